Context: an optimization exercise on an open-source flow, tuned for a short achievable clock period and few clock cycles. The choices shown serve that exercise and are no tape-out recipe.
Only simulation tests tie the RTL to the original design; equivalence was not proved.
Runs are listed by start time; runs that overlapped did not see each other's results, and the first one shown may already differ from the original design.
The series may have gaps, and a smaller design here may also do less where the tests do not look.
Power is estimated from default activity; no workload was simulated.

$ cat config.mk
export PLATFORM = sky130hd
export DESIGN_NAME = SingleCycleMIPS
export DESIGN_NICKNAME = SingleCycleMIPS
export VERILOG_FILES = /design/flow/design.v
export SDC_FILE = /design/flow/constraint.sdc
export NUM_CORES = 8
export LEC_CHECK = 0
export CAP_MARGIN = 20
export CORE_MARGIN = 2
export CORE_UTILIZATION = 35
export SLEW_MARGIN = 20
$ cat constraint.sdc
create_clock -name core_clock -period 13.0 [get_ports {clk}]
set_input_delay 2.6000 -clock core_clock [delete_from_list [all_inputs] [get_ports {clk}]]
set_output_delay 2.6000 -clock core_clock [all_outputs]
set_load 0.01 [all_outputs]
$ cat design.v
module SingleCycleMIPS(clk,
                       rst_n,
                       IR_addr,
                       IR,
                       ReadDataMem,
                       CEN,
                       WEN,
                       A,
                       Data2Mem,
                       OEN);
input         clk, rst_n;
input  [31:0] IR;
output [31:0] IR_addr;
input  [31:0] ReadDataMem;
output        CEN;
output        WEN;
output  [6:0] A;
output [31:0] Data2Mem;
output        OEN;
wire [5:0] OP;
wire [4:0] RS;
wire [4:0] RT;
wire [4:0] RD;
wire [4:0] SHAMT;
wire [31:0] SHAMT_EXT;
wire [5:0] FUNCT;
wire signed [15:0] IMME;
wire signed [31:0] IMME_EXT;
wire [25:0] ADDR;
wire Jump;
wire JumpReg;
wire StoreRA;
wire Branch;
wire RegDst;
wire RegWrite;
wire MemRead;
wire Mem2Reg;
wire MemWrite;
wire [1:0] ALUSrc;
wire [1:0] ALUOp;
wire [3:0] ALUCtrl;
wire signed [31:0] ALUResult;
wire Zero;
reg signed [31:0] REG [0:31];
reg signed [31:0] n_REG [0:31];
reg  [31:0] IR_addr;
wire [31:0] n_IR_addr;
wire [31:0] IR_addr_plus_4;
wire signed [31:0] ReadData1, ReadData2;
wire [31:0] Data2Mem;
wire [6:0] A;
wire CEN;
wire WEN;
wire OEN;
wire [4:0] WriteRegister;
wire [31:0] WriteData;
integer num;
integer i;
assign OP    = IR[31:26];
assign RS    = IR[25:21];
assign RT    = IR[20:16];
assign RD    = IR[15:11];
assign SHAMT = IR[10:6];
assign FUNCT = IR[5:0];
assign IMME  = IR[15:0];
assign ADDR  = IR[25:0];
assign WriteRegister = (RegDst)? RD : (StoreRA)? 5'b11111 : RT;
assign WriteData     = (Mem2Reg)? ReadDataMem : (StoreRA)? IR_addr_plus_4 : ALUResult;
assign A             = ALUResult[8:2];
Ctrl control(
         .OP(OP),
         .FUNCT(FUNCT),
         .Jump(Jump),
         .JumpReg(JumpReg),
         .StoreRA(StoreRA),
         .Branch(Branch),
         .RegDst(RegDst),
         .RegWrite(RegWrite),
         .MemRead(MemRead),
         .Mem2Reg(Mem2Reg),
         .MemWrite(MemWrite),
         .ALUSrc(ALUSrc),
         .ALUOp(ALUOp),
         .CEN(CEN),
         .OEN(OEN),
         .WEN(WEN)
     );
ALU alu(
        .ReadData1(ReadData1),
        .ReadData2(ReadData2),
        .SHAMT_EXT(SHAMT_EXT),
        .IMME_EXT(IMME_EXT),
        .ALUSrc(ALUSrc),
        .ALUCtrl(ALUCtrl),
        .ALUResult(ALUResult),
        .Zero(Zero)
    );
ALUCtrl alucontrol(
            .ALUOp(ALUOp),
            .FUNCT(FUNCT),
            .ALUCtrl(ALUCtrl)
        );
IRCal PC(
          .IR_addr(IR_addr),
          .ADDR(ADDR),
          .Jump(Jump),
          .JumpReg(JumpReg),
          .ReadData1(ReadData1),
          .IMME_EXT(IMME_EXT),
          .Branch(Branch),
          .Zero(Zero),
          .IR_addr_plus_4(IR_addr_plus_4),
          .n_IR_addr(n_IR_addr)
      );
SignExt sign_extension(
            .IMME(IMME),
            .IMME_EXT(IMME_EXT)
        );
UnsignExt unsign_extension(
              .SHAMT(SHAMT),
              .SHAMT_EXT(SHAMT_EXT)
          );
assign ReadData1 = (OP == 0 && (FUNCT == 0 || FUNCT == 2))? REG[RT] : REG[RS];
assign ReadData2 = REG[RT];
assign Data2Mem  = REG[RT];
always@(posedge clk)begin
    if (rst_n)begin
        if (RegWrite == 1'b1)begin
            REG[WriteRegister] <= WriteData;
        end
        IR_addr <= n_IR_addr;
    end else begin
        for(i = 0; i <= 31; i = i + 1)begin
            REG[i] <= 32'd0;
        end
        IR_addr <= 32'd0;
    end
end
endmodule
    module Ctrl(OP, FUNCT, Jump, JumpReg, StoreRA, Branch, RegDst, RegWrite, MemRead, Mem2Reg, MemWrite, ALUSrc, ALUOp,CEN ,OEN, WEN);
input  wire [5:0] OP;
input  wire [5:0] FUNCT;
output reg  Jump;
output reg  JumpReg;
output reg  StoreRA;
output reg  Branch;
output reg  RegDst;
output reg  RegWrite;
output reg  MemRead;
output reg  Mem2Reg;
output reg  MemWrite;
output reg  [1:0] ALUSrc;
output reg  [1:0] ALUOp;
output reg CEN;
output reg OEN;
output reg WEN;
parameter R_FORMAT = 6'h00;
parameter ADDI     = 6'h08;
parameter BEQ      = 6'h04;
parameter BNE      = 6'h05;
parameter JMP      = 6'h02;
parameter JAL      = 6'h03;
parameter LW       = 6'h23;
parameter SW       = 6'h2B;
always@(*)begin
    case(OP)
        R_FORMAT: begin
            RegDst  = 1'b1;
            Jump    = 1'b0;
            Branch  = 1'b0;
            MemRead = 1'b0;
            Mem2Reg = 1'b0;
            if (FUNCT == 6'h08) begin
                JumpReg  = 1'b1;
                RegWrite = 1'b0;
            end else begin
                JumpReg  = 1'b0;
                RegWrite = 1'b1;
            end
            StoreRA  = 1'b0;
            MemWrite = 1'b0;
            if (FUNCT == 6'h0 || FUNCT == 6'h2)
                ALUSrc = 2'b11;
            else
                ALUSrc = 2'b00;
            ALUOp  = 2'b10;
            CEN    = 1'b1;
            OEN = 1'b0;
            WEN = 1'b1;
        end
        ADDI: begin
            RegDst   = 1'b0;
            Jump     = 1'b0;
            Branch   = 1'b0;
            RegWrite = 1'b1;
            MemRead  = 1'b0;
            Mem2Reg  = 1'b0;
            JumpReg  = 1'b0;
            StoreRA  = 1'b0;
            MemWrite = 1'b0;
            ALUSrc   = 2'b01;
            ALUOp    = 2'b00;
            CEN      = 1'b1;
            OEN = 1'b0;
            WEN = 1'b1;
        end
        BEQ: begin
            RegDst   = 1'b0;
            Jump     = 1'b0;
            Branch   = 1'b1;
            RegWrite = 1'b0;
            MemRead  = 1'b0;
            Mem2Reg  = 1'b0;
            JumpReg  = 1'b0;
            StoreRA  = 1'b0;
            MemWrite = 1'b0;
            ALUSrc   = 2'b00;
            ALUOp    = 2'b01;
            CEN      = 1'b1;
            OEN = 1'b0;
            WEN = 1'b1;
        end
        BNE: begin
            RegDst   = 1'b0;
            Jump     = 1'b0;
            Branch   = 1'b1;
            RegWrite = 1'b0;
            MemRead  = 1'b0;
            Mem2Reg  = 1'b0;
            JumpReg  = 1'b0;
            StoreRA  = 1'b0;
            MemWrite = 1'b0;
            ALUSrc   = 2'b00;
            ALUOp = 2'b11;
            CEN   = 1'b1;
            OEN = 1'b0;
            WEN = 1'b1;
        end
        JMP: begin
            RegDst   = 1'b0;
            Jump     = 1'b1;
            Branch   = 1'b0;
            RegWrite = 1'b0;
            MemRead  = 1'b0;
            Mem2Reg  = 1'b0;
            JumpReg  = 1'b0;
            StoreRA  = 1'b0;
            MemWrite = 1'b0;
            ALUSrc = 2'b00;
            ALUOp  = 2'b00;
            CEN    = 1'b1;
            OEN = 1'b0;
            WEN = 1'b1;
        end
        JAL: begin
            RegDst = 1'b0;
            Jump   = 1'b1;
            Branch = 1'b0;
            RegWrite = 1'b1;
            StoreRA  = 1'b1;
            MemRead  = 1'b0;
            Mem2Reg  = 1'b0;
            JumpReg  = 1'b0;
            MemWrite = 1'b0;
            ALUSrc = 2'b00;
            ALUOp  = 2'b00;
            CEN    = 1'b1;
            OEN = 1'b0;
            WEN = 1'b1;
        end
        LW: begin
            RegDst   = 1'b0;
            Jump     = 1'b0;
            Branch   = 1'b0;
            RegWrite = 1'b1;
            MemRead  = 1'b0;
            Mem2Reg  = 1'b1;
            JumpReg  = 1'b0;
            StoreRA  = 1'b0;
            MemWrite = 1'b0;
            ALUSrc   = 2'b01;
            ALUOp    = 2'b00;
            CEN      = 1'b0;
            OEN      = 1'b0;
            WEN      = 1'b1;
        end
        SW: begin
            RegDst   = 1'b0;
            Jump     = 1'b0;
            Branch   = 1'b0;
            RegWrite = 1'b0;
            MemRead  = 1'b0;
            Mem2Reg  = 1'b0;
            JumpReg  = 1'b0;
            StoreRA  = 1'b0;
            MemWrite = 1'b1;
            ALUSrc   = 2'b01;
            ALUOp    = 2'b00;
            CEN      = 1'b0;
            OEN      = 1'b1;
            WEN      = 1'b0;
        end
        default: begin
            RegDst   = 1'bx;
            Jump     = 1'bx;
            Branch   = 1'bx;
            RegWrite = 1'bx;
            MemRead  = 1'bx;
            Mem2Reg  = 1'bx;
            JumpReg  = 1'bx;
            StoreRA  = 1'bx;
            MemWrite = 1'bx;
            ALUSrc   = 2'bxx;
            ALUOp    = 2'bxx;
            CEN      = 1'bx;
            OEN      = 1'bx;
            WEN      = 1'bx;
        end
    endcase
end
endmodule
    module ALU(ReadData1, ReadData2, SHAMT_EXT, IMME_EXT, ALUSrc, ALUCtrl, ALUResult, Zero);
input wire signed [31:0] ReadData1;
input wire signed [31:0] ReadData2;
input        wire [31:0] SHAMT_EXT;
input wire signed [31:0] IMME_EXT;
input        wire [1:0] ALUSrc;
input wire signed [3:0]  ALUCtrl;
output reg signed [31:0] ALUResult;
output       wire Zero;
reg        signed [31:0] SecondData;
assign Zero = (ReadData1 == SecondData)? ((ALUCtrl[0]) ? 1'b0 : 1'b1) : ((ALUCtrl[0]) ? 1'b1 :1'b0);
always@(*) begin
    case(ALUSrc)
        2'b00:
            SecondData = ReadData2;
        2'b01:
            SecondData = IMME_EXT;
        2'b11:
            SecondData = SHAMT_EXT;
        default:
            SecondData = 32'bX;
    endcase
    case(ALUCtrl)
        4'b0000:
            ALUResult = ReadData1 & SecondData;
        4'b0001:
            ALUResult = ReadData1 | SecondData;
        4'b0010:
            ALUResult = ReadData1 + SecondData;
        4'b0110:
            ALUResult = ReadData1 - SecondData;
        4'b0111:
            if (ReadData1 - SecondData < 0)begin
                ALUResult = 32'd1;
            end else begin
                ALUResult = 32'd0;
            end
        4'b1100:
            ALUResult = ~(ReadData1 | SecondData);
        4'b1111:
            ALUResult = ReadData1 << SecondData;
        4'b1110:
            ALUResult = ReadData1 >> SecondData;
        default:
            ALUResult = 32'bX;
    endcase
end
endmodule
    module ALUCtrl(ALUOp, FUNCT, ALUCtrl);
input wire [1:0] ALUOp;
input wire [5:0] FUNCT;
output reg [3:0] ALUCtrl;
reg        [7:0] Concat;
always@(*) begin
    Concat = {ALUOp,FUNCT};
    casex(Concat)
        8'b00xxxxxx:
            ALUCtrl = 4'b0010;
        8'b01xxxxxx:
            ALUCtrl = 4'b0110;
        8'b10100000:
            ALUCtrl = 4'b0010;
        8'b10100010:
            ALUCtrl = 4'b0110;
        8'b10100100:
            ALUCtrl = 4'b0000;
        8'b10100101:
            ALUCtrl = 4'b0001;
        8'b10101010:
            ALUCtrl = 4'b0111;
        8'b10000000:
            ALUCtrl = 4'b1111;
        8'b10000010:
            ALUCtrl = 4'b1110;
        8'b11xxxxxx: begin
            ALUCtrl = 4'b0111;
        end
        default: begin
            ALUCtrl = 4'bXXXX;
        end
    endcase
end
endmodule
    module IRCal(IR_addr, ADDR, Jump, JumpReg, ReadData1, IMME_EXT, Branch, Zero, IR_addr_plus_4, n_IR_addr);
input wire [31:0] IR_addr;
input wire [25:0] ADDR;
input wire [31:0] ReadData1;
input wire Jump, JumpReg;
input wire [31:0] IMME_EXT;
input wire Branch, Zero;
output wire [31:0] IR_addr_plus_4;  
output wire [31:0] n_IR_addr;
wire [31:0] IMME_EXT_Shift_2;  
wire [31:0] Jump_addr;         
wire [31:0] Branch_addr;       
assign IR_addr_plus_4   = IR_addr + 4;
assign IMME_EXT_Shift_2 = {IMME_EXT[29:0], 2'b00};
assign Jump_addr        = {IR_addr[31:28], ADDR, 2'b00};
assign Branch_addr      = IMME_EXT_Shift_2 + IR_addr_plus_4;
assign n_IR_addr        = (Jump | JumpReg)? ((Jump)? Jump_addr : ReadData1) : ((Branch & Zero)? Branch_addr : IR_addr_plus_4);
endmodule
    module SignExt(IMME, IMME_EXT);
input wire signed [15:0] IMME;
output reg signed [31:0] IMME_EXT;
integer i;
always@(*)begin
    for(i = 0; i <= 31; i = i + 1)begin
        if (i >= 16)begin
            IMME_EXT[i] = IMME[15];
        end else begin
            IMME_EXT[i] = IMME[i];
        end
    end
end
endmodule
    module UnsignExt(SHAMT, SHAMT_EXT);
input wire [4:0] SHAMT;
output reg [31:0] SHAMT_EXT;
integer i;
always@(*)begin
    for(i = 5; i <= 31; i = i + 1) begin
        SHAMT_EXT[i] = 1'b0;
    end
    SHAMT_EXT[4:0] = SHAMT;
end
endmodule
$ cat run.sh
#!/bin/bash
# synth_recipe.tcl (not shown) runs the flow's synth.tcl, then flattens the netlist and writes it again
# the make line also repeats each setting of config.mk as NAME=value (left out here)
make -C /OpenROAD-flow-scripts/flow DESIGN_CONFIG=/design/flow/config.mk WORK_HOME=/design/flow/orfs CLKGATE_MAP_FILE= SYNTH_SCRIPT=/design/flow/synth_recipe.tcl finish
==> results of run 1 <==
power by group through the flow:
stage	Sequential, mW	Combinational [mW]	Clock [mW]
global placement	3.39	1.66	0
CTS	3.32	1.66	3.38
finish	3.32	1.74	3.36
floorplan	3.38	0.988	0
global route	3.32	1.78	3.51
detailed placement	3.39	1.66	0
layout make-up:
class                      instances  area [µm²]
fill                           18540      111000
tap                             2464        3080
clock inverter                    44         572
clock buffer                     157        3250
multi-input combinational       5506       40000
sequential                      1056       21100
antenna                           11        27.5
inverter                         123         465
timing repair buffer             416        3580
layer usage:
layer | wire length, µm | track usage (%) | up-vias
met5 | 117 | 0 | -
met4 | 23400 | 20.4 | 18
met3 | 40400 | 9.31 | 1013
li1 | - | - | 27502
met2 | 135000 | 48.1 | 4586
met1 | 130000 | 44.7 | 31527
state kept, by name, summed over array words and instances (netlist names):
name and count:
REG 1024, IR_addr 32
cell usage in the layout, fill, tap and decap left out, types with 28 or more instances in the layout:
master	instances
sky130_fd_sc_hd__a21oi_2	33
sky130_fd_sc_hd__mux2i_1	562
sky130_fd_sc_hd__and3_1	67
sky130_fd_sc_hd__a211oi_1	61
sky130_fd_sc_hd__o211ai_1	59
sky130_fd_sc_hd__xnor2_1	51
sky130_fd_sc_hd__nand2_2	32
sky130_fd_sc_hd__clkbuf_16	114
sky130_fd_sc_hd__buf_4	269
sky130_fd_sc_hd__a21oi_1	455
sky130_fd_sc_hd__o31ai_1	52
sky130_fd_sc_hd__a21o_1	69
sky130_fd_sc_hd__a31oi_1	38
sky130_fd_sc_hd__nand4_1	51
sky130_fd_sc_hd__nand3_1	899
sky130_fd_sc_hd__inv_1	114
sky130_fd_sc_hd__nor2b_1	28
sky130_fd_sc_hd__mux2_2	44
sky130_fd_sc_hd__o21ai_0	921
sky130_fd_sc_hd__ha_1	126
sky130_fd_sc_hd__dfxtp_1	1056
sky130_fd_sc_hd__or3_1	29
sky130_fd_sc_hd__mux4_2	297
sky130_fd_sc_hd__a22oi_1	289
sky130_fd_sc_hd__nor3_1	59
sky130_fd_sc_hd__o21ai_1	82
sky130_fd_sc_hd__nor2_1	292
sky130_fd_sc_hd__o21a_1	28
sky130_fd_sc_hd__nand2_1	390
sky130_fd_sc_hd__clkdlybuf4s50_1	129
worst register-to-register path, cell delays in order (launching register included):
cell                        delay (ns)
sky130_fd_sc_hd__dfxtp_1          0.32
sky130_fd_sc_hd__mux4_2           0.45
sky130_fd_sc_hd__and3_1           0.19
sky130_fd_sc_hd__a31oi_1          0.23
sky130_fd_sc_hd__nand4_1          0.39
sky130_fd_sc_hd__mux2i_1          0.70
sky130_fd_sc_hd__inv_1            0.20
sky130_fd_sc_hd__ha_1             0.34
sky130_fd_sc_hd__fa_1             0.51
sky130_fd_sc_hd__a211oi_1         0.29
sky130_fd_sc_hd__o21bai_1         0.20
sky130_fd_sc_hd__a2111oi_0        0.85
sky130_fd_sc_hd__nor4_1           0.21
sky130_fd_sc_hd__a31oi_1          0.41
sky130_fd_sc_hd__o31ai_1          0.23
sky130_fd_sc_hd__a2111o_1         0.53
sky130_fd_sc_hd__a31oi_1          0.22
sky130_fd_sc_hd__o21bai_1         0.10
sky130_fd_sc_hd__xnor2_1          0.16
sky130_fd_sc_hd__a221oi_2         0.30
sky130_fd_sc_hd__buf_4            0.25
sky130_fd_sc_hd__or2_2            0.46
sky130_fd_sc_hd__o21ai_0          0.20
kinds of logic after synthesis:
family	Yosys count
AOI/OAI and AO/OA	2393
xor gates and xnor gates	73
adders and majority gates	129
buffers and inverters	901
DFF	1056
muxes	903
and+or+nand+nor	2008
how the worst max path moves through the flow:
stage / slack, ns / to
after floorplan: 3.24 / A[4]
after global placement: 1.00 / A[6]
after detailed placement: 0.91 / A[6]
after CTS: 0.88 / A[6]
after global routing: 1.09 / A[6]
final: 1.18 / A[6]
==> results_dict.tcl, run 1 <==
set metrics [dict create \
    outcome "finished clean" \
    stdcell_area_um2 72100 \
    leakagePower_nw 26.8 \
    fin_worst_hold_slack_ns 0.474 \
    combPwrFrac_pct 20.7 \
    most_numerous_cell_types_in_the_synthesized_netlist "sky130_fd_sc_hd__dfxtp_1, sky130_fd_sc_hd__o21ai_0, sky130_fd_sc_hd__nand3_1" \
    synth_compound_area_share_pct 22.8 \
    synthAdderAreaFrac_pct 2.53 \
    antenna_found_initial 21 \
    cts_inserted_buffers 113 \
    initial_utilization_pct 35.3 \
    synth_simple_gate_area_share_pct 15.0 \
    die_width_um 434 \
    synth-warning-count 6 \
    yosys.area_share.xor_xnor_pct 0.988 \
    worstHoldPathCells 2 \
    power_switching_mw 2.72 \
    cp_data_required_time_ns 10.40 \
    crit_start "IR[3]" \
    finalHoldViolCount 0 \
    postCtsResizedCells 0 \
    async_reset_ff_share_pct 0 \
    clock_tree.buffer_depth 3 \
    min_period_over_period_pct 90.9 \
    synth-seq-area-share_pct 32.7 \
    grt_start_max_net_pins 120 \
    layout-area-overhead-vs-synth_pct 11.5 \
    post-route-util_pct 39.3 \
    detailed_place.area_um2 68200 \
    final-max-slew-violation-count 0 \
    pre_cts_ws_ns 0.909 \
    timing_worst_setup_path_type "input pin to primary output" \
    ctsHoldBuffers 0 \
    worst_setup_path_end_kind "primary output" \
    ant_nets 0 \
    detail_route.first_pass.iterations 6 \
    hold_path_class "flop to flop" \
    clock_tree.htree_level_count 3 \
    clk_pin_slew_ns 0.06 \
    finalWirelength_mm 328 \
    worstPathBufferInverterCount 3 \
    max_slew.worst_pin.slew_ns 1.23 \
    core_area_um2 183000 \
    ctsRootBufferMaster "sky130_fd_sc_hd__clkbuf_16" \
    tritoncts_clock_tree "built" \
    worst_setup_path_start_kind "input pin" \
    grt.overflow.total 0 \
    synthesis.instances 7463 \
    grt_use_total_pct 33.6 \
    postSynthRegisterBits 1056 \
    synth_mux_area_share_pct 19.8 \
    timing.clock.skew_ns 0.101 \
    netlist_area_um2 64700 \
    max_freq_ghz 0.0846 \
    share_seq_of_total_power_pct 39.5 \
    post-cts-setup-buffers 0 \
    final_period_minus_worst_setup_slack_ns 11.82 \
    rsz0062_at_grt "no" \
    setup_viol 0 \
    cp_slowest_stage_delay_ns 0.71 \
    routabilityCongestion 1.07 \
    die_height_um 434 \
    sinks_on_clock_net 1056 \
    portBuffers 139 \
    regToRegSetupSlack_ns 5.12 \
    layout-drive-gt1-share_pct 13.5 \
    grt_first_pass_wirelength_mm 456 \
    remaining_drc_errors 0 \
    io_pins 140 \
    post_route_setup_slack_ns 1.18 \
    synth_top_area_cells "sky130_fd_sc_hd__dfxtp_1, sky130_fd_sc_hd__mux4_2, sky130_fd_sc_hd__mux2i_1" \
    logic_depth_of_the_worst_setup_path_including_buffers 19 \
    reg2reg_depth 22 \
    row_count 157 \
    worst_ir_drop_vdd_mv 0.126 \
    intPower_mw 5.69 \
    yosys.cell_count.top_type "sky130_fd_sc_hd__dfxtp_1" \
    switching_share_pct 32.4 \
    combinational_family_with_the_most_area_after_synthesis "compound AO/OA/AOI/OAI gates" \
    path_max_fanout 15 \
    min_from "REG[1][19]" \
    reg2reg_to "REG[18][28]" \
    first_global_vias 59258 \
    post_drt_wl_per_cell_um 33.6 \
    slowest_stage "sky130_fd_sc_hd__clkdlybuf4s50_1" \
    detail_route.vias_per_cell 6.61 \
    num_vias 64646 \
    setup_tns_ns 0 \
    min_delay_worst_endpoint "REG[1][19]" \
    top_area_cell_type_share_of_the_netlist_area_pct 32.7 \
    power_density_nw_per_um2 117 \
    clock_insertion_delay_worst_skew_ns 0.80 \
    synth_largest_area_cell "sky130_fd_sc_hd__dfxtp_1" \
    max-cap-violations 0 \
    post_layout_nonfiller_instances 9777 \
    placed_cells_incl_taps 9563 \
    ys.flop_type "sky130_fd_sc_hd__dfxtp_1" \
    synth_cell_type_count 106 \
    nets 7411 \
    post_dp_hpwl_mm 223 \
    critical-path-top-delay-family "compound AO/OA/AOI/OAI gates" \
    clock_share_of_power_pct 39.9 \
    rr_startpoint "REG[7][0]" \
    synth_area_per_cell_um2 8.67 \
    synthesis.nets 7658 \
    design_power_total_mw 8.42 \
    die_outline_area_um2 188000 \
    detail_route.iter0.violations 9738 \
    synth_enable_flop_cells 0 \
    cp_data_arrival_time_ns 9.22 \
    max_slew_margin_pct 17.3 \
    cp_cell_sequence "clkdlybuf4s50_1 > nor2_1 > nand4_1 > buf_4 > and2_1 > a21boi_0 > a221oi_2 > ha_1 > or2_2 > a221oi_1 > o21a_1 > nand2_1 > nand2_1 > a221o_1 > a21oi_1 > o211ai_1 > o21ai_0 > a31oi_1 > clkdlybuf4s50_1" \
]
Testbench counts, summed over its fixed seeds: cycles 142,138.
==> inputs of run 2 (changes only) <==
==> design.v (replaced) <==
module SingleCycleMIPS(clk,
                       rst_n,
                       IR_addr,
                       IR,
                       ReadDataMem,
                       CEN,
                       WEN,
                       A,
                       Data2Mem,
                       OEN);
input         clk, rst_n;
input  [31:0] IR;
output [31:0] IR_addr;
input  [31:0] ReadDataMem;
output        CEN;
output        WEN;
output  [6:0] A;
output [31:0] Data2Mem;
output        OEN;
localparam NB = 16;              
localparam NBL = 4;              
integer i;
reg rst_q;
always @(posedge clk) rst_q <= rst_n;
reg  [31:0] pc;
reg  [31:0] ir_d, pc_d, pc4_d, ptgt_d;
reg         v_d, ptk_d;
reg  [NB-1:0] bhit_d;
reg         v_e, wr_e, ld_e, br_e, bne_e, jr_e, ctl_e, ptk_e;
reg  [4:0]  dst_e;
reg  [31:0] a_e, b_e, pc_e, pc4_e, tgt_e, ptgt_e;
reg  [6:0]  op_e;                        
reg  [NB-1:0] bhit_e;
reg         wr_w, ld_w;
reg  [4:0]  dst_w;
reg  [31:0] res_w, ld_data_w;
reg  [31:0] REG [0:31];
reg  [31:0] ra_p;                        
reg         cen_r, wen_r, oen_r;
reg  [6:0]  a_r;
reg  [31:0] d2m_r;
reg          bv   [0:NB-1];
reg  [31:0]  btag [0:NB-1];
reg  [31:0]  btgt [0:NB-1];
reg  [1:0]   bctr [0:NB-1];
reg  [NBL-1:0] brep;
reg           u_v, u_tk, u_jr;
reg  [NB-1:0] u_hit;
reg  [31:0]   u_pc, u_tgt;
assign IR_addr  = pc;
assign CEN      = cen_r;
assign WEN      = wen_r;
assign OEN      = oen_r;
assign A        = a_r;
assign Data2Mem = d2m_r;
wire [31:0] pc4 = pc + 32'd4;
reg  [NB-1:0] f_hit;
reg  [NB-1:0] f_tk;
reg  [31:0]   f_tgt;
always @(*) begin
    f_tgt = 32'd0;
    for (i = 0; i < NB; i = i + 1) begin
        f_hit[i] = bv[i] && (btag[i] == pc);
        f_tk[i]  = f_hit[i] && bctr[i][1];
        f_tgt    = f_tgt | ({32{f_tk[i]}} & btgt[i]);
    end
end
wire f_ptk = |f_tk;
wire          alloc = u_v && u_tk && !(|u_hit);
wire [NB-1:0] amask = {NB{alloc}} & ({{(NB-1){1'b0}}, 1'b1} << brep);
wire [31:0] x = a_e;
wire [31:0] y = b_e;
wire        sub = op_e[1] | op_e[4];
wire [31:0] sum = x + (sub ? ~y : y) + {31'd0, sub};
wire [31:0] alu = ({32{op_e[0] | op_e[1]}} & sum)
                | ({32{op_e[2]}} & (x & y))
                | ({32{op_e[3]}} & (x | y))
                | ({32{op_e[4]}} & {31'd0, sum[31]})
                | ({32{op_e[5]}} & (x << y[4:0]))
                | ({32{op_e[6]}} & (x >> y[4:0]));
wire        e_brtk = (x == y) ^ bne_e;
wire        e_tk   = br_e ? e_brtk : ctl_e;
wire [31:0] e_tgt  = jr_e ? x : tgt_e;
wire        mis    = v_e && (br_e ? (e_brtk != ptk_e) : jr_e ? (x != ptgt_e) : 1'b0);
wire [31:0] e_npc  = jr_e ? x : e_brtk ? tgt_e : pc4_e;
wire [5:0]  op = ir_d[31:26];
wire [4:0]  rs = ir_d[25:21];
wire [4:0]  rt = ir_d[20:16];
wire [4:0]  rd = ir_d[15:11];
wire [4:0]  sh = ir_d[10:6];
wire [5:0]  fn = ir_d[5:0];
wire [31:0] simm = {{16{ir_d[15]}}, ir_d[15:0]};
wire is_r   = (op == 6'h00);
wire is_jr  = is_r && (fn == 6'h08);
wire is_sh  = is_r && (fn == 6'h00 || fn == 6'h02);
wire is_alu = is_r && !is_jr;
wire is_addi= (op == 6'h08);
wire is_lw  = (op == 6'h23);
wire is_sw  = (op == 6'h2b);
wire is_beq = (op == 6'h04);
wire is_bne = (op == 6'h05);
wire is_br  = is_beq || is_bne;
wire is_j   = (op == 6'h02);
wire is_jal = (op == 6'h03);
wire is_jmp = is_j || is_jal;
wire is_ctl = is_br || is_jmp || is_jr;
wire        d_wr  = is_alu || is_addi || is_lw || is_jal;
wire [4:0]  d_dst = is_alu ? rd : is_jal ? 5'd31 : rt;
wire [31:0] val_w = ld_w ? ld_data_w : res_w;
wire [31:0] rs_v = (wr_w && dst_w == rs) ? val_w : REG[rs];
wire [31:0] rt_v = (wr_w && dst_w == rt) ? val_w : REG[rt];
wire e_s = v_e && wr_e && (dst_e == rs);
wire e_t = v_e && wr_e && (dst_e == rt);
wire [4:0]  sa   = is_sh ? rt : rs;
wire        e_a  = v_e && wr_e && (dst_e == sa);
wire [31:0] av   = e_a ? (ld_e ? ReadDataMem : alu) : (is_sh ? rt_v : rs_v);
wire [31:0] bv_  = e_t ? (ld_e ? ReadDataMem : alu) : rt_v;
wire        stall = v_d && (is_lw || is_sw) && e_s && !ld_e;
wire [31:0] base = e_s ? ReadDataMem : rs_v;
wire [8:0]  addr = base[8:0] + simm[8:0];
wire        go   = v_d && !mis && !stall;
wire        st_tk = (rs == rt) ? is_beq : (ir_d[15] || is_bne);
wire [31:0] btg  = pc4_d + {simm[29:0], 2'b00};
wire [31:0] jtg  = {pc_d[31:28], ir_d[25:0], 2'b00};
wire        d_rd = go && (ptk_d ? !is_ctl : (is_jmp || is_jr || (is_br && st_tk)));
wire [31:0] d_npc = is_jmp ? jtg : is_br ? btg : is_jr ? ra_p : pc4_d;
wire [31:0] npc = mis ? e_npc : stall ? pc : d_rd ? d_npc : f_ptk ? f_tgt : pc4;
always @(posedge clk) begin
    if (!stall) begin
        ir_d   <= IR;
        pc_d   <= pc;
        pc4_d  <= pc4;
        ptk_d  <= f_ptk;
        ptgt_d <= f_tgt;
    end
    bhit_d <= (stall ? bhit_d : f_hit) & ~amask;
    wr_e   <= d_wr;
    ld_e   <= is_lw;
    br_e   <= is_br;
    bne_e  <= is_bne;
    jr_e   <= is_jr;
    ctl_e  <= is_ctl;
    ptk_e  <= ptk_d || (is_br ? st_tk : (is_jmp || is_jr));
    ptgt_e <= ptk_d ? ptgt_d : ra_p;
    tgt_e  <= is_jmp ? jtg : btg;
    pc_e   <= pc_d;
    pc4_e  <= pc4_d;
    bhit_e <= bhit_d & ~amask;
    dst_e  <= d_dst;
    a_e    <= is_jal ? pc4_d : av;
    b_e    <= is_addi ? simm : is_sh ? {27'd0, sh} : is_jal ? 32'd0 : bv_;
    op_e   <= {is_alu && fn == 6'h02,
               is_alu && fn == 6'h00,
               is_alu && fn == 6'h2a,
               is_alu && fn == 6'h25,
               is_alu && fn == 6'h24,
               is_alu && fn == 6'h22,
               (is_alu && fn == 6'h20) || is_addi || is_jal};
    a_r    <= addr[8:2];
    d2m_r  <= bv_;
    ld_w      <= ld_e;
    dst_w     <= dst_e;
    res_w     <= alu;
    ld_data_w <= ReadDataMem;
    u_tk  <= e_tk;
    u_jr  <= jr_e;
    u_hit <= bhit_e & ~amask;
    u_pc  <= pc_e;
    u_tgt <= e_tgt;
    if (!rst_n) begin
        pc    <= 32'd0;
        v_d   <= 1'b0;
        v_e   <= 1'b0;
        wr_w  <= 1'b0;
        u_v   <= 1'b0;
        cen_r <= 1'b1;
        wen_r <= 1'b1;
        oen_r <= 1'b0;
    end else begin
        pc    <= npc;
        v_d   <= mis ? 1'b0 : stall ? 1'b1 : !d_rd;
        v_e   <= go;
        wr_w  <= v_e && wr_e;
        u_v   <= v_e && ctl_e;
        cen_r <= !(go && (is_lw || is_sw));
        wen_r <= !(go && is_sw);
        oen_r <= go && is_sw;
    end
end
always @(posedge clk) begin
    if (!rst_q) begin
        for (i = 0; i < 32; i = i + 1) REG[i] <= 32'd0;
        for (i = 0; i < NB; i = i + 1) bv[i] <= 1'b0;
        brep <= {NBL{1'b0}};
        ra_p <= 32'd0;
    end else begin
        if (wr_w) REG[dst_w] <= val_w;
        if (v_d && is_jal) ra_p <= pc4_d;
        if (u_v) begin
            for (i = 0; i < NB; i = i + 1) begin
                if (u_hit[i]) begin
                    bctr[i] <= u_tk ? (bctr[i] == 2'd3 ? 2'd3 : bctr[i] + 2'd1)
                                    : (bctr[i] == 2'd0 ? 2'd0 : bctr[i] - 2'd1);
                    if (u_jr) btgt[i] <= u_tgt;
                end
            end
            if (alloc) begin
                bv[brep]   <= 1'b1;
                btag[brep] <= u_pc;
                btgt[brep] <= u_tgt;
                bctr[brep] <= 2'd2;
                brep       <= brep + 1'b1;
            end
        end
    end
end
endmodule
==> flow/run.sh (new file) <==
#!/bin/bash
set -euo pipefail
export SETUP_SLACK_MARGIN=9.5
bash standard.sh finish > flow.log 2>&1
==> standard.sh (new file) <==
#!/bin/bash
# synth_recipe.tcl (not shown) runs the flow's synth.tcl, then flattens the netlist and writes it again
# the make line also repeats each setting of config.mk as NAME=value (left out here)
make -C /OpenROAD-flow-scripts/flow DESIGN_CONFIG=/design/flow/config.mk WORK_HOME=/design/flow/orfs CLKGATE_MAP_FILE= SYNTH_SCRIPT=/design/flow/synth_recipe.tcl "${@:-finish}"
--- a/config.mk
+++ b/config.mk
@@ -5,6 +5,7 @@
 export SDC_FILE = /design/flow/constraint.sdc
 export NUM_CORES = 8
 export LEC_CHECK = 0
+export ABC_CLOCK_PERIOD_IN_PS = 3000
 export CAP_MARGIN = 20
 export CORE_MARGIN = 2
 export CORE_UTILIZATION = 35
removed: run.sh
==> results_dict.tcl, run 2 <==
set metrics [dict create \
    synth_area_per_cell_um2 13.6 \
    synth_cell_type_count 98 \
    timing_worst_setup_path_type "flop to primary output" \
    detail_route.iter0.violations 15227 \
    largest_registers "REG x1024, btag x512, btgt x512" \
    rsz0062_at_grt "yes" \
    setup_tns_ns 0 \
    postSynthRegisterBits 2741 \
    min_from "pc_e[30]" \
    synth-warning-count 1 \
    ctsHoldBuffers 0 \
    final_period_minus_worst_setup_slack_ns 4.21 \
    rr_startpoint "op_e[1]" \
    number_of_flip_flops_under_the_largest_register_name 1024 \
    detail_route.first_pass.iterations 9 \
    leakagePower_nw 55.0 \
    portBuffers 139 \
    netlist_area_um2 126000 \
    outcome "finished clean" \
    pre_cts_ws_ns 7.69 \
    synth-seq-area-share_pct 60.6 \
    max_slew.worst_pin.slew_ns 1.29 \
    post_layout_nonfiller_instances 14984 \
    clock_tree.htree_level_count 5 \
    path_max_fanout 3 \
    final-max-slew-violation-count 0 \
    cts_inserted_buffers 293 \
    num_vias 93306 \
    most_numerous_cell_types_in_the_synthesized_netlist "sky130_fd_sc_hd__edfxtp_1, sky130_fd_sc_hd__nor2_1, sky130_fd_sc_hd__mux4_2" \
    grt.overflow.total 0 \
    min_delay_worst_endpoint "u_pc[30]" \
    layout-drive-gt1-share_pct 28.5 \
    clock_tree.buffer_depth 4 \
    nets 10154 \
    post_dp_hpwl_mm 291 \
    synthesis.instances 9281 \
    worst_setup_path_start_kind "flop" \
    die_height_um 605 \
    reg2reg_depth 19 \
    routabilityCongestion 0.926 \
    synth_largest_area_cell "sky130_fd_sc_hd__edfxtp_1" \
    die_width_um 605 \
    setup_viol 0 \
    async_reset_ff_share_pct 0 \
    max_slew_margin_pct 14.2 \
    clk_pin_slew_ns 0.07 \
    initial_utilization_pct 35.2 \
    synth_top_area_cells "sky130_fd_sc_hd__edfxtp_1, sky130_fd_sc_hd__mux4_2, sky130_fd_sc_hd__dfxtp_1" \
    worst_ir_drop_vdd_mv 0.102 \
    io_pins 140 \
    min_period_over_period_pct 32.4 \
    ys.flop_type "sky130_fd_sc_hd__edfxtp_1" \
    reg2reg_to "b_e[29]" \
    final_common_cell "sky130_fd_sc_hd__edfxtp_1" \
    placed_cells_incl_taps 13775 \
    die_outline_area_um2 366000 \
    layout_common_cells "sky130_fd_sc_hd__edfxtp_1, sky130_fd_sc_hd__nor2_1, sky130_fd_sc_hd__mux4_2" \
    remaining_drc_errors 0 \
    worstHoldPathCells 0 \
    synthesis.nets 9487 \
    finalHoldViolCount 0 \
    regToRegSetupSlack_ns 9.00 \
    ant_nets 0 \
    synth_enable_flop_cells 2175 \
    first_global_vias 89071 \
    largest-register "REG" \
    antenna_found_initial 34 \
    tritoncts_clock_tree "built" \
    top_area_cell_type_share_of_the_netlist_area_pct 51.7 \
    sinks_on_clock_net 2741 \
    power_density_nw_per_um2 134 \
    finalWirelength_mm 536 \
    max_freq_ghz 0.237 \
    timing.clock.skew_ns 0.0819 \
    max-cap-violations 0 \
    post_route_setup_slack_ns 8.79 \
    ctsRootBufferMaster "sky130_fd_sc_hd__clkbuf_16" \
    clock_insertion_delay_worst_skew_ns 0.91 \
    cp_data_arrival_time_ns 1.61 \
    layout-area-overhead-vs-synth_pct 23.1 \
    row_count 220 \
    hold_path_class "flop to flop" \
    post_drt_wl_per_cell_um 35.8 \
    detail_route.vias_per_cell 6.23 \
    grt_use_total_pct 28.4 \
    cp_data_required_time_ns 10.40 \
    grt_first_pass_wirelength_mm 722 \
    worst_setup_path_end_kind "primary output" \
    yosys.cell_count.top_type "sky130_fd_sc_hd__edfxtp_1" \
    grt_start_max_net_pins 92 \
    core_area_um2 359000 \
]
## run 2: area by class of cell
type	instances	area, µm²
Antenna cell	32	80.1
Clock buffer	406	8340
Clock inverter	120	1100
Fill cell	31847	204000
Inverter	201	826
Multi-Input combinational cell	5626	49300
Sequential cell	2741	77000
Tap cell	4773	5970
Timing Repair Buffer	1084	13000
Timing Repair inverter	1	8.76
## run 2: kinds of logic after synthesis
family | Yosys count | share of synthesized area (%)
AOI/OAI and AO/OA | 1240 | 6.67
xor gates and xnor gates | 650 | 4.51
adders and majority gates | 140 | 1.40
buffers and inverters | 921 | 3.08
DFF | 2741 | 60.6
muxes | 931 | 14.4
and+or+nand+nor | 2658 | 9.38
## run 2: how the worst max path moves through the flow
stage	start	to	slack (ns)	depth (start not counted)
4_1_cts	pc[0]	IR_addr[0]	8.78	3
5_1_grt	pc[0]	IR_addr[0]	8.78	3
2_1_floorplan	ReadDataMem[1]	a_r[6]	8.86	10
3_3_place_gp	flop	a_e[13]	7.56	12
3_5_place_dp	flop	a_e[13]	7.69	12
6_report	pc[0]	IR_addr[0]	8.79	3
## run 2: critical path, stage by stage, from the launching register on
cell                      delay (ns)
sky130_fd_sc_hd__dfxtp_2        0.33
sky130_fd_sc_hd__buf_12         0.14
sky130_fd_sc_hd__buf_16         0.14
sky130_fd_sc_hd__buf_6          0.12
## run 2: stage by stage
| stage | utilization, % | total power [mW] | instance area, µm² | hold slack (ns) |
|---|---|---|---|---|
| 4_1_cts | 42.6 | 20.6 | 153000 | 0.292 |
| 3_5_place_dp | 37.3 | 12.0 | 134000 | 0.312 |
| 2_1_floorplan | - | 11.2 | 127000 | 0.310 |
| 3_3_place_gp | 37.3 | 12.0 | 134000 | 0.310 |
| 5_1_grt | 43.3 | 21.2 | 156000 | 0.287 |
| 6_report | 43.3 | 20.8 | 156000 | 0.284 |
## run 2: per-layer routing
layer,routed length [µm],up-vias,GRT usage (%)
met5,178,-,0.118
met4,42100,20,17.6
met3,75100,1688,7.96
met2,230000,7640,42.4
met1,189000,47559,36.5
li1,-,36399,-
## run 2: where the power goes
group | leakage [nW] | switching (mW) | internal, mW
sequential | 25.9 | 0.273 | 9.67
combinational | 24.4 | 1.41 | 1.02
clock | 4.64 | 3.59 | 4.84
## run 2: repair_timing
action                                 4_1_cts  5_1_grt
endpoints found under the hold margin        0        0
setup endpoints to repair                  829      806
gates resized for setup                   1244      356
pin swaps                                  180      208
setup buffers                              452      115
gates cloned                                71        7
Testbench counts for the RTL of run 2, summed over its fixed seeds: cycles 157,043.
==> inputs of run 3 (changes only) <==
==> design.v (replaced) <==
module SingleCycleMIPS(clk,
                       rst_n,
                       IR_addr,
                       IR,
                       ReadDataMem,
                       CEN,
                       WEN,
                       A,
                       Data2Mem,
                       OEN);
input         clk, rst_n;
input  [31:0] IR;
output [31:0] IR_addr;
input  [31:0] ReadDataMem;
output        CEN;
output        WEN;
output  [6:0] A;
output [31:0] Data2Mem;
output        OEN;
integer i;
reg rst_q;
always @(posedge clk) rst_q <= rst_n;
reg  [31:0] pc;
reg  [31:0] pco;                         
reg  [31:0] ir_d, pc_d, pc4_d, ptgt_d;
reg         v_d, ptk_d;
reg  [15:0] bhit_d;
reg         v_e, wr_e, ld_e, br_e, bne_e, jr_e, ptk_e, bst_e, bsm_e;
reg  [5:0]  bix_e;
reg  [4:0]  dst_e;
reg  [31:0] a_e, b_e, bs_e, pc_e, pc4_e, tgt_e, ptgt_e;
reg  [15:0] bhit_e;
reg  [6:0]  op_e;                        
reg         wr_w, ld_w;
reg  [4:0]  dst_w;
reg  [31:0] res_w, ld_data_w;
reg  [31:0] REG [0:31];
reg  [31:0] zf;                          
reg  [31:0] ra_p;                        
reg  [1:0]  bht [0:63];                  
reg          bv   [0:15];
reg  [31:0]  btag [0:15];
reg  [31:0]  btgt [0:15];
reg  [1:0]   bctr [0:15];
reg  [3:0]   brep;
reg          u_v, u_tk, u_jr;
reg  [15:0]  u_hit;
reg  [31:0]  u_pc, u_tgt;
reg         cen_r, wen_r, oen_r;
reg  [6:0]  a_r;
reg  [31:0] d2m_r;
assign IR_addr  = pco;
assign CEN      = cen_r;
assign WEN      = wen_r;
assign OEN      = oen_r;
assign A        = a_r;
assign Data2Mem = d2m_r;
wire [31:0] pc4  = pc + 32'd4;
reg  [15:0] f_hit, f_bt;
reg  [31:0] b_tgt;
always @(*) begin
    b_tgt = 32'd0;
    for (i = 0; i < 16; i = i + 1) begin
        f_hit[i] = bv[i] && (btag[i] == pc);
        f_bt[i]  = f_hit[i] && bctr[i][1];
        b_tgt    = b_tgt | ({32{f_bt[i]}} & btgt[i]);
    end
end
wire        b_tk = |f_bt;
wire        alloc = u_v && u_tk && !(|u_hit);
wire [15:0] amask = {16{alloc}} & (16'd1 << brep);
wire        dec_jmp  = (IR[31:27] == 5'b00001);
wire        dec_jr31 = (IR[31:26] == 6'h00) && (IR[5:0] == 6'h08) && (IR[25:21] == 5'd31);
wire        dec_tk   = dec_jmp || dec_jr31;
wire [31:0] dec_tgt  = dec_jmp ? {pc[31:28], IR[25:0], 2'b00} : ra_p;
wire        f_tk     = b_tk || dec_tk;
wire [31:0] x = a_e;
wire [31:0] y = b_e;
wire        sub = op_e[1] | op_e[4];
wire [31:0] sum = x + bs_e + {31'd0, sub};    
wire [31:0] shl = x << y[4:0];
wire [31:0] shr = x >> y[4:0];
wire [31:0] alu = ({32{op_e[0] | op_e[1]}} & sum)
                | ({32{op_e[2]}} & (x & y))
                | ({32{op_e[3]}} & (x | y))
                | ({32{op_e[4]}} & {31'd0, sum[31]})
                | ({32{op_e[5]}} & shl)
                | ({32{op_e[6]}} & shr);
wire        ez_as = ~|((x ^ bs_e) ^ {x[30:0] | bs_e[30:0], sub});
wire        e_z   = op_e[4] ? !sum[31] : ez_as;
wire        e_rz  = ld_e ? (ReadDataMem == 32'd0) :
                    ((op_e[0] | op_e[1]) & ez_as) | (op_e[4] & !sum[31]) |
                    (op_e[2] & ((x & y) == 32'd0)) | (op_e[3] & ((x | y) == 32'd0)) |
                    (op_e[5] & (shl == 32'd0)) | (op_e[6] & (shr == 32'd0));
wire        e_brtk = (x == y) ^ bne_e;
wire        mis    = v_e && (br_e ? (e_brtk != ptk_e) : jr_e ? (!ptk_e || x != ptgt_e) : 1'b0);
wire [31:0] e_npc  = jr_e ? x : e_brtk ? tgt_e : pc4_e;
wire [5:0]  op = ir_d[31:26];
wire [4:0]  rs = ir_d[25:21];
wire [4:0]  rt = ir_d[20:16];
wire [4:0]  rd = ir_d[15:11];
wire [4:0]  sh = ir_d[10:6];
wire [5:0]  fn = ir_d[5:0];
wire [31:0] simm = {{16{ir_d[15]}}, ir_d[15:0]};
wire is_r   = (op == 6'h00);
wire is_jr  = is_r && (fn == 6'h08);
wire is_sh  = is_r && (fn == 6'h00 || fn == 6'h02);
wire is_alu = is_r && !is_jr;
wire is_addi= (op == 6'h08);
wire is_lw  = (op == 6'h23);
wire is_sw  = (op == 6'h2b);
wire is_beq = (op == 6'h04);
wire is_bne = (op == 6'h05);
wire is_br  = is_beq || is_bne;
wire is_j   = (op == 6'h02);
wire is_jal = (op == 6'h03);
wire is_jmp = is_j || is_jal;
wire        d_wr  = is_alu || is_addi || is_lw || is_jal;
wire [4:0]  d_dst = is_alu ? rd : is_jal ? 5'd31 : rt;
wire [31:0] val_w = ld_w ? ld_data_w : res_w;
wire [31:0] rs_v = (wr_w && dst_w == rs) ? val_w : REG[rs];
wire [31:0] rt_v = (wr_w && dst_w == rt) ? val_w : REG[rt];
wire e_s = v_e && wr_e && (dst_e == rs);
wire e_t = v_e && wr_e && (dst_e == rt);
wire [4:0]  sa   = is_sh ? rt : rs;
wire        e_a  = v_e && wr_e && (dst_e == sa);
wire [31:0] ra_v = is_sh ? rt_v : rs_v;
wire [31:0] av   = ({32{e_a && (op_e[0] | op_e[1])}} & sum)
                 | ({32{e_a && op_e[2]}} & (x & y))
                 | ({32{e_a && op_e[3]}} & (x | y))
                 | ({32{e_a && op_e[4]}} & {31'd0, sum[31]})
                 | ({32{e_a && op_e[5]}} & shl)
                 | ({32{e_a && op_e[6]}} & shr)
                 | ({32{e_a && ld_e}} & ReadDataMem)
                 | ({32{!e_a}} & ra_v);
wire [31:0] bv_  = ({32{e_t && (op_e[0] | op_e[1])}} & sum)
                 | ({32{e_t && op_e[2]}} & (x & y))
                 | ({32{e_t && op_e[3]}} & (x | y))
                 | ({32{e_t && op_e[4]}} & {31'd0, sum[31]})
                 | ({32{e_t && op_e[5]}} & shl)
                 | ({32{e_t && op_e[6]}} & shr)
                 | ({32{e_t && ld_e}} & ReadDataMem)
                 | ({32{!e_t}} & rt_v);
wire        stall = v_d && (is_lw || is_sw) && e_s && !ld_e;
wire [31:0] base = e_s ? ReadDataMem : rs_v;
wire [8:0]  addr = base[8:0] + simm[8:0];
wire        oth_z = e_s ? zf[rt] : zf[rs];
wire        d_res = is_br && (e_s != e_t) && !ld_e && (op_e[0] | op_e[1] | op_e[4]) && oth_z;
wire        known = |bhit_d;
wire        st_tk = (rs == rt) ? is_beq : ((ir_d[15] || is_bne) ^ bht[pc_d[7:2]][1]);
wire        p_tk  = known ? ptk_d : st_tk;
wire        go   = v_d && !mis && !stall;
wire [31:0] btg  = pc4_d + {simm[29:0], 2'b00};
wire [31:0] jtg  = {pc_d[31:28], ir_d[25:0], 2'b00};
wire        tk1  = d_res ? !is_bne : p_tk;
wire        tk0  = d_res ?  is_bne : p_tk;
wire        rd1  = go && (is_br ? (tk1 != ptk_d) : is_jmp ? !ptk_d : is_jr ? 1'b0 : ptk_d);
wire        rd0  = go && (is_br ? (tk0 != ptk_d) : is_jmp ? !ptk_d : is_jr ? 1'b0 : ptk_d);
wire [31:0] dn1  = is_jmp ? jtg : (is_br && tk1) ? btg : pc4_d;
wire [31:0] dn0  = is_jmp ? jtg : (is_br && tk0) ? btg : pc4_d;
wire        fu1  = !(mis || stall || rd1);
wire        fu0  = !(mis || stall || rd0);
wire [31:0] o1   = mis ? e_npc : stall ? pc : dn1;
wire [31:0] o0   = mis ? e_npc : stall ? pc : dn0;
wire [31:0] oo1  = mis ? e_npc : stall ? pco : dn1;
wire [31:0] oo0  = mis ? e_npc : stall ? pco : dn0;
wire        d_tk = e_z ? tk1 : tk0;
wire        d_rd = e_z ? rd1 : rd0;
wire [31:0] npc, npo;
nsel n_pc (.z(e_z), .dk(dec_tk), .dt(dec_tgt), .bk(b_tk), .bt(b_tgt), .p4(pc4),
           .u1(fu1), .o1(o1), .u0(fu0), .o0(o0), .y(npc));
nsel n_po (.z(e_z), .dk(dec_tk), .dt(dec_tgt), .bk(b_tk), .bt(b_tgt), .p4(pc4),
           .u1(fu1), .o1(oo1), .u0(fu0), .o0(oo0), .y(npo));
always @(posedge clk) begin
    if (!stall) begin
        ir_d   <= IR;
        pc_d   <= pc;
        pc4_d  <= pc4;
        ptk_d  <= f_tk;
        ptgt_d <= b_tk ? b_tgt : ra_p;
    end
    bhit_d <= (stall ? bhit_d : f_hit) & ~amask;
    wr_e   <= d_wr;
    ld_e   <= is_lw;
    br_e   <= is_br;
    bne_e  <= is_bne;
    jr_e   <= is_jr;
    ptk_e  <= is_br ? d_tk : (ptk_d || is_jmp);
    pc_e   <= pc_d;
    bhit_e <= bhit_d & ~amask;
    bst_e  <= (rs == rt) ? 1'b1 : (ir_d[15] || is_bne);    
    bix_e  <= pc_d[7:2];
    bsm_e  <= (rs == rt);
    ptgt_e <= ptgt_d;
    tgt_e  <= btg;
    pc4_e  <= pc4_d;
    dst_e  <= d_dst;
    a_e    <= is_jal ? pc4_d : av;
    b_e    <= is_addi ? simm : is_sh ? {27'd0, sh} : is_jal ? 32'd0 : bv_;
    bs_e   <= is_addi ? simm : is_jal ? 32'd0 : (is_alu && (fn == 6'h22 || fn == 6'h2a)) ? ~bv_ : bv_;
    op_e   <= {is_alu && fn == 6'h02,
               is_alu && fn == 6'h00,
               is_alu && fn == 6'h2a,
               is_alu && fn == 6'h25,
               is_alu && fn == 6'h24,
               is_alu && fn == 6'h22,
               (is_alu && fn == 6'h20) || is_addi || is_jal};
    a_r    <= addr[8:2];
    d2m_r  <= bv_;
    ld_w      <= ld_e;
    dst_w     <= dst_e;
    res_w     <= alu;
    ld_data_w <= ReadDataMem;
    u_tk  <= br_e ? e_brtk : 1'b1;
    u_jr  <= jr_e;
    u_hit <= bhit_e & ~amask;
    u_pc  <= pc_e;
    u_tgt <= jr_e ? x : tgt_e;
    if (!rst_n) begin
        pc    <= 32'd0;
        pco   <= 32'd0;
        v_d   <= 1'b0;
        v_e   <= 1'b0;
        wr_w  <= 1'b0;
        u_v   <= 1'b0;
        cen_r <= 1'b1;
        wen_r <= 1'b1;
        oen_r <= 1'b0;
    end else begin
        pc    <= npc;
        pco   <= npo;
        v_d   <= mis ? 1'b0 : stall ? 1'b1 : !d_rd;
        v_e   <= go;
        wr_w  <= v_e && wr_e;
        u_v   <= v_e && (br_e || jr_e);
        cen_r <= !(go && (is_lw || is_sw));
        wen_r <= !(go && is_sw);
        oen_r <= go && is_sw;
    end
end
always @(posedge clk) begin
    if (!rst_q) begin
        for (i = 0; i < 32; i = i + 1) REG[i] <= 32'd0;
        for (i = 0; i < 64; i = i + 1) bht[i] <= 2'd1;
        for (i = 0; i < 16; i = i + 1) bv[i] <= 1'b0;
        brep <= 4'd0;
        zf   <= 32'hffffffff;
        ra_p <= 32'd0;
    end else begin
        if (wr_w) REG[dst_w] <= val_w;
        if (v_e && wr_e) zf[dst_e] <= e_rz;
        if (v_d && is_jal) ra_p <= pc4_d;
        if (u_v) begin
            for (i = 0; i < 16; i = i + 1) begin
                if (u_hit[i]) begin
                    bctr[i] <= u_tk ? (bctr[i] == 2'd3 ? 2'd3 : bctr[i] + 2'd1)
                                    : (bctr[i] == 2'd0 ? 2'd0 : bctr[i] - 2'd1);
                    if (u_jr) btgt[i] <= u_tgt;
                end
            end
            if (alloc) begin
                bv[brep]   <= 1'b1;
                btag[brep] <= u_pc;
                btgt[brep] <= u_tgt;
                bctr[brep] <= 2'd2;
                brep       <= brep + 4'd1;
            end
        end
        if (v_e && br_e && !bsm_e) begin
            if (e_brtk == bst_e) bht[bix_e] <= (bht[bix_e] == 2'd0) ? 2'd0 : bht[bix_e] - 2'd1;
            else                 bht[bix_e] <= (bht[bix_e] == 2'd3) ? 2'd3 : bht[bix_e] + 2'd1;
        end
    end
end
endmodule
module nsel (z, dk, dt, bk, bt, p4, u1, o1, u0, o0, y);
input         z, dk, bk, u1, u0;
input  [31:0] dt, bt, p4, o1, o0;
output [31:0] y;
wire [31:0] e1 = u1 ? (bk ? bt : p4) : o1;
wire [31:0] e0 = u0 ? (bk ? bt : p4) : o0;
wire [31:0] y1 = (u1 && !bk && dk) ? dt : e1;
wire [31:0] y0 = (u0 && !bk && dk) ? dt : e0;
assign y = z ? y1 : y0;
endmodule
==> flow/run.sh (replaced) <==
#!/bin/bash
set -euo pipefail
export SETUP_SLACK_MARGIN=9.2
export BUFFER_PORTS_ARGS="-buffer_cell sky130_fd_sc_hd__buf_8"
bash standard.sh finish > flow.log 2>&1
--- a/config.mk
+++ b/config.mk
@@ -5,8 +5,10 @@
 export SDC_FILE = /design/flow/constraint.sdc
 export NUM_CORES = 8
 export LEC_CHECK = 0
-export ABC_CLOCK_PERIOD_IN_PS = 3000
+export ABC_CLOCK_PERIOD_IN_PS = 1000
 export CAP_MARGIN = 20
 export CORE_MARGIN = 2
 export CORE_UTILIZATION = 35
 export SLEW_MARGIN = 20
+export SYNTH_HIERARCHICAL = 1
+export SYNTH_MINIMUM_KEEP_SIZE = 0
==> results_dict.tcl, run 3 <==
set metrics [dict create \
    core_area_um2 407000 \
    path_max_fanout 7 \
    cp_data_required_time_ns 13.85 \
    min_period_over_period_pct 34.9 \
    final_common_cell "sky130_fd_sc_hd__edfxtp_1" \
    max_slew_margin_pct 15.9 \
    number_of_flip_flops_under_the_largest_register_name 1024 \
    die_width_um 644 \
    detail_route.vias_per_cell 6.10 \
    crit_start "ir_d[21]" \
    finalHoldViolCount 0 \
    sinks_on_clock_net 2970 \
    grt_first_pass_wirelength_mm 795 \
    layout-drive-gt1-share_pct 26.1 \
    synth_cell_type_count 91 \
    netlist_area_um2 143000 \
    max_slew.worst_pin.slew_ns 1.25 \
    synth-seq-area-share_pct 57.6 \
    die_outline_area_um2 414000 \
    largest-register "REG" \
    post_layout_nonfiller_instances 17269 \
    rsz0062_at_grt "yes" \
    max-cap-violations 0 \
    nets 11782 \
    outcome "finished clean" \
    portBuffers 139 \
    detail_route.iter0.violations 15941 \
    ctsRootBufferMaster "sky130_fd_sc_hd__clkbuf_16" \
    clock_insertion_delay_worst_skew_ns 1.00 \
    num_vias 105304 \
    synth_enable_flop_cells 2303 \
    routabilityCongestion 0.972 \
    placed_cells_incl_taps 16143 \
    rr_startpoint "ir_d[21]" \
    remaining_drc_errors 0 \
    initial_utilization_pct 35.2 \
    hold_path_class "flop to flop" \
    final-max-slew-violation-count 0 \
    min_from "pc_e[12]" \
    final_period_minus_worst_setup_slack_ns 4.54 \
    synth_top_area_cells "sky130_fd_sc_hd__edfxtp_1, sky130_fd_sc_hd__mux4_2, sky130_fd_sc_hd__dfxtp_1" \
    max_freq_ghz 0.220 \
    fin_worst_hold_slack_ns 0.317 \
    synth_area_per_cell_um2 12.8 \
    post-route-util_pct 42.6 \
    power_density_nw_per_um2 133 \
    ctsHoldBuffers 0 \
    clock_tree.buffer_depth 4 \
    tritoncts_clock_tree "built" \
    async_reset_ff_share_pct 0 \
    regToRegSetupSlack_ns 8.46 \
    post_dp_hpwl_mm 340 \
    postSynthRegisterBits 2970 \
    grt_use_total_pct 27.1 \
    die_height_um 644 \
    synthesis.nets 11401 \
    first_global_vias 99724 \
    cts_inserted_buffers 326 \
    row_count 234 \
    grt_start_max_net_pins 102 \
    layout-area-overhead-vs-synth_pct 21.0 \
    synthesis.instances 11160 \
    yosys.cell_count.top_type "sky130_fd_sc_hd__edfxtp_1" \
    grt.overflow.total 0 \
    ant_nets 0 \
    synth-warning-count 7 \
    worst_ir_drop_vdd_mv 0.125 \
    design_power_total_mw 23.1 \
    fillerInstances 36736 \
    timing.clock.skew_ns 0.0893 \
    reg2reg_depth 20 \
    ys.flop_type "sky130_fd_sc_hd__edfxtp_1" \
    reg2reg_to "pco[13]" \
    worst_setup_path_end_kind "flop" \
    largest_registers "REG x1024, btag x512, btgt x512" \
    detail_route.first_pass.iterations 6 \
    setup_tns_ns 0 \
    post_drt_wl_per_cell_um 33.8 \
    timing.critical_path.to "pco[13]" \
    clock_tree.htree_level_count 5 \
    layout_common_cells "sky130_fd_sc_hd__edfxtp_1, sky130_fd_sc_hd__nor2_1, sky130_fd_sc_hd__nand2_1" \
    worst_setup_path_start_kind "flop" \
    synth_largest_area_cell "sky130_fd_sc_hd__edfxtp_1" \
    top_area_cell_type_share_of_the_netlist_area_pct 48.3 \
    clk_pin_slew_ns 0.06 \
    leakagePower_nw 60.2 \
    timing_worst_setup_path_type "flop to flop" \
    cp_data_arrival_time_ns 5.38 \
    io_pins 140 \
    finalWirelength_mm 583 \
    most_numerous_cell_types_in_the_synthesized_netlist "sky130_fd_sc_hd__edfxtp_1, sky130_fd_sc_hd__nor2_1, sky130_fd_sc_hd__nand2_1" \
    antenna_found_initial 37 \
    setup_viol 0 \
]
==> run 3: cell types whose count changed after synthesis, sizes merged, moves of 67 or more <==
cell	before	now
xor2	429	222
dfxtp	566	667
xnor2	220	471
nor2	1315	1409
nand3	87	161
clkbuf	480	700
edfxtp	2175	2303
a211oi	69	293
nand2	630	844
a222oi	69	2
nand4	100	169
o21ai	296	376
and2	48	118
==> run 3: how the worst min path moves through the flow <==
stage	depth (start not counted)	end
floorplan	0	u_pc[10]
global placement	0	u_pc[8]
detailed placement	0	u_pc[15]
CTS	0	u_pc[18]
global route	0	u_pc[25]
finish	0	u_pc[12]
==> run 3: what timing repair did <==
item,CTS,global route
setup endpoints to repair,1194,533
cloned,62,14
buffers inserted,269,149
pin swaps,122,153
gates resized for setup,821,312
==> run 3: layer usage <==
layer,vias to the layer above,GRT usage [%],wire length (µm)
li1,42815,-,-
met1,53363,34.8,214000
met2,7433,40.4,253000
met3,1671,7.09,71100
met4,22,17.8,45300
met5,-,0,347
==> run 3: logic make-up after synthesis <==
kind of cell    after synthesis  synth area share (%)
simple gates               3228                  10.1
buf+inv                    1170                  3.28
xor+xnor                    694                  4.25
flops                      2970                  57.6
mux                        1091                  14.3
compound gates             1830                  8.85
fa+ha+maj                   177                  1.56
==> run 3: cell type report <==
class                   count  area [µm²]  area share, %
diodes                     31        77.6         0.0448
clock buffers             460        9160           5.29
clock inverters           137        1390          0.802
inverters                 250         998          0.576
multi-input cells        7031       60000           34.6
flip-flops and latches   2970       82900           47.8
well taps                5428        6790           3.92
repair buffers            961       12000           6.91
repair inverters            1        8.76        0.00506
==> run 3: through the flow <==
step	setup WS [ns]	area, µm²
2_1_floorplan	8.61	143000
3_3_place_gp	6.80	152000
3_5_place_dp	6.79	152000
4_1_cts	8.50	170000
5_1_grt	8.38	173000
6_report	8.46	173000
==> run 3: critical path, cell delays in order (launching register included) <==
cell and delay [ns]:
sky130_fd_sc_hd__edfxtp_1 0.43, sky130_fd_sc_hd__xnor2_1 0.19, sky130_fd_sc_hd__nand3_2 0.12, sky130_fd_sc_hd__or4_4 0.51
sky130_fd_sc_hd__buf_12 0.16, sky130_fd_sc_hd__mux2_4 0.37, sky130_fd_sc_hd__mux2i_2 0.18, sky130_fd_sc_hd__a221oi_2 0.31
sky130_fd_sc_hd__a21oi_2 0.07, sky130_fd_sc_hd__a211o_4 0.39, sky130_fd_sc_hd__buf_6 0.13, sky130_fd_sc_hd__a21oi_4 0.18
sky130_fd_sc_hd__buf_12 0.14, sky130_fd_sc_hd__or3_4 0.12, sky130_fd_sc_hd__nand3_4 0.11, sky130_fd_sc_hd__buf_6 0.15
sky130_fd_sc_hd__mux2i_4 0.26, sky130_fd_sc_hd__buf_6 0.18, sky130_fd_sc_hd__buf_12 0.15, sky130_fd_sc_hd__o21ai_2 0.06
sky130_fd_sc_hd__and2_1 0.16
==> run 3: report_power, final <==
| group | internal, mW | switching (mW) | leakage (nW) |
|---|---|---|---|
| Clock | 5.28 | 4.05 | 5.15 |
| Combinational | 1.25 | 1.82 | 27.0 |
| Sequential | 10.4 | 0.278 | 28.0 |
| Total | 17.0 | 6.15 | 60.2 |
==> run 3: Yosys stat by module, one instance, submodules excluded <==
module | area (µm²) | times used | flip-flops and latches | cells inside
SingleCycleMIPS | 140000 | 1 | 2970 | 10860
nsel | 1370 | 2 | 0 | 150
Testbench counts for the RTL of run 3, summed over its fixed seeds: cycles 151,181.
==> inputs of run 4 (changes only) <==
--- a/design.v
+++ b/design.v
@@ -23,13 +23,18 @@
 reg  [31:0] pc;
 reg  [31:0] pco;                         
 reg  [31:0] ir_d, pc_d, pc4_d, ptgt_d;
-reg         v_d, ptk_d;
-reg  [15:0] bhit_d;
-reg         v_e, wr_e, ld_e, br_e, bne_e, jr_e, ptk_e, bst_e, bsm_e;
+reg         v_d, ptk_d, fb_d;
+reg  [7:0] bhit_d;
+reg         es_d, et_d, ws_d, wt_d;
+reg         zs_d, zt_d;                  
+reg  [31:0] rsr_d, rtr_d, lw_val;
+reg         wls_d, wlt_d;
+reg         dis_d;                       
+reg         v_e, wr_e, ld_e, br_e, bne_e, jr_e, ptk_e, btk_e, bst_e, bsm_e;
 reg  [5:0]  bix_e;
 reg  [4:0]  dst_e;
-reg  [31:0] a_e, b_e, bs_e, pc_e, pc4_e, tgt_e, ptgt_e;
-reg  [15:0] bhit_e;
+reg  [31:0] a_e, b_e, bs_e, pc_e, pc4_e, tgt_e;
+reg  [7:0] bhit_e;
 reg  [6:0]  op_e;                        
 reg         wr_w, ld_w;
 reg  [4:0]  dst_w;
@@ -38,13 +43,13 @@
 reg  [31:0] zf;                          
 reg  [31:0] ra_p;                        
 reg  [1:0]  bht [0:63];                  
-reg          bv   [0:15];
-reg  [31:0]  btag [0:15];
-reg  [31:0]  btgt [0:15];
-reg  [1:0]   bctr [0:15];
-reg  [3:0]   brep;
+reg          bv   [0:7];
+reg  [31:0]  btag [0:7];
+reg  [31:0]  btgt [0:7];
+reg  [1:0]   bctr [0:7];
+reg  [2:0]   brep;
 reg          u_v, u_tk, u_jr;
-reg  [15:0]  u_hit;
+reg  [7:0]  u_hit;
 reg  [31:0]  u_pc, u_tgt;
 reg         cen_r, wen_r, oen_r;
 reg  [6:0]  a_r;
@@ -56,11 +61,11 @@
 assign A        = a_r;
 assign Data2Mem = d2m_r;
 wire [31:0] pc4  = pc + 32'd4;
-reg  [15:0] f_hit, f_bt;
+reg  [7:0] f_hit, f_bt;
 reg  [31:0] b_tgt;
 always @(*) begin
     b_tgt = 32'd0;
-    for (i = 0; i < 16; i = i + 1) begin
+    for (i = 0; i < 8; i = i + 1) begin
         f_hit[i] = bv[i] && (btag[i] == pc);
         f_bt[i]  = f_hit[i] && bctr[i][1];
         b_tgt    = b_tgt | ({32{f_bt[i]}} & btgt[i]);
@@ -68,11 +73,11 @@
 end
 wire        b_tk = |f_bt;
 wire        alloc = u_v && u_tk && !(|u_hit);
-wire [15:0] amask = {16{alloc}} & (16'd1 << brep);
-wire        dec_jmp  = (IR[31:27] == 5'b00001);
-wire        dec_jr31 = (IR[31:26] == 6'h00) && (IR[5:0] == 6'h08) && (IR[25:21] == 5'd31);
-wire        dec_tk   = dec_jmp || dec_jr31;
-wire [31:0] dec_tgt  = dec_jmp ? {pc[31:28], IR[25:0], 2'b00} : ra_p;
+wire [7:0] amask = {8{alloc}} & (8'd1 << brep);
+wire        dec_tk, dec_tj, dec_fb;
+wire [31:0] dec_tgt;
+fdec f_dec (.ir(IR), .pc4(pc4), .pc_hi(pc[31:28]), .ra(ra_p), .dis(bht[pc[7:2]][1]),
+            .tk(dec_tk), .tj(dec_tj), .fb(dec_fb), .tgt(dec_tgt));
 wire        f_tk     = b_tk || dec_tk;
 wire [31:0] x = a_e;
 wire [31:0] y = b_e;
@@ -88,13 +93,10 @@
                 | ({32{op_e[6]}} & shr);
 wire        ez_as = ~|((x ^ bs_e) ^ {x[30:0] | bs_e[30:0], sub});
 wire        e_z   = op_e[4] ? !sum[31] : ez_as;
-wire        e_rz  = ld_e ? (ReadDataMem == 32'd0) :
-                    ((op_e[0] | op_e[1]) & ez_as) | (op_e[4] & !sum[31]) |
-                    (op_e[2] & ((x & y) == 32'd0)) | (op_e[3] & ((x | y) == 32'd0)) |
-                    (op_e[5] & (shl == 32'd0)) | (op_e[6] & (shr == 32'd0));
-wire        e_brtk = (x == y) ^ bne_e;
-wire        mis    = v_e && (br_e ? (e_brtk != ptk_e) : jr_e ? (!ptk_e || x != ptgt_e) : 1'b0);
-wire [31:0] e_npc  = jr_e ? x : e_brtk ? tgt_e : pc4_e;
+wire        e_rz  = ld_e ? (ReadDataMem == 32'd0) : ((op_e[0] | op_e[1]) & ez_as);
+wire        e_brtk = btk_e;          
+wire        mis    = v_e && br_e && (e_brtk != ptk_e);
+wire [31:0] e_npc  = e_brtk ? tgt_e : pc4_e;
 wire [5:0]  op = ir_d[31:26];
 wire [4:0]  rs = ir_d[25:21];
 wire [4:0]  rt = ir_d[20:16];
@@ -118,12 +120,12 @@
 wire        d_wr  = is_alu || is_addi || is_lw || is_jal;
 wire [4:0]  d_dst = is_alu ? rd : is_jal ? 5'd31 : rt;
 wire [31:0] val_w = ld_w ? ld_data_w : res_w;
-wire [31:0] rs_v = (wr_w && dst_w == rs) ? val_w : REG[rs];
-wire [31:0] rt_v = (wr_w && dst_w == rt) ? val_w : REG[rt];
-wire e_s = v_e && wr_e && (dst_e == rs);
-wire e_t = v_e && wr_e && (dst_e == rt);
+wire [31:0] rs_v = ws_d ? val_w : wls_d ? lw_val : rsr_d;
+wire [31:0] rt_v = wt_d ? val_w : wlt_d ? lw_val : rtr_d;
+wire e_s = es_d;
+wire e_t = et_d;
 wire [4:0]  sa   = is_sh ? rt : rs;
-wire        e_a  = v_e && wr_e && (dst_e == sa);
+wire        e_a  = is_sh ? e_t : e_s;
 wire [31:0] ra_v = is_sh ? rt_v : rs_v;
 wire [31:0] av   = ({32{e_a && (op_e[0] | op_e[1])}} & sum)
                  | ({32{e_a && op_e[2]}} & (x & y))
@@ -141,23 +143,26 @@
                  | ({32{e_t && op_e[6]}} & shr)
                  | ({32{e_t && ld_e}} & ReadDataMem)
                  | ({32{!e_t}} & rt_v);
-wire        stall = v_d && (is_lw || is_sw) && e_s && !ld_e;
+wire        oth_z = e_s ? zt_d : zs_d;
+wire        d_res = is_br && (e_s != e_t) && !ld_e && (op_e[0] | op_e[1] | op_e[4]) && oth_z;
+wire        stall = v_d && ((is_lw || is_sw) && e_s && !ld_e ||
+                            is_br && (e_s || e_t) && !d_res ||
+                            is_jr && e_s);
 wire [31:0] base = e_s ? ReadDataMem : rs_v;
 wire [8:0]  addr = base[8:0] + simm[8:0];
-wire        oth_z = e_s ? zf[rt] : zf[rs];
-wire        d_res = is_br && (e_s != e_t) && !ld_e && (op_e[0] | op_e[1] | op_e[4]) && oth_z;
 wire        known = |bhit_d;
-wire        st_tk = (rs == rt) ? is_beq : ((ir_d[15] || is_bne) ^ bht[pc_d[7:2]][1]);
-wire        p_tk  = known ? ptk_d : st_tk;
+wire        st_tk = (rs == rt) ? is_beq : ((ir_d[15] || is_bne) ^ dis_d);
+wire        p_tk  = (known || fb_d) ? ptk_d : st_tk;
 wire        go   = v_d && !mis && !stall;
 wire [31:0] btg  = pc4_d + {simm[29:0], 2'b00};
 wire [31:0] jtg  = {pc_d[31:28], ir_d[25:0], 2'b00};
 wire        tk1  = d_res ? !is_bne : p_tk;
 wire        tk0  = d_res ?  is_bne : p_tk;
-wire        rd1  = go && (is_br ? (tk1 != ptk_d) : is_jmp ? !ptk_d : is_jr ? 1'b0 : ptk_d);
-wire        rd0  = go && (is_br ? (tk0 != ptk_d) : is_jmp ? !ptk_d : is_jr ? 1'b0 : ptk_d);
-wire [31:0] dn1  = is_jmp ? jtg : (is_br && tk1) ? btg : pc4_d;
-wire [31:0] dn0  = is_jmp ? jtg : (is_br && tk0) ? btg : pc4_d;
+wire        jr_ok = ptk_d && (rs_v == ptgt_d);    
+wire        rd1  = go && (is_br ? (tk1 != ptk_d) : is_jmp ? !ptk_d : is_jr ? !jr_ok : ptk_d);
+wire        rd0  = go && (is_br ? (tk0 != ptk_d) : is_jmp ? !ptk_d : is_jr ? !jr_ok : ptk_d);
+wire [31:0] dn1  = is_jmp ? jtg : (is_br && tk1) ? btg : is_jr ? rs_v : pc4_d;
+wire [31:0] dn0  = is_jmp ? jtg : (is_br && tk0) ? btg : is_jr ? rs_v : pc4_d;
 wire        fu1  = !(mis || stall || rd1);
 wire        fu0  = !(mis || stall || rd0);
 wire [31:0] o1   = mis ? e_npc : stall ? pc : dn1;
@@ -167,31 +172,51 @@
 wire        d_tk = e_z ? tk1 : tk0;
 wire        d_rd = e_z ? rd1 : rd0;
 wire [31:0] npc, npo;
-nsel n_pc (.z(e_z), .dk(dec_tk), .dt(dec_tgt), .bk(b_tk), .bt(b_tgt), .p4(pc4),
-           .u1(fu1), .o1(o1), .u0(fu0), .o0(o0), .y(npc));
-nsel n_po (.z(e_z), .dk(dec_tk), .dt(dec_tgt), .bk(b_tk), .bt(b_tgt), .p4(pc4),
-           .u1(fu1), .o1(oo1), .u0(fu0), .o0(oo0), .y(npo));
+wire [31:0] e1   = fu1 ? (b_tk ? b_tgt : pc4) : o1;
+wire [31:0] e0   = fu0 ? (b_tk ? b_tgt : pc4) : o0;
+wire [31:0] eo1  = fu1 ? (b_tk ? b_tgt : pc4) : oo1;
+wire [31:0] eo0  = fu0 ? (b_tk ? b_tgt : pc4) : oo0;
+wire [31:0] r_pc = rst_n ? (e_z ? e1 : e0) : 32'd0;
+wire [31:0] r_po = rst_n ? (e_z ? eo1 : eo0) : 32'd0;
+wire        f_en = rst_n && !b_tk && (e_z ? fu1 : fu0);
+nfin n_pc (.k(dec_tk), .kj(dec_tj), .en(f_en), .t(dec_tgt), .r(r_pc), .y(npc));
+nfin n_po (.k(dec_tk), .kj(dec_tj), .en(f_en), .t(dec_tgt), .r(r_po), .y(npo));
 always @(posedge clk) begin
+    pc  <= npc;
+    pco <= npo;
     if (!stall) begin
         ir_d   <= IR;
         pc_d   <= pc;
         pc4_d  <= pc4;
         ptk_d  <= f_tk;
+        fb_d   <= dec_fb;
+        dis_d  <= bht[pc[7:2]][1];
         ptgt_d <= b_tk ? b_tgt : ra_p;
     end
     bhit_d <= (stall ? bhit_d : f_hit) & ~amask;
+    es_d   <= go && d_wr && (d_dst == IR[25:21]);
+    et_d   <= go && d_wr && (d_dst == IR[20:16]);
+    ws_d   <= v_e && wr_e && (dst_e == (stall ? rs : IR[25:21]));
+    wt_d   <= v_e && wr_e && (dst_e == (stall ? rt : IR[20:16]));
+    wls_d  <= wr_w && (dst_w == (stall ? rs : IR[25:21]));
+    wlt_d  <= wr_w && (dst_w == (stall ? rt : IR[20:16]));
+    rsr_d  <= stall ? REG[rs] : REG[IR[25:21]];
+    rtr_d  <= stall ? REG[rt] : REG[IR[20:16]];
+    lw_val <= val_w;
+    zs_d   <= (v_e && wr_e && (dst_e == (stall ? rs : IR[25:21]))) ? e_rz : stall ? zf[rs] : zf[IR[25:21]];
+    zt_d   <= (v_e && wr_e && (dst_e == (stall ? rt : IR[20:16]))) ? e_rz : stall ? zf[rt] : zf[IR[20:16]];
     wr_e   <= d_wr;
     ld_e   <= is_lw;
     br_e   <= is_br;
     bne_e  <= is_bne;
     jr_e   <= is_jr;
     ptk_e  <= is_br ? d_tk : (ptk_d || is_jmp);
+    btk_e  <= d_res ? d_tk : ((rs_v == rt_v) ^ is_bne);
     pc_e   <= pc_d;
     bhit_e <= bhit_d & ~amask;
     bst_e  <= (rs == rt) ? 1'b1 : (ir_d[15] || is_bne);    
     bix_e  <= pc_d[7:2];
     bsm_e  <= (rs == rt);
-    ptgt_e <= ptgt_d;
     tgt_e  <= btg;
     pc4_e  <= pc4_d;
     dst_e  <= d_dst;
@@ -217,8 +242,6 @@
     u_pc  <= pc_e;
     u_tgt <= jr_e ? x : tgt_e;
     if (!rst_n) begin
-        pc    <= 32'd0;
-        pco   <= 32'd0;
         v_d   <= 1'b0;
         v_e   <= 1'b0;
         wr_w  <= 1'b0;
@@ -227,8 +250,6 @@
         wen_r <= 1'b1;
         oen_r <= 1'b0;
     end else begin
-        pc    <= npc;
-        pco   <= npo;
         v_d   <= mis ? 1'b0 : stall ? 1'b1 : !d_rd;
         v_e   <= go;
         wr_w  <= v_e && wr_e;
@@ -242,8 +263,8 @@
     if (!rst_q) begin
         for (i = 0; i < 32; i = i + 1) REG[i] <= 32'd0;
         for (i = 0; i < 64; i = i + 1) bht[i] <= 2'd1;
-        for (i = 0; i < 16; i = i + 1) bv[i] <= 1'b0;
-        brep <= 4'd0;
+        for (i = 0; i < 8; i = i + 1) bv[i] <= 1'b0;
+        brep <= 3'd0;
         zf   <= 32'hffffffff;
         ra_p <= 32'd0;
     end else begin
@@ -251,7 +272,7 @@
         if (v_e && wr_e) zf[dst_e] <= e_rz;
         if (v_d && is_jal) ra_p <= pc4_d;
         if (u_v) begin
-            for (i = 0; i < 16; i = i + 1) begin
+            for (i = 0; i < 8; i = i + 1) begin
                 if (u_hit[i]) begin
                     bctr[i] <= u_tk ? (bctr[i] == 2'd3 ? 2'd3 : bctr[i] + 2'd1)
                                     : (bctr[i] == 2'd0 ? 2'd0 : bctr[i] - 2'd1);
@@ -263,7 +284,7 @@
                 btag[brep] <= u_pc;
                 btgt[brep] <= u_tgt;
                 bctr[brep] <= 2'd2;
-                brep       <= brep + 4'd1;
+                brep       <= brep + 3'd1;
             end
         end
         if (v_e && br_e && !bsm_e) begin
@@ -273,13 +294,29 @@
     end
 end
 endmodule
-module nsel (z, dk, dt, bk, bt, p4, u1, o1, u0, o0, y);
-input         z, dk, bk, u1, u0;
-input  [31:0] dt, bt, p4, o1, o0;
+module fdec (ir, pc4, pc_hi, ra, dis, tk, tj, fb, tgt);
+input  [31:0] ir, pc4, ra;
+input  [3:0]  pc_hi;
+input         dis;
+output        tk, tj, fb;
+output [31:0] tgt;
+wire [5:0]  op   = ir[31:26];
+wire        jmp  = (op == 6'h02) || (op == 6'h03);
+wire        jr31 = (op == 6'h00) && (ir[5:0] == 6'h08) && (ir[25:21] == 5'd31);
+wire        beq  = (op == 6'h04);
+wire        br   = beq || (op == 6'h05);
+wire [7:0]  lo   = {1'b0, pc4[8:2]} + {1'b0, ir[6:0]};
+wire        blk  = ((ir[15:7] == 9'h000) && !lo[7]) || ((ir[15:7] == 9'h1ff) && lo[7]);
+wire        gtk  = (ir[25:21] == ir[20:16]) ? beq : ((ir[15] || !beq) ^ dis);
+assign fb  = br && blk;
+assign tj  = jmp || jr31;
+assign tk  = tj || (fb && gtk);
+assign tgt = br ? {pc4[31:9], lo[6:0], pc4[1:0]} : jmp ? {pc_hi, ir[25:0], 2'b00} : ra;
+endmodule
+module nfin (k, kj, en, t, r, y);
+input         k, kj, en;
+input  [31:0] t, r;
 output [31:0] y;
-wire [31:0] e1 = u1 ? (bk ? bt : p4) : o1;
-wire [31:0] e0 = u0 ? (bk ? bt : p4) : o0;
-wire [31:0] y1 = (u1 && !bk && dk) ? dt : e1;
-wire [31:0] y0 = (u0 && !bk && dk) ? dt : e0;
-assign y = z ? y1 : y0;
+assign y[31:9] = (kj && en) ? t[31:9] : r[31:9];
+assign y[8:0]  = (k && en) ? t[8:0] : r[8:0];
 endmodule
==> results_dict.tcl, run 4 <==
set metrics [dict create \
    outcome "finished clean" \
    postSynthRegisterBits 2477 \
    worstPathBufferInverterCount 1 \
    leakagePower_nw 59.0 \
    clk_pin_slew_ns 0.06 \
    grt_first_pass_wirelength_mm 827 \
    grt.overflow.total 0 \
    core_area_um2 395000 \
    ctsHoldBuffers 0 \
    remaining_drc_errors 0 \
    cp_slowest_stage_delay_ns 0.42 \
    die_height_um 634 \
    initial_utilization_pct 35.1 \
    yosys.cell_count.top_type "sky130_fd_sc_hd__edfxtp_1" \
    grt_use_total_pct 29.3 \
    ys.flop_type "sky130_fd_sc_hd__edfxtp_1" \
    fillerInstances 35764 \
    cts_inserted_buffers 288 \
    synthesis.instances 10889 \
    async_reset_ff_share_pct 0 \
    power_density_nw_per_um2 127 \
    row_count 231 \
    final_common_cell "sky130_fd_sc_hd__edfxtp_1" \
    detailroute.wirelength.met3_mm 93.2 \
    max_slew.worst_pin.slew_ns 1.28 \
    critical-path-top-delay-family "flip-flops" \
    post-route-util_pct 42.6 \
    post_dp_hpwl_mm 348 \
    max_slew_margin_pct 14.6 \
    clock_insertion_delay_worst_skew_ns 0.99 \
    met2_length_mm 256 \
    most_numerous_cell_types_in_the_synthesized_netlist "sky130_fd_sc_hd__edfxtp_1, sky130_fd_sc_hd__nor2_1, sky130_fd_sc_hd__mux4_2" \
    timing_worst_setup_path_type "flop to primary output" \
    max-cap-violations 0 \
    post_drt_wl_per_cell_um 36.8 \
    routabilityCongestion 1.00 \
    top_area_cell_type_share_of_the_netlist_area_pct 38.8 \
    worst_ir_drop_vdd_mv 0.128 \
    routedLengthMet1_mm 215 \
    nets 11354 \
    setup_tns_ns 0 \
    num_vias 109261 \
    max_freq_ghz 0.245 \
    synthesis.nets 11074 \
    synth_area_per_cell_um2 12.7 \
    tritoncts_clock_tree "built" \
    portBuffers 139 \
    synth_largest_area_cell "sky130_fd_sc_hd__edfxtp_1" \
    die_outline_area_um2 402000 \
    detailed_place.area_um2 147000 \
    worst_setup_path_end_kind "primary output" \
    slowest_stage "sky130_fd_sc_hd__dfxtp_4" \
    synth_top_area_cells "sky130_fd_sc_hd__edfxtp_1, sky130_fd_sc_hd__mux4_2, sky130_fd_sc_hd__dfxtp_1" \
    number_of_flip_flops_under_the_largest_register_name 1024 \
    detail_route.first_pass.iterations 8 \
    clock_tree.buffer_depth 4 \
    ctsRootBufferMaster "sky130_fd_sc_hd__clkbuf_16" \
    path_max_fanout 2 \
    largest-register "REG" \
    cp_cell_sequence "buf_8" \
    layout-drive-gt1-share_pct 32.3 \
    detail_route.iter0.violations 17777 \
    synth_cell_type_count 112 \
    first_global_vias 102621 \
    worst_setup_path_start_kind "flop" \
    timing.clock.skew_ns 0.116 \
    stdcell_area_um2 168000 \
    final-max-slew-violation-count 0 \
    min_period_over_period_pct 31.4 \
    ant_nets 0 \
    layout_common_cells "sky130_fd_sc_hd__edfxtp_1, sky130_fd_sc_hd__nor2_1, sky130_fd_sc_hd__mux4_2" \
    cp_data_required_time_ns 10.40 \
    clock_tree.htree_level_count 5 \
    synth_enable_flop_cells 1793 \
    setup_viol 0 \
    hold_path_class "flop to flop" \
    synth-warning-count 7 \
    grt_start_max_net_pins 134 \
    die_width_um 634 \
    cp_data_arrival_time_ns 1.48 \
    io_pins 140 \
    finalHoldViolCount 0 \
    netlist_area_um2 139000 \
    rsz0062_at_grt "yes" \
    synth-seq-area-share_pct 48.7 \
    largest_registers "REG x1024, btag x256, btgt x256" \
    sinks_on_clock_net 2477 \
    layout-area-overhead-vs-synth_pct 21.4 \
    final_period_minus_worst_setup_slack_ns 4.08 \
    detail_route.vias_per_cell 6.54 \
    finalWirelength_mm 615 \
    maxUsedRoutingLayer "met5" \
    antenna_found_initial 46 \
]
==> run 4: cell count changes after synthesis, sizes merged, moves of 84 or more <==
| cell | delta |
|---|---|
| a221oi | -84 |
| xnor2 | -292 |
| a21oi | +107 |
| mux2i | +108 |
| xor2 | +94 |
| edfxtp | -510 |
| a211oi | -201 |
| mux4 | +634 |
| a22oi | -136 |
==> run 4: routing by layer <==
metal,vias up,GRT usage (%)
li1,42602,-
met1,55090,37.5
met2,9490,41.9
met3,2057,10.0
met4,22,19.6
met5,-,0
==> run 4: final cells by class <==
class / instances / area, µm² / share of cell area [%]
inverter: 232 / 963 / 0.572
timing repair inverter: 3 / 26.3 / 0.0156
clock inverter: 136 / 1770 / 1.05
multi-input combinational: 7227 / 70400 / 41.8
tap: 5242 / 6560 / 3.89
clock buffer: 397 / 8160 / 4.84
antenna: 54 / 135 / 0.0802
timing repair buffer: 940 / 12600 / 7.48
sequential: 2477 / 67800 / 40.3
==> run 4: power breakdown <==
group | leakage, nW | switching (mW) | total [mW] | internal [mW]
clock network | 4.85 | 3.62 | 8.72 | 5.10
registers | 23.6 | 0.383 | 9.11 | 8.73
logic | 30.6 | 2.01 | 3.59 | 1.58
total | 59.0 | 6.01 | 21.4 | 15.4
==> run 4: cell families (layout without fill, tap and decap cells) <==
logic type	count (synthesis)	count (layout)	share of synthesized area (%)
AOI/OAI and AO/OA	1598	1599	7.61
xor gates and xnor gates	495	495	3.12
adders and majority gates	121	122	1.11
buffers and inverters	1203	1708	3.42
DFF	2477	2477	48.7
muxes	1863	1865	26.2
other	0	54	0
and+or+nand+nor	3132	3146	9.84
==> run 4: repair_timing <==
item / in CTS / in global routing
pin swaps: 96 / 94
buffers inserted: 252 / 142
gates resized for setup: 803 / 374
gates cloned: 86 / 40
setup endpoints to repair: 709 / 371
==> run 4: worst paths after layout <==
check,start,endpoint,slack (ns),depth (start not counted)
hold / removal,pc_e[9],u_pc[9],0.31,0
setup reg to reg,ld_w,pco[9],9.01,16
setup / recovery,pco[19],IR_addr[19],8.92,1
hold reg to reg,pc_e[9],u_pc[9],0.31,0
==> run 4: Yosys stat by module, one instance, submodules excluded <==
module | cells | flip-flops and latches | copies in the design | cell area (µm²)
SingleCycleMIPS | 10646 | 2477 | 1 | 137000
fdec | 171 | 0 | 1 | 1060
nfin | 36 | 0 | 2 | 493
==> run 4: stage by stage <==
| step | hold WS, ns | cells | setup WS (ns) | power, mW |
|---|---|---|---|---|
| after floorplan | 0.310 | 10889 | 8.41 | 11.0 |
| after global placement | 0.310 | 15599 | 6.48 | 12.2 |
| after detailed placement | 0.312 | 15601 | 6.50 | 12.2 |
| after CTS | 0.313 | 16472 | 8.90 | 21.1 |
| after global routing | 0.321 | 16678 | 8.87 | 21.8 |
| final | 0.314 | 16708 | 8.92 | 21.4 |
Testbench counts for the RTL of run 4, summed over its fixed seeds: cycles 148,273.
==> inputs of run 5 (changes only) <==
--- a/design.v
+++ b/design.v
@@ -24,17 +24,16 @@
 reg  [31:0] pco;                         
 reg  [31:0] ir_d, pc_d, pc4_d, ptgt_d;
 reg         v_d, ptk_d, fb_d;
-reg  [7:0] bhit_d;
+reg  [7:0]  bhit_d;                      
 reg         es_d, et_d, ws_d, wt_d;
 reg         zs_d, zt_d;                  
 reg  [31:0] rsr_d, rtr_d, lw_val;
 reg         wls_d, wlt_d;
-reg         dis_d;                       
-reg         v_e, wr_e, ld_e, br_e, bne_e, jr_e, ptk_e, btk_e, bst_e, bsm_e;
-reg  [5:0]  bix_e;
-reg  [4:0]  dst_e;
+reg         v_e, wr_e, ld_e, br_e, bne_e, jr_e, ptk_e, btk_e;
+reg         sltz_e, sltok_e;             
+reg  [4:0]  dst_e, rs_e, rt_e;
 reg  [31:0] a_e, b_e, bs_e, pc_e, pc4_e, tgt_e;
-reg  [7:0] bhit_e;
+reg  [7:0]  bhit_e;
 reg  [6:0]  op_e;                        
 reg         wr_w, ld_w;
 reg  [4:0]  dst_w;
@@ -42,14 +41,15 @@
 reg  [31:0] REG [0:31];
 reg  [31:0] zf;                          
 reg  [31:0] ra_p;                        
-reg  [1:0]  bht [0:63];                  
 reg          bv   [0:7];
 reg  [31:0]  btag [0:7];
 reg  [31:0]  btgt [0:7];
 reg  [1:0]   bctr [0:7];
+reg  [11:0]  bsrc [0:7];                 
 reg  [2:0]   brep;
 reg          u_v, u_tk, u_jr;
-reg  [7:0]  u_hit;
+reg  [11:0]  u_src;
+reg  [7:0]   u_hit;
 reg  [31:0]  u_pc, u_tgt;
 reg         cen_r, wen_r, oen_r;
 reg  [6:0]  a_r;
@@ -61,24 +61,24 @@
 assign A        = a_r;
 assign Data2Mem = d2m_r;
 wire [31:0] pc4  = pc + 32'd4;
-reg  [7:0] f_hit, f_bt;
+reg  [7:0]  f_hit, f_bt;
 reg  [31:0] b_tgt;
 always @(*) begin
     b_tgt = 32'd0;
     for (i = 0; i < 8; i = i + 1) begin
         f_hit[i] = bv[i] && (btag[i] == pc);
         f_bt[i]  = f_hit[i] && bctr[i][1];
-        b_tgt    = b_tgt | ({32{f_bt[i]}} & btgt[i]);
+        b_tgt    = b_tgt | ({32{f_hit[i]}} & btgt[i]);
     end
 end
-wire        b_tk = |f_bt;
 wire        alloc = u_v && u_tk && !(|u_hit);
-wire [7:0] amask = {8{alloc}} & (8'd1 << brep);
+wire [7:0]  amask = {8{alloc}} & (8'd1 << brep);    
 wire        dec_tk, dec_tj, dec_fb;
+wire        b_res, b_out;
 wire [31:0] dec_tgt;
-fdec f_dec (.ir(IR), .pc4(pc4), .pc_hi(pc[31:28]), .ra(ra_p), .dis(bht[pc[7:2]][1]),
+fdec f_dec (.ir(IR), .pc4(pc4), .pc_hi(pc[31:28]), .ra(ra_p),
+            .bres(b_res), .bout(b_out),
             .tk(dec_tk), .tj(dec_tj), .fb(dec_fb), .tgt(dec_tgt));
-wire        f_tk     = b_tk || dec_tk;
 wire [31:0] x = a_e;
 wire [31:0] y = b_e;
 wire        sub = op_e[1] | op_e[4];
@@ -91,9 +91,12 @@
                 | ({32{op_e[4]}} & {31'd0, sum[31]})
                 | ({32{op_e[5]}} & shl)
                 | ({32{op_e[6]}} & shr);
-wire        ez_as = ~|((x ^ bs_e) ^ {x[30:0] | bs_e[30:0], sub});
-wire        e_z   = op_e[4] ? !sum[31] : ez_as;
-wire        e_rz  = ld_e ? (ReadDataMem == 32'd0) : ((op_e[0] | op_e[1]) & ez_as);
+wire        ez_as;
+zero32 z_as (.a((x ^ bs_e) ^ {x[30:0] | bs_e[30:0], sub}), .z(ez_as));
+wire        e_z   = op_e[4] ? sltz_e : ez_as;
+wire        m_z;
+zero32 z_m (.a(ReadDataMem), .z(m_z));
+wire        e_rz  = ld_e ? m_z : ((op_e[0] | op_e[1]) & ez_as);
 wire        e_brtk = btk_e;          
 wire        mis    = v_e && br_e && (e_brtk != ptk_e);
 wire [31:0] e_npc  = e_brtk ? tgt_e : pc4_e;
@@ -124,7 +127,27 @@
 wire [31:0] rt_v = wt_d ? val_w : wlt_d ? lw_val : rtr_d;
 wire e_s = es_d;
 wire e_t = et_d;
-wire [4:0]  sa   = is_sh ? rt : rs;
+wire        d_zok = v_d && is_addi && (rs == rt) && !e_s;
+wire        dz_m, dz_a, dz_l, dz_r;
+zt32 z_dm (.x(ld_data_w), .imm(ir_d[15:0]), .z(dz_m));
+zt32 z_da (.x(res_w), .imm(ir_d[15:0]), .z(dz_a));
+zt32 z_dl (.x(lw_val), .imm(ir_d[15:0]), .z(dz_l));
+zt32 z_dr (.x(rsr_d), .imm(ir_d[15:0]), .z(dz_r));
+wire        dz    = ws_d ? (ld_w ? dz_m : dz_a) : wls_d ? dz_l : dz_r;
+reg  [7:0]  e_res, e_bne;
+reg         ms_i, mt_i;
+always @(*) begin
+    for (i = 0; i < 8; i = i + 1) begin
+        ms_i     = (bsrc[i][9:5] == rt);      
+        mt_i     = (bsrc[i][4:0] == rt);
+        e_res[i] = bsrc[i][11] && (ms_i != mt_i);
+        e_bne[i] = bsrc[i][10];
+    end
+end
+assign      b_res = d_zok && |(f_hit & e_res);
+assign      b_out = dz ^ |(f_hit & e_bne);
+wire        b_tk  = b_res ? b_out : |f_bt;
+wire        f_tk     = b_tk || dec_tk;
 wire        e_a  = is_sh ? e_t : e_s;
 wire [31:0] ra_v = is_sh ? rt_v : rs_v;
 wire [31:0] av   = ({32{e_a && (op_e[0] | op_e[1])}} & sum)
@@ -144,21 +167,30 @@
                  | ({32{e_t && ld_e}} & ReadDataMem)
                  | ({32{!e_t}} & rt_v);
 wire        oth_z = e_s ? zt_d : zs_d;
-wire        d_res = is_br && (e_s != e_t) && !ld_e && (op_e[0] | op_e[1] | op_e[4]) && oth_z;
+wire        d_res = is_br && (e_s != e_t) && !ld_e && (op_e[0] | op_e[1] | (op_e[4] & sltok_e)) && oth_z;
 wire        stall = v_d && ((is_lw || is_sw) && e_s && !ld_e ||
                             is_br && (e_s || e_t) && !d_res ||
                             is_jr && e_s);
 wire [31:0] base = e_s ? ReadDataMem : rs_v;
+wire [31:0] d_df;                                           
+ks_add #(32) a_df (.a(base), .b(~(e_t ? ReadDataMem : rt_v)), .cin(1'b1), .s(d_df), .cout());
 wire [8:0]  addr = base[8:0] + simm[8:0];
+wire        st_eq;
+zero32 z_st (.a(rs_v ^ rt_v), .z(st_eq));
 wire        known = |bhit_d;
-wire        st_tk = (rs == rt) ? is_beq : ((ir_d[15] || is_bne) ^ dis_d);
+wire        st_tk = (rs == rt) ? is_beq : (ir_d[15] || is_bne);
 wire        p_tk  = (known || fb_d) ? ptk_d : st_tk;
 wire        go   = v_d && !mis && !stall;
 wire [31:0] btg  = pc4_d + {simm[29:0], 2'b00};
 wire [31:0] jtg  = {pc_d[31:28], ir_d[25:0], 2'b00};
 wire        tk1  = d_res ? !is_bne : p_tk;
 wire        tk0  = d_res ?  is_bne : p_tk;
-wire        jr_ok = ptk_d && (rs_v == ptgt_d);    
+wire        jq_m, jq_a, jq_l, jq_r;
+zero32 z_jm (.a(ld_data_w ^ ptgt_d), .z(jq_m));
+zero32 z_ja (.a(res_w ^ ptgt_d), .z(jq_a));
+zero32 z_jl (.a(lw_val ^ ptgt_d), .z(jq_l));
+zero32 z_jr (.a(rsr_d ^ ptgt_d), .z(jq_r));
+wire        jr_ok = ptk_d && (ws_d ? (ld_w ? jq_m : jq_a) : wls_d ? jq_l : jq_r);
 wire        rd1  = go && (is_br ? (tk1 != ptk_d) : is_jmp ? !ptk_d : is_jr ? !jr_ok : ptk_d);
 wire        rd0  = go && (is_br ? (tk0 != ptk_d) : is_jmp ? !ptk_d : is_jr ? !jr_ok : ptk_d);
 wire [31:0] dn1  = is_jmp ? jtg : (is_br && tk1) ? btg : is_jr ? rs_v : pc4_d;
@@ -172,15 +204,11 @@
 wire        d_tk = e_z ? tk1 : tk0;
 wire        d_rd = e_z ? rd1 : rd0;
 wire [31:0] npc, npo;
-wire [31:0] e1   = fu1 ? (b_tk ? b_tgt : pc4) : o1;
-wire [31:0] e0   = fu0 ? (b_tk ? b_tgt : pc4) : o0;
-wire [31:0] eo1  = fu1 ? (b_tk ? b_tgt : pc4) : oo1;
-wire [31:0] eo0  = fu0 ? (b_tk ? b_tgt : pc4) : oo0;
-wire [31:0] r_pc = rst_n ? (e_z ? e1 : e0) : 32'd0;
-wire [31:0] r_po = rst_n ? (e_z ? eo1 : eo0) : 32'd0;
-wire        f_en = rst_n && !b_tk && (e_z ? fu1 : fu0);
-nfin n_pc (.k(dec_tk), .kj(dec_tj), .en(f_en), .t(dec_tgt), .r(r_pc), .y(npc));
-nfin n_po (.k(dec_tk), .kj(dec_tj), .en(f_en), .t(dec_tgt), .r(r_po), .y(npo));
+wire        f_u  = rst_n && (e_z ? fu1 : fu0);
+wire [31:0] r_pc = rst_n ? (e_z ? o1 : o0) : 32'd0;
+wire [31:0] r_po = rst_n ? (e_z ? oo1 : oo0) : 32'd0;
+nfin n_pc (.u(f_u), .b(b_tk), .bt(b_tgt), .k(dec_tk), .kj(dec_tj), .t(dec_tgt), .p4(pc4), .o(r_pc), .y(npc));
+nfin n_po (.u(f_u), .b(b_tk), .bt(b_tgt), .k(dec_tk), .kj(dec_tj), .t(dec_tgt), .p4(pc4), .o(r_po), .y(npo));
 always @(posedge clk) begin
     pc  <= npc;
     pco <= npo;
@@ -190,8 +218,7 @@
         pc4_d  <= pc4;
         ptk_d  <= f_tk;
         fb_d   <= dec_fb;
-        dis_d  <= bht[pc[7:2]][1];
-        ptgt_d <= b_tk ? b_tgt : ra_p;
+        ptgt_d <= (|f_hit) ? b_tgt : ra_p;    
     end
     bhit_d <= (stall ? bhit_d : f_hit) & ~amask;
     es_d   <= go && d_wr && (d_dst == IR[25:21]);
@@ -211,15 +238,16 @@
     bne_e  <= is_bne;
     jr_e   <= is_jr;
     ptk_e  <= is_br ? d_tk : (ptk_d || is_jmp);
-    btk_e  <= d_res ? d_tk : ((rs_v == rt_v) ^ is_bne);
+    btk_e  <= d_res ? d_tk : (st_eq ^ is_bne);
+    sltz_e <= !d_df[31];
+    sltok_e<= !(e_s && !ld_e) && !(e_t && !ld_e);
     pc_e   <= pc_d;
     bhit_e <= bhit_d & ~amask;
-    bst_e  <= (rs == rt) ? 1'b1 : (ir_d[15] || is_bne);    
-    bix_e  <= pc_d[7:2];
-    bsm_e  <= (rs == rt);
     tgt_e  <= btg;
     pc4_e  <= pc4_d;
     dst_e  <= d_dst;
+    rs_e   <= rs;
+    rt_e   <= rt;
     a_e    <= is_jal ? pc4_d : av;
     b_e    <= is_addi ? simm : is_sh ? {27'd0, sh} : is_jal ? 32'd0 : bv_;
     bs_e   <= is_addi ? simm : is_jal ? 32'd0 : (is_alu && (fn == 6'h22 || fn == 6'h2a)) ? ~bv_ : bv_;
@@ -238,6 +266,7 @@
     ld_data_w <= ReadDataMem;
     u_tk  <= br_e ? e_brtk : 1'b1;
     u_jr  <= jr_e;
+    u_src <= {br_e, bne_e, rs_e, rt_e};
     u_hit <= bhit_e & ~amask;
     u_pc  <= pc_e;
     u_tgt <= jr_e ? x : tgt_e;
@@ -262,7 +291,6 @@
 always @(posedge clk) begin
     if (!rst_q) begin
         for (i = 0; i < 32; i = i + 1) REG[i] <= 32'd0;
-        for (i = 0; i < 64; i = i + 1) bht[i] <= 2'd1;
         for (i = 0; i < 8; i = i + 1) bv[i] <= 1'b0;
         brep <= 3'd0;
         zf   <= 32'hffffffff;
@@ -284,39 +312,80 @@
                 btag[brep] <= u_pc;
                 btgt[brep] <= u_tgt;
                 bctr[brep] <= 2'd2;
+                bsrc[brep] <= u_src;
                 brep       <= brep + 3'd1;
             end
         end
-        if (v_e && br_e && !bsm_e) begin
-            if (e_brtk == bst_e) bht[bix_e] <= (bht[bix_e] == 2'd0) ? 2'd0 : bht[bix_e] - 2'd1;
-            else                 bht[bix_e] <= (bht[bix_e] == 2'd3) ? 2'd3 : bht[bix_e] + 2'd1;
-        end
     end
 end
 endmodule
-module fdec (ir, pc4, pc_hi, ra, dis, tk, tj, fb, tgt);
+module fdec (ir, pc4, pc_hi, ra, bres, bout, tk, tj, fb, tgt);
 input  [31:0] ir, pc4, ra;
 input  [3:0]  pc_hi;
-input         dis;
+input         bres, bout;    
 output        tk, tj, fb;
 output [31:0] tgt;
 wire [5:0]  op   = ir[31:26];
-wire        jmp  = (op == 6'h02) || (op == 6'h03);
-wire        jr31 = (op == 6'h00) && (ir[5:0] == 6'h08) && (ir[25:21] == 5'd31);
-wire        beq  = (op == 6'h04);
-wire        br   = beq || (op == 6'h05);
+wire        jmp  = op[1] && !op[5];                      
+wire        br   = op[2];                                
+wire        beq  = !op[0];
+wire        jr   = !op[5] && !op[3] && !op[2] && !op[1] &&   
+                   ir[3] && !ir[5];                      
 wire [7:0]  lo   = {1'b0, pc4[8:2]} + {1'b0, ir[6:0]};
 wire        blk  = ((ir[15:7] == 9'h000) && !lo[7]) || ((ir[15:7] == 9'h1ff) && lo[7]);
-wire        gtk  = (ir[25:21] == ir[20:16]) ? beq : ((ir[15] || !beq) ^ dis);
+wire        gtk  = bres ? bout : (ir[25:21] == ir[20:16]) ? beq : (ir[15] || !beq);
 assign fb  = br && blk;
-assign tj  = jmp || jr31;
+assign tj  = jmp || jr;
 assign tk  = tj || (fb && gtk);
 assign tgt = br ? {pc4[31:9], lo[6:0], pc4[1:0]} : jmp ? {pc_hi, ir[25:0], 2'b00} : ra;
 endmodule
-module nfin (k, kj, en, t, r, y);
-input         k, kj, en;
-input  [31:0] t, r;
+module nfin (u, b, bt, k, kj, t, p4, o, y);
+input         u, b, k, kj;
+input  [31:0] bt, t, p4, o;
 output [31:0] y;
-assign y[31:9] = (kj && en) ? t[31:9] : r[31:9];
-assign y[8:0]  = (k && en) ? t[8:0] : r[8:0];
+assign y[31:9] = u ? (b ? bt[31:9] : kj ? t[31:9] : p4[31:9]) : o[31:9];
+assign y[8:0]  = u ? (b ? bt[8:0]  : k  ? t[8:0]  : p4[8:0])  : o[8:0];
+endmodule
+module zero32 (a, z);
+input  [31:0] a;
+output        z;
+assign z = ~|a;
+endmodule
+module zt32 (x, imm, z);
+input  [31:0] x;
+input  [15:0] imm;
+output        z;
+wire [16:0] s   = {imm[15], imm};
+wire [16:0] lo  = (x[16:0] ^ s) ^ {x[15:0] | s[15:0], 1'b0};
+wire        up1 = ~|x[31:17];                       
+wire        up0 = ~|(x[31:17] ^ x[30:16]);          
+assign z = ~|lo && (imm[15] ? up1 : up0);
+endmodule
+module ks_add #(parameter W = 32) (a, b, cin, s, cout);
+input  [W-1:0] a, b;
+input          cin;
+output [W-1:0] s;
+output         cout;
+localparam L = (W > 16) ? 5 : (W > 8) ? 4 : (W > 4) ? 3 : (W > 2) ? 2 : 1;    
+wire [W-1:0] p = a ^ b;
+wire [W-1:0] gp [0:L];
+wire [W-1:0] pp [0:L];
+assign gp[0] = (a & b) | {{(W-1){1'b0}}, p[0] & cin};
+assign pp[0] = p;
+genvar l, k;
+generate
+    for (l = 0; l < L; l = l + 1) begin : lvl
+        for (k = 0; k < W; k = k + 1) begin : bt
+            if (k >= (1 << l)) begin : comb
+                assign gp[l+1][k] = gp[l][k] | (pp[l][k] & gp[l][k - (1 << l)]);
+                assign pp[l+1][k] = pp[l][k] & pp[l][k - (1 << l)];
+            end else begin : thru
+                assign gp[l+1][k] = gp[l][k];
+                assign pp[l+1][k] = pp[l][k];
+            end
+        end
+    end
+endgenerate
+assign s    = p ^ {gp[L][W-2:0], cin};
+assign cout = gp[L][W-1];
 endmodule
--- a/config.mk
+++ b/config.mk
@@ -8,7 +8,7 @@
 export ABC_CLOCK_PERIOD_IN_PS = 1000
 export CAP_MARGIN = 20
 export CORE_MARGIN = 2
-export CORE_UTILIZATION = 35
+export CORE_UTILIZATION = 40
 export SLEW_MARGIN = 20
 export SYNTH_HIERARCHICAL = 1
 export SYNTH_MINIMUM_KEEP_SIZE = 0
==> results_dict.tcl, run 5 <==
set metrics [dict create \
    outcome "finished clean" \
    tritoncts_clock_tree "built" \
    row_count 217 \
    post_dp_hpwl_mm 360 \
    antenna_found_initial 44 \
    grt_start_max_net_pins 149 \
    io_pins 140 \
    nets 11452 \
    die_outline_area_um2 355000 \
    ctsRootBufferMaster "sky130_fd_sc_hd__clkbuf_16" \
    min_from "pc_d[25]" \
    sinks_on_clock_net 2467 \
    initial_utilization_pct 40.1 \
    routabilityCongestion 1.00 \
    worst_setup_path_start_kind "flop" \
    min_period_over_period_pct 31.9 \
    portBuffers 139 \
    detail_route.first_pass.iterations 8 \
    path_max_fanout 5 \
    die_width_um 596 \
    regToRegSetupSlack_ns 8.86 \
    detail_route.iter0.violations 17228 \
    share_seq_of_total_power_pct 42.8 \
    synthesis.instances 10933 \
    synth-warning-count 8 \
    cp_data_required_time_ns 13.80 \
    global_route.usage.met3_pct 11.5 \
    clock_insertion_delay_worst_skew_ns 0.95 \
    layout-area-overhead-vs-synth_pct 18.5 \
    layout_common_cells "sky130_fd_sc_hd__edfxtp_1, sky130_fd_sc_hd__nor2_1, sky130_fd_sc_hd__mux4_2" \
    layout-drive-gt1-share_pct 30.4 \
    reg2reg_to "pc[4]" \
    max_freq_ghz 0.241 \
    power_density_nw_per_um2 132 \
    worstHoldPathCells 0 \
    grt_use_total_pct 33.6 \
    max-cap-violations 0 \
    worstPathBufferInverterCount 3 \
    clk_pin_slew_ns 0.06 \
    clock_share_of_power_pct 37.9 \
    rr_startpoint "ld_data_w[1]" \
    synth_area_per_cell_um2 12.8 \
    reg2reg_depth 16 \
    power_switching_mw 6.39 \
    worst_setup_path_end_kind "flop" \
    fin_worst_hold_slack_ns 0.289 \
    grt_first_pass_wirelength_mm 836 \
    netlist_area_um2 140000 \
    final-max-slew-violation-count 0 \
    num_vias 108086 \
    largest-register "REG" \
    final_common_cell "sky130_fd_sc_hd__edfxtp_1" \
    cp_data_arrival_time_ns 4.94 \
    setup_viol 0 \
    synthesis.nets 11242 \
    timing.clock.skew_ns 0.0989 \
    intPower_mw 15.5 \
    post_drt_wl_per_cell_um 38.7 \
    leakagePower_nw 59.3 \
    ant_nets 0 \
    finalHoldViolCount 0 \
    hold_path_class "flop to flop" \
    max_slew.worst_pin.slew_ns 1.31 \
    number_of_flip_flops_under_the_largest_register_name 1024 \
    ctsHoldBuffers 0 \
    grt.overflow.total 0 \
    slowest_stage "sky130_fd_sc_hd__dfxtp_1" \
    combPwrFrac_pct 19.3 \
    finalWirelength_mm 620 \
    final_period_minus_worst_setup_slack_ns 4.14 \
    setup_tns_ns 0 \
    timing_worst_setup_path_type "flop to flop" \
    design_power_total_mw 21.8 \
    clock_tree.buffer_depth 4 \
    cts_inserted_buffers 282 \
    first_global_vias 103346 \
    detail_route.vias_per_cell 6.75 \
    critical-path-top-delay-family "compound AO/OA/AOI/OAI gates" \
    cp_cell_sequence "inv_1 > ha_1 > xnor2_1 > nor4_1 > nand4_1 > a21oi_2 > mux2i_2 > a21oi_4 > xnor2_2 > inv_1 > nor2b_2 > a21oi_2 > buf_6 > a31o_4 > mux2_4 > a221o_1" \
    rsz0062_at_grt "yes" \
    remaining_drc_errors 0 \
    die_height_um 596 \
    min_delay_worst_endpoint "pc_e[25]" \
    switching_share_pct 29.2 \
    core_area_um2 349000 \
    cp_slowest_stage_delay_ns 0.53 \
    clock_tree.htree_level_count 5 \
    largest_registers "REG x1024, btag x256, btgt x256" \
    global_route.usage.met1_pct 42.4 \
    worst_ir_drop_vdd_mv 0.107 \
    grt_util_met2_pct 49.5 \
    grt.busiest_layer "met2" \
    max_slew_margin_pct 12.3 \
]
==> run 5: cell count changes in the layout (fill, tap and decap cells not counted), moves of 56 or more <==
cell	previous run	this run
sky130_fd_sc_hd__a221o_1	9	75
sky130_fd_sc_hd__a222oi_1	64	1
sky130_fd_sc_hd__nor2_1	1416	1346
sky130_fd_sc_hd__inv_1	215	340
sky130_fd_sc_hd__xnor2_1	156	388
sky130_fd_sc_hd__o21ai_0	326	270
sky130_fd_sc_hd__nor3_1	131	72
sky130_fd_sc_hd__nand2_1	808	649
sky130_fd_sc_hd__a21oi_1	320	223
sky130_fd_sc_hd__ha_1	72	197
==> run 5: cell type report <==
class / instances / area (µm²)
clock buffers: 393 / 8010
well taps: 4599 / 5750
diodes: 42 / 105
fillers: 30084 / 183000
inverters: 370 / 1420
repair buffers: 816 / 10600
clock inverters: 124 / 1370
multi-input cells: 7206 / 71400
flip-flops and latches: 2467 / 67400
==> run 5: worst max-delay path by stage <==
stage / from / end / slack, ns / cells after the start
2_1_floorplan: IR[6] / pc[0] / 8.46 / 9
3_3_place_gp: IR[16] / rtr_d[16] / 6.38 / 7
3_5_place_dp: IR[16] / rtr_d[16] / 6.35 / 7
4_1_cts: pco[3] / IR_addr[3] / 8.86 / 1
5_1_grt: ir_d[12] / pc[4] / 8.87 / 17
6_report: ld_data_w[1] / pc[4] / 8.86 / 16
==> run 5: what timing repair did <==
action,in CTS,in global routing
pin swaps,114,97
gates cloned,61,25
endpoints found under the hold margin,0,0
gates resized for setup,748,245
buffers inserted,188,87
setup endpoints to repair,922,296
==> run 5: metrics by stage <==
stage / instance area (µm²) / std cells / worst slack [ns] / utilization, %
6_report: 166000 / 16017 / 8.86 / 47.6
3_5_place_dp: 148000 / 15096 / 6.35 / 42.4
4_1_cts: 164000 / 15862 / 8.86 / 46.8
2_1_floorplan: 141000 / 10933 / 8.46 / -
3_3_place_gp: 148000 / 15095 / 6.38 / 42.4
5_1_grt: 166000 / 16010 / 8.87 / 47.6
==> run 5: power by group through the flow <==
stage | clock network (mW) | logic (mW) | registers, mW
after floorplan | 0 | 2.31 | 9.21
after global placement | 0 | 3.54 | 9.47
after detailed placement | 0 | 3.56 | 9.49
after CTS | 8.28 | 3.93 | 9.33
after global routing | 8.59 | 4.32 | 9.37
final | 8.28 | 4.21 | 9.36
==> run 5: routing by layer <==
layer | part of all wire [%] | vias to the layer above | wire length [µm]
met5 | 0.11 | - | 700
met4 | 7.9 | 42 | 48800
met3 | 15 | 2200 | 92600
met2 | 43 | 9263 | 264000
met1 | 34 | 54403 | 214000
li1 | - | 42178 | -
Testbench counts for the RTL of run 5, summed over its fixed seeds: cycles 145,965.
==> inputs of run 6 (changes only) <==
--- a/design.v
+++ b/design.v
@@ -27,10 +27,12 @@
 reg  [7:0]  bhit_d;                      
 reg         es_d, et_d, ws_d, wt_d;
 reg         zs_d, zt_d;                  
+reg         os_d, im1_d;                 
 reg  [31:0] rsr_d, rtr_d, lw_val;
 reg         wls_d, wlt_d;
 reg         v_e, wr_e, ld_e, br_e, bne_e, jr_e, ptk_e, btk_e;
 reg         sltz_e, sltok_e;             
+reg         ezp_e, ezok_e;               
 reg  [4:0]  dst_e, rs_e, rt_e;
 reg  [31:0] a_e, b_e, bs_e, pc_e, pc4_e, tgt_e;
 reg  [7:0]  bhit_e;
@@ -40,6 +42,7 @@
 reg  [31:0] res_w, ld_data_w;
 reg  [31:0] REG [0:31];
 reg  [31:0] zf;                          
+reg  [31:0] of;                          
 reg  [31:0] ra_p;                        
 reg          bv   [0:7];
 reg  [31:0]  btag [0:7];
@@ -91,12 +94,16 @@
                 | ({32{op_e[4]}} & {31'd0, sum[31]})
                 | ({32{op_e[5]}} & shl)
                 | ({32{op_e[6]}} & shr);
-wire        ez_as;
-zero32 z_as (.a((x ^ bs_e) ^ {x[30:0] | bs_e[30:0], sub}), .z(ez_as));
-wire        e_z   = op_e[4] ? sltz_e : ez_as;
+wire        e_z   = op_e[4] ? sltz_e : ezp_e;
 wire        m_z;
 zero32 z_m (.a(ReadDataMem), .z(m_z));
-wire        e_rz  = ld_e ? m_z : ((op_e[0] | op_e[1]) & ez_as);
+wire        e_rz  = ld_e ? m_z : ((op_e[0] | op_e[1]) & ezok_e & ezp_e);
+wire        e1_as, m_1;
+zero32 z_1as (.a({(x[31:2] ^ bs_e[31:2]) ^ (x[30:1] | bs_e[30:1]),
+                  x[1] ^ bs_e[1] ^ (x[0] & bs_e[0]),
+                  ~(x[0] ^ bs_e[0] ^ sub)}), .z(e1_as));
+zero32 z_m1 (.a(ReadDataMem ^ 32'd1), .z(m_1));
+wire        e_r1  = ld_e ? m_1 : ((op_e[0] | op_e[1]) & e1_as);
 wire        e_brtk = btk_e;          
 wire        mis    = v_e && br_e && (e_brtk != ptk_e);
 wire [31:0] e_npc  = e_brtk ? tgt_e : pc4_e;
@@ -127,26 +134,22 @@
 wire [31:0] rt_v = wt_d ? val_w : wlt_d ? lw_val : rtr_d;
 wire e_s = es_d;
 wire e_t = et_d;
-wire        d_zok = v_d && is_addi && (rs == rt) && !e_s;
-wire        dz_m, dz_a, dz_l, dz_r;
-zt32 z_dm (.x(ld_data_w), .imm(ir_d[15:0]), .z(dz_m));
-zt32 z_da (.x(res_w), .imm(ir_d[15:0]), .z(dz_a));
-zt32 z_dl (.x(lw_val), .imm(ir_d[15:0]), .z(dz_l));
-zt32 z_dr (.x(rsr_d), .imm(ir_d[15:0]), .z(dz_r));
-wire        dz    = ws_d ? (ld_w ? dz_m : dz_a) : wls_d ? dz_l : dz_r;
-reg  [7:0]  e_res, e_bne;
+wire        d_zok = v_d && is_addi && (rs == rt) && im1_d && !e_s;
+wire        dz    = os_d;
+reg  [7:0]  e_res, e_bne, e_tk;
 reg         ms_i, mt_i;
 always @(*) begin
     for (i = 0; i < 8; i = i + 1) begin
         ms_i     = (bsrc[i][9:5] == rt);      
         mt_i     = (bsrc[i][4:0] == rt);
-        e_res[i] = bsrc[i][11] && (ms_i != mt_i);
+        e_res[i] = d_zok && bsrc[i][11] && (ms_i != mt_i);
         e_bne[i] = bsrc[i][10];
+        e_tk[i]  = e_res[i] ? (dz ^ e_bne[i]) : bctr[i][1];
     end
 end
-assign      b_res = d_zok && |(f_hit & e_res);
+assign      b_res = |(f_hit & e_res);
 assign      b_out = dz ^ |(f_hit & e_bne);
-wire        b_tk  = b_res ? b_out : |f_bt;
+wire        b_tk  = |(f_hit & e_tk);
 wire        f_tk     = b_tk || dec_tk;
 wire        e_a  = is_sh ? e_t : e_s;
 wire [31:0] ra_v = is_sh ? rt_v : rs_v;
@@ -167,46 +170,47 @@
                  | ({32{e_t && ld_e}} & ReadDataMem)
                  | ({32{!e_t}} & rt_v);
 wire        oth_z = e_s ? zt_d : zs_d;
-wire        d_res = is_br && (e_s != e_t) && !ld_e && (op_e[0] | op_e[1] | (op_e[4] & sltok_e)) && oth_z;
-wire        stall = v_d && ((is_lw || is_sw) && e_s && !ld_e ||
+wire        d_res = is_br && (e_s != e_t) && !ld_e && ((op_e[0] | op_e[1]) & ezok_e | op_e[4] & sltok_e) && oth_z;
+wire        stall = v_d && ((is_lw || is_sw) && e_s && !ld_e && !(op_e[0] | op_e[1]) ||
                             is_br && (e_s || e_t) && !d_res ||
                             is_jr && e_s);
 wire [31:0] base = e_s ? ReadDataMem : rs_v;
 wire [31:0] d_df;                                           
 ks_add #(32) a_df (.a(base), .b(~(e_t ? ReadDataMem : rt_v)), .cin(1'b1), .s(d_df), .cout());
-wire [8:0]  addr = base[8:0] + simm[8:0];
+wire [8:0]  e_lo = x[8:0] ^ bs_e[8:0] ^ simm[8:0];
+wire [8:0]  e_cy = (x[8:0] & bs_e[8:0]) | (x[8:0] & simm[8:0]) | (bs_e[8:0] & simm[8:0]);
+wire [8:0]  addr = (e_s && !ld_e) ? e_lo + {e_cy[7:0], 1'b0} + {8'd0, sub}
+                                  : base[8:0] + simm[8:0];
 wire        st_eq;
 zero32 z_st (.a(rs_v ^ rt_v), .z(st_eq));
+wire        d_sb = is_alu && (fn == 6'h22);
+wire [31:0] zpa  = is_jal ? pc4_d : ra_v;
+wire [31:0] zpb  = is_addi ? simm : is_jal ? 32'd0 : d_sb ? ~rt_v : rt_v;
+wire        zp;
+zero32 z_p (.a((zpa ^ zpb) ^ {zpa[30:0] | zpb[30:0], d_sb}), .z(zp));
 wire        known = |bhit_d;
 wire        st_tk = (rs == rt) ? is_beq : (ir_d[15] || is_bne);
 wire        p_tk  = (known || fb_d) ? ptk_d : st_tk;
 wire        go   = v_d && !mis && !stall;
 wire [31:0] btg  = pc4_d + {simm[29:0], 2'b00};
 wire [31:0] jtg  = {pc_d[31:28], ir_d[25:0], 2'b00};
-wire        tk1  = d_res ? !is_bne : p_tk;
-wire        tk0  = d_res ?  is_bne : p_tk;
+wire        tk   = d_res ? (e_z ^ is_bne) : p_tk;
 wire        jq_m, jq_a, jq_l, jq_r;
 zero32 z_jm (.a(ld_data_w ^ ptgt_d), .z(jq_m));
 zero32 z_ja (.a(res_w ^ ptgt_d), .z(jq_a));
 zero32 z_jl (.a(lw_val ^ ptgt_d), .z(jq_l));
 zero32 z_jr (.a(rsr_d ^ ptgt_d), .z(jq_r));
 wire        jr_ok = ptk_d && (ws_d ? (ld_w ? jq_m : jq_a) : wls_d ? jq_l : jq_r);
-wire        rd1  = go && (is_br ? (tk1 != ptk_d) : is_jmp ? !ptk_d : is_jr ? !jr_ok : ptk_d);
-wire        rd0  = go && (is_br ? (tk0 != ptk_d) : is_jmp ? !ptk_d : is_jr ? !jr_ok : ptk_d);
-wire [31:0] dn1  = is_jmp ? jtg : (is_br && tk1) ? btg : is_jr ? rs_v : pc4_d;
-wire [31:0] dn0  = is_jmp ? jtg : (is_br && tk0) ? btg : is_jr ? rs_v : pc4_d;
-wire        fu1  = !(mis || stall || rd1);
-wire        fu0  = !(mis || stall || rd0);
-wire [31:0] o1   = mis ? e_npc : stall ? pc : dn1;
-wire [31:0] o0   = mis ? e_npc : stall ? pc : dn0;
-wire [31:0] oo1  = mis ? e_npc : stall ? pco : dn1;
-wire [31:0] oo0  = mis ? e_npc : stall ? pco : dn0;
-wire        d_tk = e_z ? tk1 : tk0;
-wire        d_rd = e_z ? rd1 : rd0;
+wire        d_rd = go && (is_br ? (tk != ptk_d) : is_jmp ? !ptk_d : is_jr ? !jr_ok : ptk_d);
+wire [31:0] dn   = is_jmp ? jtg : (is_br && tk) ? btg : is_jr ? rs_v : pc4_d;
+wire        fu   = !(mis || stall || d_rd);
+wire [31:0] o    = mis ? e_npc : stall ? pc : dn;
+wire [31:0] oo   = mis ? e_npc : stall ? pco : dn;
+wire        d_tk = tk;
 wire [31:0] npc, npo;
-wire        f_u  = rst_n && (e_z ? fu1 : fu0);
-wire [31:0] r_pc = rst_n ? (e_z ? o1 : o0) : 32'd0;
-wire [31:0] r_po = rst_n ? (e_z ? oo1 : oo0) : 32'd0;
+wire        f_u  = rst_n && fu;
+wire [31:0] r_pc = rst_n ? o : 32'd0;
+wire [31:0] r_po = rst_n ? oo : 32'd0;
 nfin n_pc (.u(f_u), .b(b_tk), .bt(b_tgt), .k(dec_tk), .kj(dec_tj), .t(dec_tgt), .p4(pc4), .o(r_pc), .y(npc));
 nfin n_po (.u(f_u), .b(b_tk), .bt(b_tgt), .k(dec_tk), .kj(dec_tj), .t(dec_tgt), .p4(pc4), .o(r_po), .y(npo));
 always @(posedge clk) begin
@@ -232,6 +236,8 @@
     lw_val <= val_w;
     zs_d   <= (v_e && wr_e && (dst_e == (stall ? rs : IR[25:21]))) ? e_rz : stall ? zf[rs] : zf[IR[25:21]];
     zt_d   <= (v_e && wr_e && (dst_e == (stall ? rt : IR[20:16]))) ? e_rz : stall ? zf[rt] : zf[IR[20:16]];
+    os_d   <= (v_e && wr_e && (dst_e == (stall ? rs : IR[25:21]))) ? e_r1 : stall ? of[rs] : of[IR[25:21]];
+    im1_d  <= stall ? im1_d : (IR[15:0] == 16'hffff);
     wr_e   <= d_wr;
     ld_e   <= is_lw;
     br_e   <= is_br;
@@ -240,6 +246,8 @@
     ptk_e  <= is_br ? d_tk : (ptk_d || is_jmp);
     btk_e  <= d_res ? d_tk : (st_eq ^ is_bne);
     sltz_e <= !d_df[31];
+    ezp_e  <= zp;
+    ezok_e <= !(e_a && !is_jal) && !(e_t && is_alu && !is_sh);
     sltok_e<= !(e_s && !ld_e) && !(e_t && !ld_e);
     pc_e   <= pc_d;
     bhit_e <= bhit_d & ~amask;
@@ -294,11 +302,13 @@
         for (i = 0; i < 8; i = i + 1) bv[i] <= 1'b0;
         brep <= 3'd0;
         zf   <= 32'hffffffff;
+        of   <= 32'd0;
         ra_p <= 32'd0;
     end else begin
         if (wr_w) REG[dst_w] <= val_w;
         if (v_e && wr_e) zf[dst_e] <= e_rz;
-        if (v_d && is_jal) ra_p <= pc4_d;
+        if (v_e && wr_e) of[dst_e] <= e_r1;
+        if (v_d && (is_jal || (is_jr && !jr_ok))) ra_p <= pc4_d;
         if (u_v) begin
             for (i = 0; i < 8; i = i + 1) begin
                 if (u_hit[i]) begin
@@ -351,16 +361,6 @@
 output        z;
 assign z = ~|a;
 endmodule
-module zt32 (x, imm, z);
-input  [31:0] x;
-input  [15:0] imm;
-output        z;
-wire [16:0] s   = {imm[15], imm};
-wire [16:0] lo  = (x[16:0] ^ s) ^ {x[15:0] | s[15:0], 1'b0};
-wire        up1 = ~|x[31:17];                       
-wire        up0 = ~|(x[31:17] ^ x[30:16]);          
-assign z = ~|lo && (imm[15] ? up1 : up0);
-endmodule
 module ks_add #(parameter W = 32) (a, b, cin, s, cout);
 input  [W-1:0] a, b;
 input          cin;
==> results_dict.tcl, run 6 <==
set metrics [dict create \
    netlist_area_um2 140000 \
    intPower_mw 15.6 \
    hold_path_class "flop to flop" \
    grt_start_max_net_pins 149 \
    regToRegSetupSlack_ns 8.96 \
    sinks_on_clock_net 2503 \
    antenna_found_initial 21 \
    die_outline_area_um2 354000 \
    post_drt_wl_per_cell_um 37.5 \
    grt_first_pass_wirelength_mm 816 \
    slowest_stage "sky130_fd_sc_hd__dfxtp_4" \
    switching_share_pct 29.1 \
    synthesis.nets 11000 \
    timing.critical_path.to "IR_addr[24]" \
    remaining_drc_errors 0 \
    setup_tns_ns 0 \
    timing_worst_setup_path_type "flop to primary output" \
    timing.clock.skew_ns 0.108 \
    io_pins 140 \
    detail_route.vias_per_cell 6.74 \
    nets 11281 \
    final-max-slew-violation-count 0 \
    cts_inserted_buffers 281 \
    portBuffers 139 \
    die_height_um 595 \
    detail_route.first_pass.iterations 6 \
    number_of_flip_flops_under_the_largest_register_name 1024 \
    fillerInstances 29822 \
    row_count 217 \
    worstPathBufferInverterCount 1 \
    cp_cell_sequence "buf_8" \
    max-cap-violations 0 \
    outcome "finished clean" \
    post_route_setup_slack_ns 8.92 \
    die_width_um 595 \
    max_slew.worst_pin.slew_ns 1.23 \
    logic_depth_of_the_worst_setup_path_including_buffers 1 \
    ff_latch_area_um2 68000 \
    multiInputGateArea_um2 70800 \
    grt.overflow.total 0 \
    share_seq_of_total_power_pct 43.1 \
    layout_common_cells "sky130_fd_sc_hd__edfxtp_1, sky130_fd_sc_hd__mux4_2, sky130_fd_sc_hd__nor2_1" \
    min_period_over_period_pct 31.4 \
    worst_setup_path_end_kind "primary output" \
    post_dp_hpwl_mm 348 \
    routabilityCongestion 0.958 \
    rsz0062_at_grt "yes" \
    first_global_vias 102734 \
    initial_utilization_pct 40.1 \
    stdcell_area_um2 167000 \
    ctsRootBufferMaster "sky130_fd_sc_hd__clkbuf_16" \
    path_max_fanout 2 \
    final_period_minus_worst_setup_slack_ns 4.08 \
    final_common_cell "sky130_fd_sc_hd__edfxtp_1" \
    power_switching_mw 6.40 \
    clk_pin_slew_ns 0.06 \
    reg2reg_depth 15 \
    clock_tree.htree_level_count 5 \
    cp_data_arrival_time_ns 1.48 \
    detail_route.iter0.violations 17230 \
    clock_tree.buffer_depth 4 \
    ant_nets 0 \
    rr_startpoint "pc[0]" \
    max_slew_margin_pct 18.0 \
    power_density_nw_per_um2 132 \
    worst_setup_path_start_kind "flop" \
    clock_share_of_power_pct 37.8 \
    pre_cts_ws_ns 6.37 \
    layout-area-overhead-vs-synth_pct 19.7 \
    leakagePower_nw 59.8 \
    core_area_um2 349000 \
    design_power_total_mw 22.0 \
    clock_insertion_delay_worst_skew_ns 0.95 \
    setup_viol 0 \
    largest_registers "REG x1024, btag x256, btgt x256" \
    num_vias 106860 \
    reg2reg_to "pco[1]" \
    synth_area_per_cell_um2 13.0 \
    tritoncts_clock_tree "built" \
    synthesis.instances 10739 \
    combPwrFrac_pct 19.1 \
    detailed_place.area_um2 148000 \
    critical-path-top-delay-family "flip-flops" \
    finalWirelength_mm 595 \
    crit_start "pco[24]" \
    max_freq_ghz 0.245 \
    synth-warning-count 8 \
    cp_data_required_time_ns 10.40 \
    layout-drive-gt1-share_pct 31.1 \
    cp_slowest_stage_delay_ns 0.44 \
    worst_ir_drop_vdd_mv 0.125 \
    largest-register "REG" \
    grt_use_total_pct 32.5 \
    finalHoldViolCount 0 \
]
run 6: changes by cell type in the layout (fill, tap and decap cells not counted), sizes merged, moves of 34 or more:
cell   delta
buf      +74
xor2     -63
a22o     -45
ha       -56
dfxtp    +35
a21oi    +57
inv     -186
xnor2    +64
a22oi    +42
nand2    -68
nor2b    +39
diode    -34
run 6: layout make-up:
type                            count  area share [%]
Multi-Input combinational cell   7152            42.3
Sequential cell                  2503            40.7
Timing Repair Buffer              893            7.31
Clock buffer                      375            4.76
Tap cell                         4599            3.44
Clock inverter                    142           0.950
Inverter                          182           0.461
Timing Repair inverter              7          0.0561
Antenna cell                        8          0.0120
run 6: power groups by stage:
stage | Clock (mW) | Combinational, mW | Sequential [mW]
4_1_cts | 8.34 | 3.95 | 9.44
3_3_place_gp | 0 | 3.60 | 9.59
2_1_floorplan | 0 | 2.46 | 9.33
3_5_place_dp | 0 | 3.63 | 9.61
5_1_grt | 8.65 | 4.35 | 9.49
6_report | 8.32 | 4.20 | 9.47
run 6: through the flow:
| stage | cells | hold WS, ns | util, % |
|---|---|---|---|
| floorplan | 10739 | 0.310 | - |
| global placement | 14875 | 0.310 | 42.4 |
| detailed placement | 14878 | 0.312 | 42.4 |
| CTS | 15686 | 0.290 | 47.1 |
| global route | 15854 | 0.306 | 48.0 |
| finish | 15861 | 0.278 | 48.0 |
run 6: worst min path at each step:
stage	endpoint	slack [ns]	from	cells after the start
2_1_floorplan	u_pc[10]	0.31	pc_e[10]	0
3_3_place_gp	u_pc[26]	0.31	pc_e[26]	0
3_5_place_dp	u_pc[15]	0.31	pc_e[15]	0
4_1_cts	u_pc[23]	0.29	pc_e[23]	0
5_1_grt	u_pc[23]	0.31	pc_e[23]	0
6_report	u_pc[23]	0.28	pc_e[23]	0
run 6: metal layers:
metal / track usage (%) / up-vias / wire, µm
met5: 0 / - / 75
met4: 22.3 / 10 / 50900
met3: 10.7 / 2267 / 84200
met2: 48.4 / 8959 / 257000
met1: 39.9 / 53697 / 203000
li1: - / 41927 / -
run 6: timing repair:
action,4_1_cts,5_1_grt
gates cloned,108,26
gates resized for setup,629,285
pin swaps,111,92
hold buffers,0,0
endpoints found under the hold margin,0,0
setup buffers,183,135
endpoints found under the setup margin,636,366
run 6: worst register-to-register path, stage by stage, from the launching register on:
cell,delay [ns]
sky130_fd_sc_hd__dfxtp_1,0.36
sky130_fd_sc_hd__buf_12,0.17
sky130_fd_sc_hd__xnor2_1,0.15
sky130_fd_sc_hd__nand4_1,0.22
sky130_fd_sc_hd__nor4_4,0.44
sky130_fd_sc_hd__nand4_1,0.21
sky130_fd_sc_hd__nor4_4,0.41
sky130_fd_sc_hd__buf_12,0.18
sky130_fd_sc_hd__a22oi_1,0.07
sky130_fd_sc_hd__nand4_1,0.14
sky130_fd_sc_hd__xor2_2,0.20
sky130_fd_sc_hd__nor2b_4,0.11
sky130_fd_sc_hd__a21oi_4,0.31
sky130_fd_sc_hd__a31o_4,0.28
sky130_fd_sc_hd__mux2_2,0.35
sky130_fd_sc_hd__a221o_1,0.32
Testbench counts for the RTL of run 6, summed over its fixed seeds: cycles 145,321.

-- static timing again, ports no longer ideal --
The flow's constraints put no driver on any port. The routed layouts listed below were extracted and timed again, unchanged, in two steps. Step 1 assumes that a clkbuf_16 drives the clock port and a buf_2 every other input. Step 2 adds t to the input delays and takes it off the output delays; t is the mean of the earliest and latest rising clock arrival at the registers after step 1. Input paths then give back, and output paths get back, about the clock's delay inside the block. Slacks: ideal ports / drivers / drivers and shift; pairs: ideal ports / drivers.
| run | t (ns) | slack for setup (ns) | slew at the worst register clock pin (ns) | pins driven straight from the clock port |
|---|---|---|---|---|
| run 1 | 0.824 | 1.181 / 1.103 / 1.103 | 0.07 / 0.07 | 1 |
| run 2 | 0.985 | 8.789 / 8.679 / 8.058 | 0.07 / 0.07 | 1 |
| run 3 | 1.065 | 8.465 / 8.465 / 7.538 | 0.08 / 0.08 | 1 |
| run 4 | 1.030 | 8.917 / 8.649 / 7.619 | 0.07 / 0.07 | 1 |
| run 5 | 1.004 | 8.857 / 8.570 / 7.566 | 0.07 / 0.07 | 1 |
| run 6 | 0.997 | 8.922 / 8.596 / 7.599 | 0.07 / 0.07 | 1 |
After both steps every run listed still meets setup and hold. For run 6, which loses most, drivers alone change the setup slack by -0.326 ns; drivers and shift together by -1.323 ns.
